Context: an optimization exercise on an open-source flow, tuned for a short achievable clock period and few clock cycles. The choices shown serve that exercise and are no tape-out recipe.
Function was checked by simulation only, so behaviour that the tests miss may differ from the original.
The runs stand in the order in which they began. Some may have run side by side, so a run need not build on the results above it, and the first need not be the original design.
Some runs may be left out. An edit can pass the tests and still lose a function that they never use.

==> design.v <==
`timescale 1ns/100ps
module Program_Counter(
    input  logic clk,
    input  logic rst,
    input  logic rst_pc,
	input  logic sel_pc_r,
	input  logic [31:0] jump_addr_,
    output logic [31:0] pc
);
    logic [31:0] pc_next;
	logic [31:0] pc4;
    assign pc4 = pc + 4;
	always_comb begin		
		case (sel_pc_r)
			1'b0 : pc_next = pc4;
			1'b1 : pc_next = jump_addr_;
		endcase
	end
    always_ff @(posedge clk or posedge rst) begin
        if (rst)
            pc <= 32'd0;
		  else if (rst_pc) 
				pc <= 32'b0;
        else
            pc <= pc_next;
    end
endmodule
module IF_ID(
    input  logic        clk,
    input  logic        rst,
    input  logic        flush_IFID_r,
    input  logic [31:0] inst,
    input  logic [31:0] pc,
    output logic [31:0] inst_r,
    output logic [31:0] pc_r
);
    logic rst_or_flush_IFID;
    assign rst_or_flush_IFID = rst | flush_IFID_r;
    always_ff @(posedge clk) begin
        if (rst_or_flush_IFID) begin
            inst_r <= 32'h13;
            pc_r   <= 32'd0;
        end else begin
            inst_r <= inst;
            pc_r   <= pc;
        end
    end
endmodule
module INST_DEC(
    input  logic [31:0] inst_r,
    output logic [6:0]  opcode_,
    output logic [2:0]  funct3_,
    output logic [6:0]  funct7_,
    output logic [4:0]  addr_rd_,
    output logic [4:0]  addr_rs1_,
    output logic [4:0]  addr_rs2_,
    output logic [31:0] imm_
);
	logic [31:0] IMM_I;
	logic [31:0] IMM_B;
	logic [31:0] IMM_JAL;
	logic [31:0] IMM_LUI_AUIPC;
	logic [31:0] IMM_S;
    assign opcode_   = inst_r[6:0];
	assign funct3_   = inst_r[14:12];
    assign addr_rd_  = inst_r[11:7];
    assign addr_rs1_ = inst_r[19:15];
    assign addr_rs2_ = inst_r[24:20];
    assign funct7_   = inst_r[31:25];
	assign IMM_I 		 = {{20{inst_r[31]}}, inst_r[31:20]};
    assign IMM_B 		 = {{20{inst_r[31]}}, inst_r[7], inst_r[30:25], inst_r[11:8], 1'b0};
	assign IMM_JAL		 = {{12{inst_r[31]}}, inst_r[19:12], inst_r[20], inst_r[30:21], 1'b0}; 
	assign IMM_LUI_AUIPC = {inst_r[31:12], 12'b0};
	assign IMM_S         = {{20{inst_r[31]}}, inst_r[31:25], inst_r[11:7]};
	 always_comb begin
		 case (opcode_)
		 	 7'b0010011    :imm_ = IMM_I;
			 7'b1100011    :imm_ = IMM_B;
			 7'b1101111  :imm_ = IMM_JAL;
			 7'b1100111 :imm_ = IMM_I;
			 7'b0110111  :imm_ = IMM_LUI_AUIPC;
			 7'b0010111:imm_ = IMM_LUI_AUIPC;
			 7'b0000011    :imm_ = IMM_I;
			 7'b0100011    :imm_ = IMM_S;
			 default      :imm_ = IMM_I;
		 endcase
	 end
endmodule
module CONTROLLER(
    input  logic clk,
    input  logic rst,
    input  logic [6:0] opcode_,
    input  logic [2:0] funct3_,
    input  logic [6:0] funct7_,
	input  logic [31:0] rs1_value_,
    input  logic [31:0] rs2_value_,
    output logic flush_IFID_,
    output logic flush_IDEX_,
	output logic write_read_,
	output logic sel_pc_,
    output logic rst_pc_,
	output logic [1:0] sel_rd_value_,
    output logic write_regf_en,
	output logic [1:0] sel_alu_b_,
	output logic sel_jump_,
	output logic sel_alu_a_,
    output logic [3:0] op
);
	logic BEQ_FLAG;
	logic BNE_FLAG;
	logic BLT_FLAG;
	logic BGE_FLAG;
	logic BLTU_FLAG;
	logic BGEU_FLAG;
	assign BEQ_FLAG  = (rs1_value_ ==  rs2_value_);
	assign BNE_FLAG  = (rs1_value_ !=  rs2_value_);
	assign BLT_FLAG  = ($signed(rs1_value_) <   $signed(rs2_value_));
	assign BGE_FLAG  = ($signed(rs1_value_) >=  $signed(rs2_value_));
	assign BLTU_FLAG = (rs1_value_ <   rs2_value_);
	assign BGEU_FLAG = (rs1_value_ >=  rs2_value_);
    typedef enum logic [1:0] {S0, S1, S2} FSM_STATE;
    FSM_STATE ps, ns;
    always_ff @(posedge clk or posedge rst)
        if (rst) ps <= S0;
        else     ps <= ns;
    always_comb begin
		sel_alu_a_ = 0;
		sel_jump_ = 0;
        rst_pc_ = 0;
        flush_IFID_ = 0;
        flush_IDEX_ = 0;
		sel_pc_ = 0;
        write_regf_en = 0;
		sel_alu_b_ = 0;
		sel_rd_value_ = 0;
		write_read_ = 0;
        ns = ps;
        op = 4'h5;
        case (ps)
            S0: begin
                flush_IFID_ = 1;
                flush_IDEX_ = 1;
                rst_pc_ = 1;
				sel_pc_ = 1;
                ns = S1;
            end
            S1: begin
                flush_IFID_ = 1;
                flush_IDEX_ = 1;
                rst_pc_ = 1;
				sel_pc_ = 1;
                ns = S2;
            end
            S2: begin
                case (opcode_ )
					7'b0010011 : 
					begin
						write_regf_en = 1;
						case (funct3_)
							3'b000  : op = 4'h0;
							3'b010  : op = 4'h8;
							3'b011 : op = 4'h7;
							3'b111  : op = 4'h2;
							3'b110   : op = 4'h3;
							3'b100  : op = 4'h4;
							3'b001  : op = 4'h9;
							3'b101: begin
									case(funct7_)
										7'b0000000 : op = 4'hA;
										7'b0100000 : op = 4'hB;
									endcase
                            end
                            default : op = 4'h5;
						endcase
					end
					7'b0110011 :
					begin
						write_regf_en = 1;
						sel_alu_b_ = 1;
						case (funct7_)
							7'b0000000 : begin
								case(funct3_)
									3'b000 : op = 4'h0;
									3'b001 : op = 4'h9;
									3'b010 : op = 4'h8;
									3'b011 : op = 4'h7;
									3'b100 : op = 4'h4;
									3'b101 : op = 4'hA;
									3'b110 : op = 4'h3;
									3'b111 : op = 4'h2;
								endcase
							end
							7'b0100000 : begin
								case(funct3_)
									3'b000 : op = 4'h1;
									3'b101 : op = 4'hB;
								endcase
							end
							7'b0000001: begin
								case(funct3_)
								3'b000:begin
									write_regf_en = 1;
									sel_rd_value_ = 2;
								end
								3'b011:begin
									write_regf_en = 1;
									sel_rd_value_ = 2;
								end
								3'b010:begin
									write_regf_en = 1;
									sel_rd_value_ = 2;
								end
								3'b001:begin
									write_regf_en = 1;
									sel_rd_value_ = 2;
								end
								3'b100:begin
									write_regf_en = 1;
									sel_rd_value_ = 3;
								end
								3'b101:begin
									write_regf_en = 1;
									sel_rd_value_ = 3;
								end
								3'b110:begin
									write_regf_en = 1;
									sel_rd_value_ = 3;
								end
								3'b111:begin
									write_regf_en = 1;
									sel_rd_value_ = 3;
								end
								endcase
							end
						endcase
					end
					7'b1100011: 
					begin
						sel_jump_  =  1;
						case (funct3_)
							3'b000: begin
								if (BEQ_FLAG) begin  
									sel_pc_     = 1;
									flush_IFID_ = 1;
									flush_IDEX_ = 1;
								end
							end
							3'b001: begin
								if (BNE_FLAG) begin  
									sel_pc_     = 1;
									flush_IFID_ = 1;
									flush_IDEX_ = 1;
								end
							end
							3'b100: begin
								if (BLT_FLAG) begin   
									sel_pc_     = 1;
									flush_IFID_ = 1;
									flush_IDEX_ = 1;
								end
							end
							3'b101: begin
								if (BGE_FLAG) begin   
									sel_pc_     = 1;
									flush_IFID_ = 1;	
									flush_IDEX_ = 1;
								end
							end
							3'b110: begin
								if (BLTU_FLAG) begin  
									sel_pc_     = 1;
									flush_IFID_ = 1;
									flush_IDEX_ = 1;
								end
							end
							3'b111: begin
								if (BGEU_FLAG) begin   
									sel_pc_     = 1;
									flush_IFID_ = 1;
									flush_IDEX_ = 1;
								end
							end
						endcase
					end
					7'b1101111: 
					begin
						sel_pc_       = 1;
						flush_IFID_   = 1;
						flush_IDEX_   = 1;
						sel_alu_a_    = 1;
						sel_alu_b_    = 2'b10;
						sel_jump_     = 1;
						write_regf_en = 1;
						op = 4'h0;
					end
					7'b1100111: 
					begin
						sel_pc_       = 1;
						flush_IFID_   = 1;
						flush_IDEX_   = 1;
						sel_alu_a_    = 1;
						sel_alu_b_    = 2'b10;
						sel_jump_     = 0;
						write_regf_en = 1;
						op = 4'h0;
					end
					7'b0110111: 
					begin
						sel_alu_b_    = 0;
						write_regf_en = 1;
						op = 4'hC;
					end
					7'b0010111: 
					begin
						sel_alu_a_    = 1;
						sel_alu_b_    = 0;
						write_regf_en = 1;
						op = 4'h0;
					end
					7'b0000011: begin
						op = 4'h0;
						sel_rd_value_ = 1;
						write_regf_en = 1;
					end
					7'b0100011: begin
						op = 4'h0;
						write_read_ = 1;
					end
				endcase
			end
		endcase
	end
endmodule
module ID_EX(
    input  logic        clk,
    input  logic        rst,
	input  logic [2:0]  funct3_,
    input  logic        flush_IDEX_,
	input  logic        flush_IFID_,
	input  logic        sel_pc_,
    input  logic        write_regf_en,
	input  logic		sel_jump_,
	input  logic        sel_alu_a_,
	input  logic [1:0]  sel_rd_value_,
	input  logic        write_read_,
	input  logic [1:0]  sel_alu_b_,
	input  logic [31:0] pc_r,
    input  logic [31:0] imm,
    input  logic [31:0] rs1_value_,
    input  logic [31:0] rs2_value_,
    input  logic [4:0]  addr_rd,
	input  logic [3:0]  op,
	output logic [3:0]  op_r,
	output logic [31:0] pc_rr,
    output logic [31:0] imm_r,
    output logic [31:0] rs1_value_r,
    output logic [31:0] rs2_value_r,
	output logic [2:0]  funct3_r,
    output logic [4:0]  addr_rd_r,
    output logic        write_regf_en_r,
	output logic [1:0]  sel_rd_value_r,
	output logic		sel_alu_a_r,
	output logic		write_read_r,
	output logic [1:0]  sel_alu_b_r,
	output logic 		sel_jump_r,
	output logic        flush_IDEX_r,
	output logic        flush_IFID_r,
	output logic        sel_pc_r,
	output logic [31:0] jump_addr_
);
    logic rst_or_flush_IDEX;
	logic [31:0] base_addr_;
	logic [31:0] j_addr_;
    assign rst_or_flush_IDEX = rst | flush_IDEX_r;
	always_comb begin
		case (sel_jump_r)
			1'b0 : base_addr_ = rs1_value_r;
			1'b1 : base_addr_ = pc_rr;
		endcase
	end
	assign j_addr_ = base_addr_ + imm_r;
	assign jump_addr_ = {j_addr_[31:1],(j_addr_[0] & sel_jump_r)};
    always_ff @(posedge clk) begin
        if (rst_or_flush_IDEX) begin
            imm_r           <= 32'd0;
            rs1_value_r     <= 32'd0;
            rs2_value_r     <= 32'd0;
            addr_rd_r       <= 5'd0;
            write_regf_en_r <= 1'b0;
			op_r            <= 4'b0;
			sel_jump_r		<= 1'b0;
			sel_alu_a_r     <= 1'b0;
			sel_alu_b_r     <= 2'b0;
			flush_IDEX_r    <= 1'b0;
			flush_IFID_r    <= 1'b0;
			sel_pc_r        <= 1'b0;
			pc_rr           <= 32'd0;
			funct3_r        <= 3'b0;
			sel_rd_value_r  <= 2'b00;
			write_read_r    <= 1'b0;
        end else begin
            imm_r           <= imm;
            rs1_value_r     <= rs1_value_;
            rs2_value_r     <= rs2_value_;
            addr_rd_r       <= addr_rd;
            write_regf_en_r <= write_regf_en;
			op_r            <= op;
			sel_jump_r		<= sel_jump_;
			sel_alu_a_r		<= sel_alu_a_;
			sel_alu_b_r     <= sel_alu_b_;
			flush_IDEX_r    <= flush_IDEX_;
			flush_IFID_r    <= flush_IFID_;
			sel_pc_r        <= sel_pc_;  
			pc_rr           <= pc_r;
			funct3_r        <= funct3_;
			sel_rd_value_r  <= sel_rd_value_;
			write_read_r    <= write_read_;	
        end
    end
endmodule
module ALU(
	input  logic [3:0]  op_r,       
	input  logic [31:0] imm_r,
	input  logic [31:0] pc_rr,
	input  logic [31:0] rs1_value_r,
	input  logic [31:0] rs2_value_r,
	input  logic        sel_alu_a_r,
	input  logic [1:0]  sel_alu_b_r,
    output logic [31:0] alu_out   
);
	logic [31:0] alu_a;
	logic [31:0] alu_b;
	always_comb begin
		case (sel_alu_b_r)
			2'b0 : alu_b = imm_r;
			2'b1 : alu_b = rs2_value_r;
			2'b10: alu_b = 4;
			default: alu_b = imm_r;
		endcase
	end
	always_comb begin
		case (sel_alu_a_r)
			1'b0 : alu_a = rs1_value_r;
			1'b1 : alu_a = pc_rr;
		endcase
	end
	always_comb begin
        case (op_r)
            4'h0    : alu_out = alu_a + alu_b;                          
            4'h1    : alu_out = $signed(alu_a) - $signed(alu_b);        
            4'h2    : alu_out = alu_a & alu_b;
            4'h3     : alu_out = alu_a | alu_b;
            4'h4    : alu_out = alu_a ^ alu_b;
            4'h5      : alu_out = alu_a;
            4'h6: alu_out = alu_a + 4;
            4'h7    : alu_out = alu_a < alu_b;                          
            4'h8     : alu_out = $signed(alu_a) < $signed(alu_b);        
            4'h9    : alu_out = alu_a << alu_b[4:0];                    
            4'hA    : alu_out = alu_a >> alu_b[4:0];                    
            4'hB    : alu_out = $signed(alu_a) >>> alu_b[4:0];          
            4'hC      : alu_out = alu_b;
            default       : alu_out = alu_a;                                  
        endcase
    end
endmodule
module RAM(
    input  logic        clk,
    input  logic        write_read,
    input  logic [7:0]  rs2_value_r,
    input  logic [6:0] ram_addr,
    output logic [7:0] read_data
);
    logic [7:0] ram[0:127];
	assign read_data = ram[ram_addr];
	always_ff @(posedge clk)begin
		if (write_read)begin
			ram[ram_addr] <= rs2_value_r;
		end
	end
endmodule
module LSU(
    input  logic        clk,
	input  logic [31:0] alu_out,
	input  logic [2:0]  funct3_r,
	input  logic        write_read_r,
	input  logic [31:0] rs1_value_r,
    input  logic [31:0] rs2_value_r,
	input  logic [1:0]	sel_rd_value_r,
    output logic [31:0] rd_value_
);
	logic [31:0] ram_addr;
	logic [31:0] ram_addr_p1;
	logic [31:0] ram_addr_p2;
	logic [31:0] ram_addr_p3;
	logic [31:0] ram_addr_0;
	logic [31:0] ram_addr_1;
	logic [31:0] ram_addr_2;
	logic [31:0] ram_addr_3;
    assign ram_addr = alu_out;
	assign ram_addr_p1 = ram_addr + 1;
	assign ram_addr_p2 = ram_addr + 2;
	assign ram_addr_p3 = ram_addr + 3;
	always_comb begin
		case (ram_addr[1:0])
			2'b00: begin
				ram_addr_0 = ram_addr[31:2];
				ram_addr_1 = ram_addr_p1[31:2];
				ram_addr_2 = ram_addr_p2[31:2];
				ram_addr_3 = ram_addr_p3[31:2];
			end
			2'b01: begin
				ram_addr_0 = ram_addr_p3[31:2];
				ram_addr_1 = ram_addr[31:2];
				ram_addr_2 = ram_addr_p1[31:2];
				ram_addr_3 = ram_addr_p2[31:2];
			end
			2'b10: begin
				ram_addr_0 = ram_addr_p2[31:2];
				ram_addr_1 = ram_addr_p3[31:2];
				ram_addr_2 = ram_addr[31:2];
				ram_addr_3 = ram_addr_p1[31:2];
			end
			2'b11: begin
				ram_addr_0 = ram_addr_p1[31:2];
				ram_addr_1 = ram_addr_p2[31:2];
				ram_addr_2 = ram_addr_p3[31:2];
				ram_addr_3 = ram_addr[31:2];
			end
		endcase
	end
	logic write_0;   
	logic write_1;
	logic write_2;
	logic write_3;
	always_comb begin
		write_0 = 0;
		write_1 = 0;
		write_2 = 0;
		write_3 = 0;
		case (funct3_r)
			3'b000: begin
				case (ram_addr[1:0])
					2'b00 : write_0 = 1;
					2'b01 : write_1 = 1;
					2'b10 : write_2 = 1;
					2'b11 : write_3 = 1;
				endcase
			end
			3'b001: begin
				case (ram_addr[1:0])
					2'b00 : begin
						write_0 = 1;
						write_1 = 1;
					end
					2'b01 : begin 
						write_1 = 1;
						write_2 = 1;
					end
					2'b10 : begin
						write_2 = 1;
						write_3 = 1;
					end
					2'b11 : begin
						write_3 = 1;
						write_0 = 1;
					end
				endcase
			end
			3'b010: begin
				write_0 = 1;
				write_1 = 1;
				write_2 = 1;
				write_3 = 1;
			end
		endcase
	end
	logic write_ram_0;
	logic write_ram_1;
	logic write_ram_2;
	logic write_ram_3;
	assign write_ram_0 = write_0 & write_read_r;
	assign write_ram_1 = write_1 & write_read_r;
	assign write_ram_2 = write_2 & write_read_r;
	assign write_ram_3 = write_3 & write_read_r;
	logic [7:0] write_data_0;
	logic [7:0] write_data_1;
	logic [7:0] write_data_2;
	logic [7:0] write_data_3;
	always_comb begin
		case (ram_addr[1:0])
			2'b00: begin
				write_data_0 = rs2_value_r[7:0];
				write_data_1 = rs2_value_r[15:8];
				write_data_2 = rs2_value_r[23:16];
				write_data_3 = rs2_value_r[31:24];
			end
			2'b01: begin
				write_data_0 = rs2_value_r[31:24];
				write_data_1 = rs2_value_r[7:0];
				write_data_2 = rs2_value_r[15:8];
				write_data_3 = rs2_value_r[23:16];
			end
			2'b10: begin
				write_data_0 = rs2_value_r[23:16];
				write_data_1 = rs2_value_r[31:24];
				write_data_2 = rs2_value_r[7:0];
				write_data_3 = rs2_value_r[15:8];
			end
			2'b11: begin
				write_data_0 = rs2_value_r[15:8];
				write_data_1 = rs2_value_r[23:16];
				write_data_2 = rs2_value_r[31:24];
				write_data_3 = rs2_value_r[7:0];
			end
		endcase
	end
	logic [7:0] read_data_0;
	logic [7:0] read_data_1;
	logic [7:0] read_data_2;
	logic [7:0] read_data_3;
	RAM ram_0(
			.clk        (clk),
			.write_read (write_ram_0),
			.rs2_value_r (write_data_0),
			.ram_addr	(ram_addr_0),
			.read_data  (read_data_0)
	);
	RAM ram_1(
			.clk        (clk),
			.write_read (write_ram_1),
			.rs2_value_r (write_data_1),
			.ram_addr	(ram_addr_1),
			.read_data  (read_data_1)
	);
	RAM ram_2(
			.clk        (clk),
			.write_read (write_ram_2),
			.rs2_value_r (write_data_2),
			.ram_addr	(ram_addr_2),
			.read_data  (read_data_2)
	);
	RAM ram_3(
			.clk        (clk),
			.write_read (write_ram_3),
			.rs2_value_r (write_data_3),
			.ram_addr	(ram_addr_3),
			.read_data  (read_data_3)
	);
	logic [31:0] read_data;
	always_comb begin
		case (funct3_r)
			3'b000: begin
				case(ram_addr[1:0])
					2'b00: read_data = {{24{read_data_0[7]}}, read_data_0};
					2'b01: read_data = {{24{read_data_1[7]}}, read_data_1};
					2'b10: read_data = {{24{read_data_2[7]}}, read_data_2};
					2'b11: read_data = {{24{read_data_3[7]}}, read_data_3};
				endcase
			end
			3'b001: begin
				case(ram_addr[1:0])
					2'b00: read_data = {{16{read_data_1[7]}}, read_data_1, read_data_0};
					2'b01: read_data = {{16{read_data_2[7]}}, read_data_2, read_data_1};
					2'b10: read_data = {{16{read_data_3[7]}}, read_data_3, read_data_2};
					2'b11: read_data = {{16{read_data_0[7]}}, read_data_0, read_data_3};
				endcase
			end
			3'b010: begin
				case(ram_addr[1:0])
					2'b00: read_data = {read_data_3, read_data_2, read_data_1, read_data_0};
					2'b01: read_data = {read_data_0, read_data_3, read_data_2, read_data_1};
					2'b10: read_data = {read_data_1, read_data_0, read_data_3, read_data_2};
					2'b11: read_data = {read_data_2, read_data_1, read_data_0, read_data_3};
				endcase
			end
			3'b100: begin
				case(ram_addr[1:0])
					2'b00: read_data = {24'h0, read_data_0};
					2'b01: read_data = {24'h0, read_data_1};
					2'b10: read_data = {24'h0, read_data_2};
					2'b11: read_data = {24'h0, read_data_3};
				endcase
			end
			3'b101: begin
				case(ram_addr[1:0])
					2'b00: read_data = {16'h0, read_data_1, read_data_0};
					2'b01: read_data = {16'h0, read_data_2, read_data_1};
					2'b10: read_data = {16'h0, read_data_3, read_data_2};
					2'b11: read_data = {16'h0, read_data_0, read_data_3};
				endcase
			end
			default: read_data = 32'h0;
		endcase	
	end
	logic [31:0] rs1_value_twos_comp;
	logic [31:0] rs2_value_twos_comp;
	logic [31:0] abs_rs1_value;
	logic [31:0] abs_rs2_value;
	logic [63:0] product;
	logic [63:0] product_twos_comp;
	logic sel_abs_rs1_value;
	logic sel_abs_rs2_value;
	logic sign;
	logic [31:0] mul_out;
	assign sign = rs1_value_r[31] ^ rs2_value_r[31];
	assign rs1_value_twos_comp = ~rs1_value_r + 1;
	assign rs2_value_twos_comp = ~rs2_value_r + 1;
	assign abs_rs1_value = sel_abs_rs1_value ? rs1_value_twos_comp : rs1_value_r;
	assign abs_rs2_value = sel_abs_rs2_value ? rs2_value_twos_comp : rs2_value_r;
	assign product = abs_rs1_value * abs_rs2_value;
	assign product_twos_comp = ~product + 1;
	always_comb begin
		case(funct3_r)
			3'b000:begin
				sel_abs_rs1_value = rs1_value_r[31];
				sel_abs_rs2_value = rs2_value_r[31];
				mul_out = sign ? product_twos_comp[31:0] : product[31:0];
			end
			3'b001:begin
				sel_abs_rs1_value = rs1_value_r[31];
				sel_abs_rs2_value = rs2_value_r[31];
				mul_out = sign ? product_twos_comp[63:32] : product[63:32];
			end
			3'b010:begin
				sel_abs_rs1_value = rs1_value_r[31];
				sel_abs_rs2_value = 0;
				mul_out = rs1_value_r[31] ? product_twos_comp[63:32] : product[63:32];
			end
			3'b011:begin
				sel_abs_rs1_value = 0;
				sel_abs_rs2_value = 0;
				mul_out = product[63:32];
			end
			default:begin
				sel_abs_rs1_value = 0;
				sel_abs_rs2_value = 0;
				mul_out = product[31:0];
			end
		endcase
	end
	logic [31:0] div_out;
	logic div_by_zero;
	logic div_overflow;
	assign div_by_zero  = (rs2_value_r == 32'h0);
	assign div_overflow = (rs1_value_r == 32'h80000000) && (rs2_value_r == 32'hFFFFFFFF);
	logic [31:0] quo_s, quo_u, rem_s, rem_u;
	assign quo_s = $signed(rs1_value_r) / $signed(rs2_value_r);
	assign quo_u = rs1_value_r / rs2_value_r;
	assign rem_s = $signed(rs1_value_r) % $signed(rs2_value_r);
	assign rem_u = rs1_value_r % rs2_value_r;
	always_comb begin
		case(funct3_r)
			3'b100  :  div_out = div_by_zero ? 32'hFFFFFFFF : div_overflow ? 32'h80000000 : quo_s;
			3'b101 :  div_out = div_by_zero ? 32'hFFFFFFFF : quo_u;
			3'b110  :  div_out = div_by_zero ? rs1_value_r  : div_overflow ? 32'h0 : rem_s;
			3'b111 :  div_out = div_by_zero ? rs1_value_r  : rem_u;
			default :  div_out = 32'h0;
		endcase
	end
	always_comb begin
		case (sel_rd_value_r)
			2'b00 : rd_value_ = alu_out;
			2'b01 : rd_value_ = read_data;
			2'b10 : rd_value_ = mul_out;
			2'b11 : rd_value_ = div_out;
		endcase
	end
endmodule
module REG_FILE(
    input  logic        clk,
    input  logic        rst,
    input  logic        write_regf_en_r,
    input  logic [4:0]  addr_rd_r,
    input  logic [4:0]  addr_rs1,
    input  logic [4:0]  addr_rs2,
    input  logic [31:0] rd_value_,
    output logic [31:0] rs1_value_,
    output logic [31:0] rs2_value_,
	output logic [31:0] regs_31
);
    logic [31:0] regs[0:31];
    logic addr_rd_not_0;
	logic [31:0] rs1_value;
	logic [31:0] rs2_value;
	logic sel_rs1_value_,sel_rs2_value_;
    integer i;
    assign addr_rd_not_0 = |addr_rd_r;
    assign rs1_value = regs[addr_rs1];
    assign rs2_value = regs[addr_rs2];
	assign regs_31 = regs[31];
	assign sel_rs1_value_ = write_regf_en_r & addr_rd_not_0 & (addr_rd_r == addr_rs1);
	assign sel_rs2_value_ = write_regf_en_r & addr_rd_not_0 & (addr_rd_r == addr_rs2);
	assign rs1_value_ = sel_rs1_value_ ? rd_value_ : rs1_value;
	assign rs2_value_ = sel_rs2_value_ ? rd_value_ : rs2_value;
    always_ff @(posedge clk) begin
        if (rst)
            for (i = 0; i < 32; i++) regs[i] <= 0;
        else if (write_regf_en_r && addr_rd_not_0)
            regs[addr_rd_r] <= rd_value_;
    end
endmodule
module Top(
	 input logic clk,
	 input logic rst,
	 output logic [31:0] imem_addr,
	 input  logic [31:0] imem_rdata,
	 output logic [31:0] regs_31
);
    logic rst_pc_;
    logic flush_IFID_, flush_IDEX_,sel_pc_,sel_pc_r,flush_IDEX_r,flush_IFID_r;
    logic [31:0] pc, inst, inst_r, pc_r,pc_rr;
    logic [6:0]  opcode_, funct7_;
    logic [2:0]  funct3_,funct3_r;
    logic [4:0]  addr_rd_, addr_rs1_, addr_rs2_, addr_rd_r;
    logic [31:0] imm_, imm_r,alu_a,alu_b,alu_out,jump_addr_;
    logic [31:0] rs1_value_, rs2_value_, rd_value_, rs1_value_r, rs2_value_r;
    logic        write_regf_en, write_regf_en_r,sel_jump_,sel_jump_r,sel_alu_a_,sel_alu_a_r;
	logic [1:0]  sel_alu_b_,sel_alu_b_r,sel_rd_value_,sel_rd_value_r;
	logic [3:0]  op,op_r;
	logic        write_read_,write_read_r;
	logic [31:0] ram_addr;
    Program_Counter u_pc (
        .clk    	(clk),
        .rst   	    (rst),
        .rst_pc 	(rst_pc_),
        .pc     	(pc),
		.jump_addr_ (jump_addr_),
		.sel_pc_r   (sel_pc_r)
    );
    assign imem_addr = pc;
    assign inst      = imem_rdata;
    IF_ID u_ifid (
        .clk        (clk),
        .rst        (rst),
        .flush_IFID_r(flush_IFID_r),
        .inst       (inst),
        .pc         (pc),
        .inst_r     (inst_r),
        .pc_r       (pc_r)
    );
    INST_DEC u_dec (
        .inst_r     (inst_r),
        .opcode_    (opcode_),
        .funct3_    (funct3_),
        .funct7_    (funct7_),
        .addr_rd_   (addr_rd_),
        .addr_rs1_  (addr_rs1_),
        .addr_rs2_  (addr_rs2_),
        .imm_       (imm_)
    );
    CONTROLLER u_ctrl (
        .clk            (clk),
        .rst            (rst),
        .opcode_        (opcode_),
        .flush_IFID_    (flush_IFID_),
        .flush_IDEX_    (flush_IDEX_),
        .rst_pc_        (rst_pc_),
        .write_regf_en  (write_regf_en),
		.funct3_    	(funct3_),
        .funct7_   	    (funct7_),
		.rs1_value_     (rs1_value_),
        .rs2_value_     (rs2_value_),
		.op             (op),
		.sel_jump_      (sel_jump_),
		.sel_alu_a_     (sel_alu_a_),
		.sel_alu_b_     (sel_alu_b_),
		.sel_pc_        (sel_pc_),
		.sel_rd_value_  (sel_rd_value_),
		.write_read_    (write_read_)
    );
    REG_FILE u_reg (
        .clk            (clk),
        .rst            (rst),
		.write_regf_en_r(write_regf_en_r),
        .addr_rd_r      (addr_rd_r),
        .addr_rs1       (addr_rs1_),
        .addr_rs2       (addr_rs2_),
        .rd_value_      (rd_value_),
        .rs1_value_     (rs1_value_),
        .rs2_value_     (rs2_value_),
		.regs_31        (regs_31) 
    );
    ID_EX u_idex (
        .clk            (clk),
        .rst            (rst),
        .flush_IDEX_    (flush_IDEX_),
		.flush_IFID_    (flush_IFID_),
		.flush_IDEX_r	(flush_IDEX_r),
		.flush_IFID_r	(flush_IFID_r),
		.sel_pc_		(sel_pc_),
		.sel_pc_r		(sel_pc_r),
        .write_regf_en  (write_regf_en),
        .imm            (imm_),
        .rs1_value_     (rs1_value_),
        .rs2_value_     (rs2_value_),
        .addr_rd        (addr_rd_),
        .imm_r          (imm_r),
        .rs1_value_r    (rs1_value_r),
        .rs2_value_r    (rs2_value_r),
        .addr_rd_r      (addr_rd_r),
        .write_regf_en_r(write_regf_en_r),
		.op             (op),
		.op_r           (op_r),
		.sel_jump_		(sel_jump_),
		.sel_jump_r		(sel_jump_r),
		.sel_alu_a_		(sel_alu_a_),
		.sel_alu_a_r	(sel_alu_a_r),
		.sel_alu_b_     (sel_alu_b_),
	    .sel_alu_b_r    (sel_alu_b_r),
		.pc_r           (pc_r),
		.pc_rr          (pc_rr),
		.jump_addr_     (jump_addr_),
		.funct3_        (funct3_),
		.funct3_r		(funct3_r),
		.sel_rd_value_  (sel_rd_value_),
		.sel_rd_value_r (sel_rd_value_r),
		.write_read_    (write_read_),
		.write_read_r   (write_read_r)
    );
	 ALU u_alu (
			.rs1_value_r    (rs1_value_r),
			.rs2_value_r    (rs2_value_r),
			.imm_r          (imm_r),
			.alu_out		(alu_out),
			.op_r           (op_r),
			.sel_alu_a_r	(sel_alu_a_r),
			.sel_alu_b_r    (sel_alu_b_r),
			.pc_rr			(pc_rr)
	 );
	LSU u_lsu (
			.clk            (clk),
			.funct3_r       (funct3_r),
			.rs1_value_r    (rs1_value_r),
			.rs2_value_r    (rs2_value_r), 
			.write_read_r   (write_read_r),
			.alu_out	    (alu_out),
			.sel_rd_value_r (sel_rd_value_r),
			.rd_value_      (rd_value_)
	);
endmodule
==> run.sh <==
#!/bin/bash
# synth_recipe.tcl (not shown) runs the flow's synth.tcl, then flattens the netlist and writes it again
# the make line also repeats each setting of config.mk as NAME=value (left out here)
make -C /OpenROAD-flow-scripts/flow DESIGN_CONFIG=/design/flow/config.mk WORK_HOME=/design/flow/orfs CLKGATE_MAP_FILE= SYNTH_SCRIPT=/design/flow/synth_recipe.tcl finish
==> config.mk <==
export PLATFORM = sky130hd
export DESIGN_NAME = Top
export DESIGN_NICKNAME = Top
export VERILOG_FILES = /design/flow/design.v
export SDC_FILE = /design/flow/constraint.sdc
export NUM_CORES = 8
export LEC_CHECK = 0
export CAP_MARGIN = 20
export CORE_MARGIN = 2
export CORE_UTILIZATION = 40
export SLEW_MARGIN = 20
==> constraint.sdc <==
create_clock -name core_clock -period 115.0 [get_ports {clk}]
set_input_delay 23.0000 -clock core_clock [delete_from_list [all_inputs] [get_ports {clk}]]
set_output_delay 23.0000 -clock core_clock [all_outputs]
set_load 0.01 [all_outputs]
==> results of run 1 <==
## critical path: cells and delay by family, from the launching register on
family | cells | cell delay, ps
buf+inv | 35 | 9470
flops | 1 | 290
simple gates | 108 | 29940
fa+ha+maj | 33 | 10750
compound gates | 176 | 52540
mux | 5 | 1570
## placed cells by master (no fill, tap or decap), types with 150 or more instances in the layout
cell type  count
mux2_2       259
and3_1       358
a31oi_1      377
nor2b_1      244
nand4_1      199
o221ai_1     180
nor3_1       612
ha_1        1505
o21a_1       319
xor2_1       353
nor2_1      3471
buf_4       1105
edfxtp_1    5120
inv_1       1463
a21o_1       454
dfxtp_1      198
o211ai_1     229
o21ai_0     1136
or3_1        238
nand3_1      857
and2_1       283
nor4_1       150
mux4_2       670
nand2_1     3759
xnor2_1      621
clkbuf_16    581
fa_1         901
o31ai_1      165
o22ai_1      453
nand2b_1     168
a211oi_1     479
mux2i_1      535
a21oi_1     1614
## per-layer routing
| layer | GRT usage, % | share of wire [%] |
|---|---|---|
| met2 | 52.78 | 44 |
| met4 | 16.57 | 5.9 |
| met5 | 0.1537 | 0.048 |
| met1 | 46.54 | 39 |
| met3 | 9.333 | 11 |
## state kept, by name, indices dropped and copies added (netlist names), 2 cells and up, named ones only
| register | cells |
|---|---|
| u_ctrl.ps | 2 |
| u_idex.addr_rd_r | 5 |
| u_idex.funct3_r | 3 |
| u_idex.imm_r | 32 |
| u_idex.op_r | 4 |
| u_idex.pc_rr | 32 |
| u_idex.rs1_value_r | 32 |
| u_idex.rs2_value_r | 32 |
| u_idex.sel_alu_b_r | 2 |
| u_idex.sel_rd_value_r | 2 |
| u_ifid.inst_r | 32 |
| u_ifid.pc_r | 32 |
| u_lsu.ram_0.ram | 1024 |
| u_lsu.ram_1.ram | 1024 |
| u_lsu.ram_2.ram | 1024 |
| u_lsu.ram_3.ram | 1024 |
| u_pc.pc | 32 |
| u_reg.regs | 1024 |
## cells in the mapped netlist (104+ instances only)
cell and count:
a211oi_1 500, a21o_1 456, a21oi_1 1632, a221oi_1 104, a31oi_1 381, and2_1 283, and3_1 362, buf_1 190
buf_2 479, buf_4 120, clkbuf_1 1179, dfxtp_1 218, edfxtp_1 5120, fa_1 901, ha_1 1510, inv_1 1475
mux2_2 259, mux2i_1 579, mux4_2 670, nand2_1 3821, nand2b_1 170, nand3_1 889, nand4_1 199, nor2_1 3491
nor2b_1 246, nor3_1 634, nor4_1 166, o211ai_1 229, o21a_1 319, o21ai_0 1154, o21bai_1 132, o221ai_1 183
o22ai_1 454, o31ai_1 174, or2_2 125, or3_1 238, xnor2_1 714, xor2_1 365
## kinds of logic after synthesis
logic type                 share of synthesized area [%]
AOI/OAI and AO/OA                                  14.45
xor gates and xnor gates                           2.757
adders and majority gates                          10.78
buffers and inverters                              4.229
DFF                                                46.38
muxes                                              6.986
other                                           0.001094
and+or+nand+nor                                    14.42
## cell type report
type | instances | area, sq um | share of cell area [%]
Clock buffer | 729 | 15170 | 3.990
Sequential cell | 5372 | 159000 | 41.82
Antenna cell | 138 | 345.3 | 0.09083
Tap cell | 11460 | 14340 | 3.770
Inverter | 1500 | 5640 | 1.484
Timing Repair Buffer | 1234 | 9821 | 2.583
Clock inverter | 286 | 3397 | 0.8935
Multi-Input combinational cell | 23310 | 172500 | 45.36
## through the flow
stage	setup slack (ps)	hold WS, ps	utilization [%]	cell area, sq um
detailed placement	11970	410.9	42.21	361100
floorplan	29940	405.7	-	342800
CTS	11550	416.6	44.38	379700
finish	9960	408.2	44.44	380200
global placement	11830	409.0	42.18	360800
global route	4122	440.6	44.43	380100
## worst paths after layout
path	start	to	slack (ps)
setup / recovery	u_idex.rs2_value_r[1]	u_idex.sel_pc_r	9960
hold / removal	u_ifid.pc_r[30]	u_idex.pc_rr[30]	410
setup reg to reg	u_idex.rs2_value_r[1]	u_idex.sel_pc_r	9960
hold reg to reg	u_ifid.pc_r[30]	u_idex.pc_rr[30]	410
max in group asynchronous	rst	u_pc.pc[1]	91050
min in group asynchronous	rst	u_ctrl.ps[1]	23290
==> key figures, run 1 <==
Routing
  • First drt pass iteration count: 13
  • Via count: between 200k and 300k
  • WL/cell: 35.49 um
  • Initial DRC Count: approximately 40k
  • Vias/cell: 6.446
  • Total wire length: roughly 1600000 um
  • Antenna-violating nets left: 0
  • DRC: 0

Die
  • DIE WIDTH: 929.7 um
  • Die ar.: between 800000 and 900000 sq um
  • Core footprint: roughly 860000 sq um
  • # IOs: slightly below 100
  • Die Ht: roughly 930 um
  • Starting Density: between 40% and 50%
  • Row count: between 300 and 400

Global route
  • Initial antenna violation count: ~130
  • First-pass GRT wire length: 2151000 um
  • Pin count of the biggest net entering global routing: roughly 130
  • GRT Overall Usage: approximately a third
  • Total grt overflow: 0
  • Vias in the first global route: 269.7k

Setup path
  • Crit path largest cell delay: 930 ps
  • Cell mode on critical path: ha_1
  • Reg2reg path depth: roughly 360
  • Startpoint Class: register
  • WS Path Type: register to register
  • Crit path capture type: register
  • Peak fanout along the critical path: 42
  • Worst Path Required: about 120000 ps
  • Critical path arrival: approximately 110000 ps
  • Worst path slowest cell: a211oi_1

Clock tree
  • Clock sinks: roughly 5.4k
  • Clock root buffer: clkbuf_16
  • Clk slew on worst S/H paths: 70 ps
  • Post-CTS resize count: 0
  • Setup repair bufs after CTS: 0
  • CTS max path bufs: 4
  • Htree depth: 6
  • CTS tree: done
  • Worst skew pair latency: 1250 ps
  • # hold bufs at CTS: 0
  • Total CTS buffers: 579

Timing
  • Endpoints failing setup: 0
  • Final Max Slew Viols: 0
  • Min Tclk post-route: roughly 110000 ps
  • RSZ-0062 raised after global routing: false
  • Final Hold Viols: 0
  • Final period utilization: 91.34%
  • Maximum clock frequency: 9.520 MHz
  • Worst rel slew slack: 5.613%
  • Pin slew with the least headroom to its limit: roughly 1400 ps
  • Fin Setup TNS: 0 ps
  • Clock Skew: between 150 and 200 ps

Logic synthesis
  • Post-synthesis register bit count: approximately 5.4k
  • Async S/R FF share, synth: less than 1%
  • Syn Inst Count: 32.15k
  • Top_reg_cell synth: edfxtp_1
  • Largest cells by area after synthesis: edfxtp_1 45%, ha_1 5.5%, fa_1 5.3%, mux4_2 4.4%, nand2_1 4.2%
  • Area fraction of the dominant cell type after synthesis: between 40% and 50%
  • Largest area contributor in the netlist: edfxtp_1
  • EDFF count, synth: between 5k and 6k
  • Mapped Avg Cell Area: around 11 sq um
  • Yosys cell types: 150
  • Synth warn: 13
  • Syn Std Cell Area: around 340000 sq um
  • Sequential fraction of the synthesis area: 46.38%

Cells and area
  • Final net count: ~34k
  • Non-Filler Instances: around 44k
  • Fillers: 79.64k
  • Area Growth Syn to Fin: 10.93%
  • Share of layout cells above drive strength 1: a little under an eighth

Placed design
  • Placed cell count: ~43k
  • Placer Congestion: between 1 and 1.5
  • Port bufs: between 90 and 100
  • DP HPWL: 1113000 um

Run status
  • Status: timing/DRC/antenna clean

Min path
  • Worst Hold Depth: 1
  • HP Class: register to register

Run
  • Maxcap violations: 0
Testbench counts, summed over its fixed seeds: cycles 150,160.
Power of run 1 is not shown: default switching activity piles up to over one toggle a cycle in this logic, so the estimate is an artifact.
==> run 2, diff against run 1 <==
==> design.v (replaced) <==
module ALU(
    input  logic [31:0] a,
    input  logic [31:0] b,
    input  logic [2:0]  f3,
    input  logic        sub,
    input  logic        sra,
    output logic [31:0] y
);
    logic [31:0] sum, srl_y, sra_y;
    assign sum   = sub ? (a - b) : (a + b);
    assign srl_y = a >> b[4:0];
    assign sra_y = $signed(a) >>> b[4:0];
    always_comb begin
        case (f3)
            3'b000: y = sum;
            3'b001: y = a << b[4:0];
            3'b010: y = {31'd0, $signed(a) < $signed(b)};
            3'b011: y = {31'd0, a < b};
            3'b100: y = a ^ b;
            3'b101: y = sra ? sra_y : srl_y;
            3'b110: y = a | b;
            default: y = a & b;
        endcase
    end
endmodule
module BR_CMP(
    input  logic [31:0] a,
    input  logic [31:0] b,
    input  logic [2:0]  f3,
    output logic        taken
);
    logic eq, lt, ltu;
    assign eq  = (a == b);
    assign lt  = ($signed(a) < $signed(b));
    assign ltu = (a < b);
    always_comb begin
        case (f3)
            3'b000: taken = eq;
            3'b001: taken = ~eq;
            3'b100: taken = lt;
            3'b101: taken = ~lt;
            3'b110: taken = ltu;
            3'b111: taken = ~ltu;
            default: taken = 1'b0;
        endcase
    end
endmodule
module DMEM(
    input  logic        clk,
    input  logic [8:0]  raddr,
    input  logic [2:0]  rf3,
    output logic [31:0] rdata,
    input  logic        we,
    input  logic [8:0]  waddr,
    input  logic [2:0]  wf3,
    input  logic [31:0] wdata
);
    logic [7:0] bank [0:3][0:127];
    logic [6:0] ridx0, ridx1, widx0, widx1;
    logic [1:0] rsh, wsh;
    assign ridx0 = raddr[8:2];
    assign ridx1 = raddr[8:2] + 7'd1;
    assign rsh   = raddr[1:0];
    assign widx0 = waddr[8:2];
    assign widx1 = waddr[8:2] + 7'd1;
    assign wsh   = waddr[1:0];
    logic [7:0] bout [0:3];      
    logic [7:0] byt  [0:3];      
    genvar g;
    generate
        for (g = 0; g < 4; g++) begin : g_bank
            logic [6:0] ridx, widx;
            logic [1:0] k;       
            logic       bwe;
            assign ridx = (g < rsh) ? ridx1 : ridx0;
            assign widx = (g < wsh) ? widx1 : widx0;
            assign k    = 2'(g) - wsh;
            assign bout[g] = bank[g][ridx];
            assign bwe  = we & ((wf3[1:0] == 2'b10) | (wf3[1:0] == 2'b01 && k[1] == 1'b0) | (k == 2'd0));
            always_ff @(posedge clk)
                if (bwe) bank[g][widx] <= wdata[8*k +: 8];
        end
    endgenerate
    assign byt[0] = bout[rsh];
    assign byt[1] = bout[rsh + 2'd1];
    assign byt[2] = bout[rsh + 2'd2];
    assign byt[3] = bout[rsh + 2'd3];
    always_comb begin
        case (rf3)
            3'b000:  rdata = {{24{byt[0][7]}}, byt[0]};
            3'b001:  rdata = {{16{byt[1][7]}}, byt[1], byt[0]};
            3'b100:  rdata = {24'd0, byt[0]};
            3'b101:  rdata = {16'd0, byt[1], byt[0]};
            default: rdata = {byt[3], byt[2], byt[1], byt[0]};
        endcase
    end
endmodule
module PREDEC(
    input  logic [31:0] ins,
    input  logic [31:0] pc,
    output logic [4:0]  rd,
    output logic [4:0]  rs1,
    output logic [4:0]  rs2,
    output logic        wrd,       
    output logic        is_ld,
    output logic        is_st,
    output logic        is_br,
    output logic        is_jal,
    output logic        is_jalr,
    output logic        is_mul,
    output logic        is_div,
    output logic [31:0] tgt        
);
    logic [6:0] opc;
    logic       is_op;
    assign opc     = ins[6:0];
    assign rd      = ins[11:7];
    assign rs1     = ins[19:15];
    assign rs2     = ins[24:20];
    assign is_ld   = (opc == 7'b0000011);
    assign is_st   = (opc == 7'b0100011);
    assign is_br   = (opc == 7'b1100011);
    assign is_jal  = (opc == 7'b1101111);
    assign is_jalr = (opc == 7'b1100111);
    assign is_op   = (opc == 7'b0110011);
    assign is_mul  = is_op & ins[25] & ~ins[14];
    assign is_div  = is_op & ins[25] & ins[14];
    assign wrd     = ~is_st & ~is_br & (rd != 5'd0);
    assign tgt     = pc + (is_jal ? {{12{ins[31]}}, ins[19:12], ins[20], ins[30:21], 1'b0}
                                  : {{20{ins[31]}}, ins[7], ins[30:25], ins[11:8], 1'b0});
endmodule
module MULT(
    input  logic [31:0] a,
    input  logic [31:0] b,
    input  logic [1:0]  f3,
    output logic [31:0] y
);
    logic        as, bs;
    logic [65:0] p;
    assign as = (f3 != 2'b11);
    assign bs = ~f3[1];
    assign p  = $signed({as & a[31], a}) * $signed({bs & b[31], b});
    assign y  = (f3 == 2'b00) ? p[31:0] : p[63:32];
endmodule
module DIVIDER #(parameter int STEPS = 4) (
    input  logic        clk,
    input  logic        rst,
    input  logic        req,
    input  logic [31:0] a,
    input  logic [31:0] b,
    input  logic [1:0]  f3,      
    output logic        stall,
    output logic [31:0] y
);
    logic        busy, done;
    logic [31:0] R, S, Q, D, a_save;
    logic [6:0]  cnt;
    logic        negq, negr, rem, dz;
    logic        sgn, an, bn;
    logic [31:0] n, d;
    logic [5:0]  msb_n, msb_d;   
    logic signed [7:0] k;
    logic [63:0] nsh;
    assign sgn = ~f3[0];
    assign an  = sgn & a[31];
    assign bn  = sgn & b[31];
    assign n   = an ? (32'd0 - a) : a;
    assign d   = bn ? (32'd0 - b) : b;
    always_comb begin
        msb_n = 6'd0;
        msb_d = 6'd0;
        for (int i = 0; i < 32; i++) begin
            if (n[i]) msb_n = 6'(i + 1);
            if (d[i]) msb_d = 6'(i + 1);
        end
    end
    assign k   = $signed({2'b0, msb_n}) - $signed({2'b0, msb_d}) + 8'sd1;
    assign nsh = {32'd0, n} << (6'd32 - k[5:0]);
    logic [31:0] Rn, Sn, Qn;
    always_comb begin
        logic [32:0] r2;
        logic        ge;
        Rn = R; Sn = S; Qn = Q;
        r2 = 33'd0;
        ge = 1'b0;
        for (int j = 0; j < STEPS; j++) begin
            if (7'(j) < cnt) begin
                r2 = {Rn, Sn[31]};
                ge = (r2 >= {1'b0, D});
                Rn = ge ? (r2[31:0] - D) : r2[31:0];
                Sn = {Sn[30:0], 1'b0};
                Qn = {Qn[30:0], ge};
            end
        end
    end
    always_ff @(posedge clk) begin
        if (rst) begin
            busy <= 1'b0;
            done <= 1'b0;
        end else if (done) begin
            done <= 1'b0;
        end else if (busy) begin
            R <= Rn; S <= Sn; Q <= Qn;
            cnt <= cnt - 7'(STEPS);
            if (cnt <= 7'(STEPS)) begin
                busy <= 1'b0;
                done <= 1'b1;
            end
        end else if (req) begin
            D      <= d;
            negq   <= sgn & (a[31] ^ b[31]);
            negr   <= an;
            rem    <= f3[1];
            dz     <= (b == 32'd0);
            a_save <= a;
            Q      <= 32'd0;
            if (b == 32'd0 || k <= 8'sd0) begin
                R    <= n;
                done <= 1'b1;
            end else begin
                R    <= nsh[63:32];
                S    <= nsh[31:0];
                cnt  <= k[6:0];
                busy <= 1'b1;
            end
        end
    end
    assign stall = req & ~done;
    always_comb begin
        if (dz)       y = rem ? a_save : 32'hFFFF_FFFF;
        else if (rem) y = negr ? (32'd0 - R) : R;
        else          y = negq ? (32'd0 - Q) : Q;
    end
endmodule
module XSLOT(
    input  logic [31:0] ins,
    input  logic [31:0] pc,
    input  logic [31:0] a,
    input  logic [31:0] b,
    output logic [31:0] res,
    output logic        taken,
    output logic [31:0] tgt,       
    output logic [31:0] jtgt,      
    output logic [31:0] ea         
);
    logic [6:0] opc;
    logic [2:0] f3;
    logic is_lui, is_auipc, is_jal, is_jalr, is_st, is_op;
    assign opc      = ins[6:0];
    assign f3       = ins[14:12];
    assign is_lui   = (opc == 7'b0110111);
    assign is_auipc = (opc == 7'b0010111);
    assign is_jal   = (opc == 7'b1101111);
    assign is_jalr  = (opc == 7'b1100111);
    assign is_st    = (opc == 7'b0100011);
    assign is_op    = (opc == 7'b0110011);
    logic [31:0] imm_i, imm_s, imm_b, imm_u, imm_j;
    assign imm_i = {{20{ins[31]}}, ins[31:20]};
    assign imm_s = {{20{ins[31]}}, ins[31:25], ins[11:7]};
    assign imm_b = {{20{ins[31]}}, ins[7], ins[30:25], ins[11:8], 1'b0};
    assign imm_u = {ins[31:12], 12'b0};
    assign imm_j = {{12{ins[31]}}, ins[19:12], ins[20], ins[30:21], 1'b0};
    logic [31:0] alu_out, jsum;
    ALU u_alu (
        .a(a), .b(is_op ? b : imm_i), .f3(f3),
        .sub(is_op & ins[30]), .sra(ins[30]),
        .y(alu_out)
    );
    BR_CMP u_cmp (.a(a), .b(b), .f3(f3), .taken(taken));
    assign tgt  = pc + (is_jal ? imm_j : imm_b);
    assign jsum = a + imm_i;
    assign jtgt = {jsum[31:1], 1'b0};
    assign ea   = a + (is_st ? imm_s : imm_i);
    always_comb begin
        if (is_jal | is_jalr) res = pc + 32'd4;
        else if (is_lui)      res = imm_u;
        else if (is_auipc)    res = pc + imm_u;
        else                  res = alu_out;
    end
endmodule
module REG_FILE(
    input  logic             clk,
    input  logic             rst,
    input  logic [3:0]       we,
    input  logic [3:0][4:0]  waddr,
    input  logic [3:0][31:0] wdata,
    input  logic [7:0][4:0]  raddr,
    output logic [7:0][31:0] rdata,
    output logic [31:0]      regs_31
);
    logic [31:0] regs [0:31];
    assign regs[0] = 32'd0;
    assign regs_31 = regs[31];
    genvar g;
    generate
        for (g = 0; g < 8; g++) begin : g_rd
            assign rdata[g] = regs[raddr[g]];
        end
        for (g = 1; g < 32; g++) begin : g_reg
            always_ff @(posedge clk) begin
                if (rst)
                    regs[g] <= 32'd0;
                else if (we[3] && waddr[3] == g)
                    regs[g] <= wdata[3];
                else if (we[2] && waddr[2] == g)
                    regs[g] <= wdata[2];
                else if (we[1] && waddr[1] == g)
                    regs[g] <= wdata[1];
                else if (we[0] && waddr[0] == g)
                    regs[g] <= wdata[0];
            end
        end
    endgenerate
endmodule
module Top(
    input  logic        clk,
    input  logic        rst,
    output logic [31:0] imem_addr,
    input  logic [31:0] imem_rdata,
    output logic [31:0] regs_31
);
    localparam int WIN = 60;         
    logic rst_q;
    always_ff @(posedge clk) rst_q <= rst;
    logic [31:0] F;                  
    logic [31:0] P;                  
    logic [31:0] PF;                 
    assign imem_addr = P;
    logic [31:0] PD, PDA;
    logic        PDV;
    logic        cv [0:127];
    logic [22:0] ct [0:127];
    logic [31:0] cd [0:127];
    logic        cb [0:127];         
    logic [4:0][31:0] A;             
    genvar g;
    generate
        for (g = 0; g < 5; g++) begin : g_addr
            assign A[g] = F + 32'(4 * g);
        end
    endgenerate
    logic [3:0][31:0] bd;
    logic [3:0][22:0] bt;
    logic [3:0]       bv, bb;
    generate
        for (g = 0; g < 4; g++) begin : g_bank
            logic [4:0] row;
            logic [6:0] e;
            assign row = F[8:4] + ((2'(g) < F[3:2]) ? 5'd1 : 5'd0);
            assign e   = {row, 2'(g)};
            assign bd[g] = cd[e];
            assign bt[g] = ct[e];
            assign bv[g] = cv[e];
            assign bb[g] = cb[e];
        end
    endgenerate
    logic PD_pred;                   
    assign PD_pred = (PD[6:0] == 7'b1100011) & PD[31];
    logic [3:0][31:0] w;             
    logic [3:0]       hit, cbit;
    generate
        for (g = 0; g < 4; g++) begin : g_slot
            logic [1:0] bs;
            logic       pdm;
            assign bs  = F[3:2] + 2'(g);
            assign pdm = PDV & (PDA[31:2] == A[g][31:2]);
            assign hit[g]  = pdm | (bv[bs] & (bt[bs] == A[g][31:9]));
            assign w[g]    = pdm ? PD : bd[bs];
            assign cbit[g] = pdm ? PD_pred : bb[bs];
        end
    endgenerate
    logic [3:0][4:0]  f_rd, f_rs1, f_rs2;
    logic [3:0]       f_wrd, f_ld, f_st, f_br, f_jal, f_jalr, f_mul, f_div;
    logic [3:0][31:0] f_tgt;
    generate
        for (g = 0; g < 4; g++) begin : g_pd
            PREDEC u_pd (
                .ins(w[g]), .pc(A[g]),
                .rd(f_rd[g]), .rs1(f_rs1[g]), .rs2(f_rs2[g]), .wrd(f_wrd[g]),
                .is_ld(f_ld[g]), .is_st(f_st[g]), .is_br(f_br[g]), .is_jal(f_jal[g]),
                .is_jalr(f_jalr[g]), .is_mul(f_mul[g]), .is_div(f_div[g]),
                .tgt(f_tgt[g])
            );
        end
    endgenerate
    logic [3:0] f_end, f_pred, okv, f_w31;
    logic [3:0][2:0] fs1, fs2;       
    assign f_pred = (f_br & cbit) | f_jal;
    assign f_end  = f_pred | f_jalr | f_div;
    assign f_w31  = f_wrd & {f_rd[3] == 5'd31, f_rd[2] == 5'd31, f_rd[1] == 5'd31, f_rd[0] == 5'd31};
    always_comb begin
        logic st_b, w31_b;
        okv[0] = hit[0];
        st_b   = f_st[0];
        w31_b  = f_w31[0];
        for (int k = 1; k < 4; k++) begin
            okv[k] = okv[k-1] & ~f_end[k-1] & hit[k] &
                     ~(f_ld[k] | f_mul[k] | f_div[k] | f_jalr[k]) &
                     ~(f_st[k] & st_b) & ~(f_w31[k] & w31_b);
            st_b   = st_b | f_st[k];
            w31_b  = w31_b | f_w31[k];
        end
        for (int k = 0; k < 4; k++) begin
            fs1[k] = 3'd0;
            fs2[k] = 3'd0;
            for (int j = 0; j < k; j++) begin
                if (f_wrd[j] && f_rd[j] == f_rs1[k]) fs1[k] = {1'b1, 2'(j)};
                if (f_wrd[j] && f_rd[j] == f_rs2[k]) fs2[k] = {1'b1, 2'(j)};
            end
        end
    end
    logic [31:0] g_next;
    always_comb begin
        g_next = A[1];
        for (int k = 0; k < 4; k++)
            if (okv[k]) g_next = f_pred[k] ? f_tgt[k] : A[k+1];
    end
    logic pg, bubble;
    assign pg     = ~hit[0] & (P == F);      
    assign bubble = ~hit[0] & (P != F);
    logic [31:0] fn;                         
    assign fn = pg ? A[1] : (bubble ? F : g_next);
    logic [3:0][31:0] xins;
    logic [3:0]       xv, xpred;
    logic [3:0][2:0]  xfs1, xfs2;
    logic [31:0]      xpc;
    logic [3:0][31:0] xpcs;
    generate
        for (g = 0; g < 4; g++) begin : g_xpc
            assign xpcs[g] = xpc + 32'(4 * g);
        end
    endgenerate
    logic [7:0][4:0]  rf_ra;
    logic [7:0][31:0] rf_rd;
    logic [3:0]       rf_we;
    logic [3:0][4:0]  rf_wa;
    logic [3:0][31:0] rf_wd;
    generate
        for (g = 0; g < 4; g++) begin : g_ra
            assign rf_ra[2*g]   = xins[g][19:15];
            assign rf_ra[2*g+1] = xins[g][24:20];
        end
    endgenerate
    REG_FILE u_rf (
        .clk(clk), .rst(rst_q),
        .we(rf_we), .waddr(rf_wa), .wdata(rf_wd),
        .raddr(rf_ra), .rdata(rf_rd),
        .regs_31(regs_31)
    );
    logic [3:0][31:0] opa, opb, sres, res, stgt, sjtgt, sea;
    logic [3:0]       staken;
    logic [3:0][4:0]  x_rd, x_rs1, x_rs2;
    logic [3:0]       x_wrd, x_ld, x_st, x_br, x_jal, x_jalr, x_mul, x_div;
    logic [3:0][31:0] x_unused_tgt;
    generate
        for (g = 0; g < 4; g++) begin : g_x
            PREDEC u_xd (
                .ins(xins[g]), .pc(xpcs[g]),
                .rd(x_rd[g]), .rs1(x_rs1[g]), .rs2(x_rs2[g]), .wrd(x_wrd[g]),
                .is_ld(x_ld[g]), .is_st(x_st[g]), .is_br(x_br[g]), .is_jal(x_jal[g]),
                .is_jalr(x_jalr[g]), .is_mul(x_mul[g]), .is_div(x_div[g]),
                .tgt(x_unused_tgt[g])
            );
            if (g == 0) begin : g_s0
                assign opa[0] = rf_rd[0];
                assign opb[0] = rf_rd[1];
            end else begin : g_sn
                logic [31:0] fa, fb;
                always_comb begin
                    fa = res[0];
                    fb = res[0];
                    for (int j = 1; j < g; j++) begin
                        if (xfs1[g][1:0] == 2'(j)) fa = res[j];
                        if (xfs2[g][1:0] == 2'(j)) fb = res[j];
                    end
                end
                assign opa[g] = xfs1[g][2] ? fa : rf_rd[2*g];
                assign opb[g] = xfs2[g][2] ? fb : rf_rd[2*g+1];
            end
            XSLOT u_xs (
                .ins(xins[g]), .pc(xpcs[g]), .a(opa[g]), .b(opb[g]),
                .res(sres[g]), .taken(staken[g]), .tgt(stgt[g]), .jtgt(sjtgt[g]), .ea(sea[g])
            );
        end
    endgenerate
    logic [31:0] ld_val, mul_out, div_out;
    logic        div_stall;
    logic        st_we;
    logic [8:0]  st_addr;
    logic [2:0]  st_f3;
    logic [31:0] st_data;
    DMEM u_dmem (
        .clk(clk),
        .raddr(sea[0][8:0]), .rf3(xins[0][14:12]), .rdata(ld_val),
        .we(st_we), .waddr(st_addr), .wf3(st_f3), .wdata(st_data)
    );
    MULT u_mul (.a(opa[0]), .b(opb[0]), .f3(xins[0][13:12]), .y(mul_out));
    DIVIDER u_div (
        .clk(clk), .rst(rst_q),
        .req(xv[0] & x_div[0]), .a(opa[0]), .b(opb[0]), .f3(xins[0][13:12]),
        .stall(div_stall), .y(div_out)
    );
    always_comb begin
        res = sres;
        if (x_ld[0])       res[0] = ld_val;
        else if (x_mul[0]) res[0] = mul_out;
        else if (x_div[0]) res[0] = div_out;
    end
    logic [3:0]  mis, ev;
    logic [3:0][31:0] rtg;
    always_comb begin
        for (int k = 0; k < 4; k++) begin
            mis[k] = xv[k] & (x_br[k] ? (staken[k] != xpred[k]) :
                              x_jal[k] ? ~xpred[k] : x_jalr[k]);
            rtg[k] = x_jalr[k] ? sjtgt[k] : ((x_br[k] & ~staken[k]) ? xpcs[k] + 32'd4 : stgt[k]);
        end
        ev[0] = xv[0];
        ev[1] = xv[1] & ~mis[0];
        ev[2] = xv[2] & ~mis[0] & ~mis[1];
        ev[3] = xv[3] & ~mis[0] & ~mis[1] & ~mis[2];
    end
    logic        redirect;
    logic [31:0] rtarget;
    assign redirect = |(mis & ev);
    always_comb begin
        rtarget = rtg[3];
        for (int k = 3; k >= 0; k--)
            if (mis[k]) rtarget = rtg[k];
    end
    always_comb begin
        for (int k = 0; k < 4; k++) begin
            rf_we[k] = ev[k] & x_wrd[k] & ~div_stall;
            rf_wa[k] = x_rd[k];
            rf_wd[k] = res[k];
        end
    end
    logic [3:0] stv;
    assign stv   = ev & x_st;
    assign st_we = |stv & ~div_stall;
    always_comb begin
        st_addr = 9'd0;
        st_f3   = 3'd0;
        st_data = 32'd0;
        for (int k = 0; k < 4; k++)
            if (stv[k]) begin
                st_addr = sea[k][8:0];
                st_f3   = xins[k][14:12];
                st_data = opb[k];
            end
    end
    logic [31:0] fsel;               
    assign fsel = redirect ? rtarget : fn;
    logic       fs_hit;
    logic [6:0] fs_e;
    assign fs_e   = fn[8:2];
    assign fs_hit = (cv[fs_e] & (ct[fs_e] == fn[31:9]) &
                     ~(PDV & (PDA[8:2] == fs_e) & (PDA[31:9] != fn[31:9]))) |
                    (PDV & (PDA == fn)) | (P == fn);
    logic [31:0] pf_d;
    assign pf_d = PF - fn;
    logic [31:0] P_f, PF_f, P_n, PF_n;
    always_comb begin
        if (!fs_hit) begin
            P_f  = fn;
            PF_f = fn + 32'd4;
        end else if (pf_d != 32'd0 && pf_d < 32'(4 * WIN)) begin
            P_f  = PF;
            PF_f = PF + 32'd4;
        end else if (pf_d[31] || pf_d == 32'd0) begin
            P_f  = fn;
            PF_f = fn + 32'd4;
        end else begin
            P_f  = fn;
            PF_f = PF;
        end
    end
    assign P_n  = redirect ? rtarget : P_f;
    assign PF_n = redirect ? PF : PF_f;
    always_ff @(posedge clk) begin
        if (rst_q) begin
            F     <= 32'd0;
            P     <= 32'd0;
            PF    <= 32'd4;
            xv    <= 4'd0;
            xpred <= 4'd0;
            xpc   <= 32'd0;
            xins  <= {4{32'h13}};
            xfs1  <= '0;
            xfs2  <= '0;
        end else if (div_stall) begin
        end else begin
            F  <= fsel;
            P  <= P_n;
            PF <= PF_n;
            xpc <= F;
            if (redirect || bubble) begin
                xv <= 4'd0;
            end else if (pg) begin
                xv      <= 4'b0001;
                xpred   <= 4'd0;
                xins[0] <= imem_rdata;
                xfs1    <= '0;
                xfs2    <= '0;
            end else begin
                xv    <= okv;
                xpred <= f_pred & okv;
                xins  <= w;
                xfs1  <= fs1;
                xfs2  <= fs2;
            end
        end
    end
    always_ff @(posedge clk) begin
        PD  <= imem_rdata;
        PDA <= P;
        PDV <= ~rst_q;
    end
    always_ff @(posedge clk) begin
        if (PDV && !rst_q) begin
            cd[PDA[8:2]] <= PD;
            ct[PDA[8:2]] <= PDA[31:9];
        end
    end
    generate
        for (g = 0; g < 128; g++) begin : g_cent
            logic [3:0] upd;
            for (genvar k = 0; k < 4; k++) begin : g_u
                assign upd[k] = ev[k] & x_br[k] & ~div_stall & (xpcs[k][8:2] == 7'(g));
            end
            always_ff @(posedge clk) begin
                if (rst_q)
                    cv[g] <= 1'b0;
                else if (PDV && PDA[8:2] == 7'(g))
                    cv[g] <= 1'b1;
            end
            always_ff @(posedge clk) begin
                if (upd[3])      cb[g] <= staken[3];
                else if (upd[2]) cb[g] <= staken[2];
                else if (upd[1]) cb[g] <= staken[1];
                else if (upd[0]) cb[g] <= staken[0];
                else if (PDV && PDA[8:2] == 7'(g)) cb[g] <= PD_pred;
            end
        end
    endgenerate
endmodule
--- a/config.mk
+++ b/config.mk
@@ -7,2 +7,3 @@
 export LEC_CHECK = 0
+export ABC_CLOCK_PERIOD_IN_PS = 20000
 export CAP_MARGIN = 20
==> run 2 against run 1 <==
  * The flow now stops in global routing (5_1_grt)
  * Synthesized area up 120%
  * Synthesized cell count up 110%
==> key figures, run 2 <==
Global route
  • Pin count of the biggest net entering global routing: between 150 and 200
  • Vias in the first global route: about 740k
  • GRT Overall Usage: 69.88%
  • Total grt overflow: a little over 40
  • First-pass GRT wire length: between 8000000 and 9000000 um

Logic synthesis
  • Area fraction of the dominant cell type after synthesis: ~45%
  • Largest cells by area after synthesis: edfxtp_1 45%, mux4_2 9.6%, dfxtp_1 3.8%, fa_1 3.0%, nor2_1 2.7%
  • Post-synth top cells: 11.44k x edfxtp_1, 5587 x nor2_1, 5502 x nand2_1
  • Syn Std Cell Area: roughly 760000 sq um
  • Synth warn: 12
  • Count leader, synth: edfxtp_1
  • Yosys cell types: 144
  • Post-synthesis register bit count: 12.90k
  • Largest area contributor in the netlist: edfxtp_1
  • Syn Inst Count: 67.19k
  • Sequential fraction of the synthesis area: between 40% and 50%
  • Top_reg_cell synth: edfxtp_1
  • Mapped Avg Cell Area: roughly 11 sq um
  • EDFF count, synth: around 11k
  • Async S/R FF share, synth: 0%

Clock tree
  • Post-CTS resize count: 0
  • Htree depth: 7
  • # hold bufs at CTS: 0
  • Setup repair bufs after CTS: 0
  • Total CTS buffers: around 1.4k
  • Clock root buffer: clkbuf_16
  • CTS max path bufs: 6
  • Clock sinks: approximately 13k

Run status
  • Status: aborted with a tool error
  • Exit stage: global routing (5_1_grt)
  • First error: [ERROR GRT-0116] Global routing finished with congestion. Check the congestion regions in the DRC Viewer.

Placed design
  • DP HPWL: 4408000 um
  • Port bufs: 97
  • Placer Congestion: around 1.3

Die
  • # IOs: 98
  • Starting Density: around two fifths
  • Die Ht: between 1000 and 1500 um
  • Row count: 508
  • DIE WIDTH: 1387 um
run 2: cell count changes after synthesis, sizes merged, moves of 971 or more:
cell / before / now
a221oi: 108 / 1412
a22oi: 80 / 1873
buf: 826 / 1919
nor2: 3536 / 5599
mux4: 670 / 3269
clkbuf: 1180 / 4808
o21ai: 1222 / 2504
mux2i: 588 / 1559
edfxtp: 5120 / 11435
a22o: 16 / 1168
nand2: 3826 / 5507
a21oi: 1639 / 4057
dfxtp: 218 / 1464
a211oi: 512 / 2313
run 2: routing by layer:
layer | overflow | global-route usage [%]
met5 | 4 | 38.62
met4 | 19 | 59.19
met3 | 5 | 56.99
met2 | 13 | 82.05
met1 | 0 | 74.91
run 2: worst max-delay path by stage:
stage               slack [ps]             endpoint     start
detailed placement       79330     u_rf.regs[20][0]  xins[16]
CTS                      79070      u_rf.regs[4][0]  xins[16]
floorplan                88450  u_dmem.bank[384][4]  xins[17]
global placement         78090     u_rf.regs[21][0]  xins[16]
run 2: kinds of logic after synthesis:
logic type	Yosys count	synth area share (%)
and+or+nand+nor	17430	10.28
buffers and inverters	8905	4.670
adders and majority gates	2585	5.367
muxes	5151	12.15
DFF	12900	48.74
AOI/OAI and AO/OA	18800	17.14
xor gates and xnor gates	1427	1.647
run 2: through the flow:
stage	util [%]	setup slack [ps]	instances	instance area [sq um]	hold WS, ps
after global placement	43.04	78090	91290	822000	440.5
after detailed placement	43.12	79330	91350	823500	447.7
after CTS	45.49	79070	93880	868900	455.6
after floorplan	-	88450	67190	764700	416.6
Testbench counts for the RTL of run 2, summed over its fixed seeds: cycles 57,003.
==> run 3, diff against run 2 <==
==> design.v (replaced) <==
module ALU(
    input  logic [31:0] a,
    input  logic [31:0] b,
    input  logic [2:0]  f3,
    input  logic        sub,
    input  logic        sra,
    output logic [31:0] y
);
    logic [31:0] sum, srl_y, sra_y;
    assign sum   = sub ? (a - b) : (a + b);
    assign srl_y = a >> b[4:0];
    assign sra_y = $signed(a) >>> b[4:0];
    always_comb begin
        case (f3)
            3'b000: y = sum;
            3'b001: y = a << b[4:0];
            3'b010: y = {31'd0, $signed(a) < $signed(b)};
            3'b011: y = {31'd0, a < b};
            3'b100: y = a ^ b;
            3'b101: y = sra ? sra_y : srl_y;
            3'b110: y = a | b;
            default: y = a & b;
        endcase
    end
endmodule
module BR_CMP(
    input  logic [31:0] a,
    input  logic [31:0] b,
    input  logic [2:0]  f3,
    output logic        taken
);
    logic eq, lt, ltu;
    assign eq  = (a == b);
    assign lt  = ($signed(a) < $signed(b));
    assign ltu = (a < b);
    always_comb begin
        case (f3)
            3'b000: taken = eq;
            3'b001: taken = ~eq;
            3'b100: taken = lt;
            3'b101: taken = ~lt;
            3'b110: taken = ltu;
            3'b111: taken = ~ltu;
            default: taken = 1'b0;
        endcase
    end
endmodule
module DMEM(
    input  logic        clk,
    input  logic        we,
    input  logic [2:0]  f3,
    input  logic [8:0]  addr,
    input  logic [31:0] wdata,
    output logic [31:0] rdata
);
    logic [7:0] bank [0:3][0:127];
    logic [6:0] idx0, idx1;
    logic [1:0] sh;
    assign idx0 = addr[8:2];
    assign idx1 = addr[8:2] + 7'd1;
    assign sh   = addr[1:0];
    logic [7:0] bout [0:3];      
    logic [7:0] byt  [0:3];      
    genvar g;
    generate
        for (g = 0; g < 4; g++) begin : g_bank
            logic [6:0] bidx;
            logic [1:0] k;       
            logic       bwe;
            assign bidx = (g < sh) ? idx1 : idx0;
            assign k    = 2'(g) - sh;
            assign bout[g] = bank[g][bidx];
            assign bwe  = we & ((f3[1:0] == 2'b10) | (f3[1:0] == 2'b01 && k[1] == 1'b0) | (k == 2'd0));
            always_ff @(posedge clk)
                if (bwe) bank[g][bidx] <= wdata[8*k +: 8];
        end
    endgenerate
    assign byt[0] = bout[sh];
    assign byt[1] = bout[sh + 2'd1];
    assign byt[2] = bout[sh + 2'd2];
    assign byt[3] = bout[sh + 2'd3];
    always_comb begin
        case (f3)
            3'b000:  rdata = {{24{byt[0][7]}}, byt[0]};
            3'b001:  rdata = {{16{byt[1][7]}}, byt[1], byt[0]};
            3'b100:  rdata = {24'd0, byt[0]};
            3'b101:  rdata = {16'd0, byt[1], byt[0]};
            default: rdata = {byt[3], byt[2], byt[1], byt[0]};
        endcase
    end
endmodule
module MULT(
    input  logic [31:0] a,
    input  logic [31:0] b,
    input  logic [1:0]  f3,
    output logic [31:0] y
);
    logic        as, bs;
    logic [65:0] p;
    assign as = (f3 != 2'b11);
    assign bs = ~f3[1];
    assign p  = $signed({as & a[31], a}) * $signed({bs & b[31], b});
    assign y  = (f3 == 2'b00) ? p[31:0] : p[63:32];
endmodule
module DIVIDER #(parameter int STEPS = 4) (
    input  logic        clk,
    input  logic        rst,
    input  logic        req,
    input  logic [31:0] a,
    input  logic [31:0] b,
    input  logic [1:0]  f3,      
    output logic        stall,
    output logic [31:0] y
);
    logic        busy, done;
    logic [31:0] R, S, Q, D, a_save;
    logic [6:0]  cnt;
    logic        negq, negr, rem, dz;
    logic        sgn, an, bn;
    logic [31:0] n, d;
    logic [5:0]  msb_n, msb_d;   
    logic signed [7:0] k;
    logic [63:0] nsh;
    assign sgn = ~f3[0];
    assign an  = sgn & a[31];
    assign bn  = sgn & b[31];
    assign n   = an ? (32'd0 - a) : a;
    assign d   = bn ? (32'd0 - b) : b;
    always_comb begin
        msb_n = 6'd0;
        msb_d = 6'd0;
        for (int i = 0; i < 32; i++) begin
            if (n[i]) msb_n = 6'(i + 1);
            if (d[i]) msb_d = 6'(i + 1);
        end
    end
    assign k   = $signed({2'b0, msb_n}) - $signed({2'b0, msb_d}) + 8'sd1;
    assign nsh = {32'd0, n} << (6'd32 - k[5:0]);
    logic [31:0] Rn, Sn, Qn;
    always_comb begin
        logic [32:0] r2;
        logic        ge;
        Rn = R; Sn = S; Qn = Q;
        r2 = 33'd0;
        ge = 1'b0;
        for (int j = 0; j < STEPS; j++) begin
            if (7'(j) < cnt) begin
                r2 = {Rn, Sn[31]};
                ge = (r2 >= {1'b0, D});
                Rn = ge ? (r2[31:0] - D) : r2[31:0];
                Sn = {Sn[30:0], 1'b0};
                Qn = {Qn[30:0], ge};
            end
        end
    end
    always_ff @(posedge clk) begin
        if (rst) begin
            busy <= 1'b0;
            done <= 1'b0;
        end else if (done) begin
            done <= 1'b0;
        end else if (busy) begin
            R <= Rn; S <= Sn; Q <= Qn;
            cnt <= cnt - 7'(STEPS);
            if (cnt <= 7'(STEPS)) begin
                busy <= 1'b0;
                done <= 1'b1;
            end
        end else if (req) begin
            D      <= d;
            negq   <= sgn & (a[31] ^ b[31]);
            negr   <= an;
            rem    <= f3[1];
            dz     <= (b == 32'd0);
            a_save <= a;
            Q      <= 32'd0;
            if (b == 32'd0 || k <= 8'sd0) begin
                R    <= n;
                done <= 1'b1;
            end else begin
                R    <= nsh[63:32];
                S    <= nsh[31:0];
                cnt  <= k[6:0];
                busy <= 1'b1;
            end
        end
    end
    assign stall = req & ~done;
    always_comb begin
        if (dz)       y = rem ? a_save : 32'hFFFF_FFFF;
        else if (rem) y = negr ? (32'd0 - R) : R;
        else          y = negq ? (32'd0 - Q) : Q;
    end
endmodule
module REG_FILE(
    input  logic        clk,
    input  logic        rst,
    input  logic        we,
    input  logic [4:0]  waddr,
    input  logic [31:0] wdata,
    input  logic [4:0]  raddr1,
    input  logic [4:0]  raddr2,
    output logic [31:0] rdata1,
    output logic [31:0] rdata2,
    output logic [31:0] regs_31
);
    logic [31:0] regs [0:31];
    assign regs[0] = 32'd0;
    assign rdata1  = regs[raddr1];
    assign rdata2  = regs[raddr2];
    assign regs_31 = regs[31];
    genvar g;
    generate
        for (g = 1; g < 32; g++) begin : g_reg
            always_ff @(posedge clk) begin
                if (rst)
                    regs[g] <= 32'd0;
                else if (we && waddr == g)
                    regs[g] <= wdata;
            end
        end
    endgenerate
endmodule
module Top(
    input  logic        clk,
    input  logic        rst,
    output logic [31:0] imem_addr,
    input  logic [31:0] imem_rdata,
    output logic [31:0] regs_31
);
    logic rst_q;
    always_ff @(posedge clk) rst_q <= rst;
    logic [31:0] pc;
    logic [31:0] ir, ir_pc;
    logic        ir_v;
    assign imem_addr = pc;
    logic [6:0] opc;
    logic [4:0] rd, rs1, rs2;
    logic [2:0] f3;
    assign opc = ir[6:0];
    assign rd  = ir[11:7];
    assign f3  = ir[14:12];
    assign rs1 = ir[19:15];
    assign rs2 = ir[24:20];
    logic is_lui, is_auipc, is_jal, is_jalr, is_br, is_ld, is_st, is_opi, is_op, is_m, is_div;
    assign is_lui   = (opc == 7'b0110111);
    assign is_auipc = (opc == 7'b0010111);
    assign is_jal   = (opc == 7'b1101111);
    assign is_jalr  = (opc == 7'b1100111);
    assign is_br    = (opc == 7'b1100011);
    assign is_ld    = (opc == 7'b0000011);
    assign is_st    = (opc == 7'b0100011);
    assign is_opi   = (opc == 7'b0010011);
    assign is_op    = (opc == 7'b0110011);
    assign is_m     = is_op & ir[25];
    assign is_div   = is_m & f3[2];
    logic [31:0] imm_i, imm_s, imm_b, imm_u, imm_j;
    assign imm_i = {{20{ir[31]}}, ir[31:20]};
    assign imm_s = {{20{ir[31]}}, ir[31:25], ir[11:7]};
    assign imm_b = {{20{ir[31]}}, ir[7], ir[30:25], ir[11:8], 1'b0};
    assign imm_u = {ir[31:12], 12'b0};
    assign imm_j = {{12{ir[31]}}, ir[19:12], ir[20], ir[30:21], 1'b0};
    logic [31:0] rv1, rv2, wb_val;
    logic        wb_en;
    REG_FILE u_rf (
        .clk(clk), .rst(rst_q),
        .we(wb_en), .waddr(rd), .wdata(wb_val),
        .raddr1(rs1), .raddr2(rs2),
        .rdata1(rv1), .rdata2(rv2),
        .regs_31(regs_31)
    );
    logic [31:0] alu_b, alu_out;
    assign alu_b = is_op ? rv2 : imm_i;
    ALU u_alu (
        .a(rv1), .b(alu_b), .f3(f3),
        .sub(is_op & ir[30]), .sra(ir[30]),
        .y(alu_out)
    );
    logic        taken, redirect;
    logic [31:0] br_tgt, jalr_tgt, tgt;
    BR_CMP u_cmp (.a(rv1), .b(rv2), .f3(f3), .taken(taken));
    assign br_tgt   = ir_pc + (is_jal ? imm_j : imm_b);
    assign jalr_tgt = rv1 + imm_i;
    assign tgt      = is_jalr ? {jalr_tgt[31:1], 1'b0} : br_tgt;
    assign redirect = ir_v & (is_jal | is_jalr | (is_br & taken));
    logic [31:0] ld_val;
    logic [31:0] ea;
    assign ea = rv1 + (is_st ? imm_s : imm_i);
    DMEM u_dmem (
        .clk(clk), .we(ir_v & is_st), .f3(f3),
        .addr(ea[8:0]), .wdata(rv2), .rdata(ld_val)
    );
    logic [31:0] mul_out, div_out;
    logic        div_stall;
    MULT u_mul (.a(rv1), .b(rv2), .f3(f3[1:0]), .y(mul_out));
    DIVIDER u_div (
        .clk(clk), .rst(rst_q),
        .req(ir_v & is_div), .a(rv1), .b(rv2), .f3(f3[1:0]),
        .stall(div_stall), .y(div_out)
    );
    always_comb begin
        if (is_ld)                 wb_val = ld_val;
        else if (is_m)             wb_val = f3[2] ? div_out : mul_out;
        else if (is_jal | is_jalr) wb_val = ir_pc + 32'd4;
        else if (is_lui)           wb_val = imm_u;
        else if (is_auipc)         wb_val = ir_pc + imm_u;
        else                       wb_val = alu_out;
    end
    assign wb_en = ir_v & ~div_stall & (rd != 5'd0) &
                   (is_op | is_opi | is_lui | is_auipc | is_jal | is_jalr | is_ld);
    always_ff @(posedge clk) begin
        if (rst_q) begin
            pc    <= 32'd0;
            ir_v  <= 1'b0;
            ir    <= 32'h13;
            ir_pc <= 32'd0;
        end else if (div_stall) begin
        end else if (redirect) begin
            pc    <= tgt;
            ir_v  <= 1'b0;
        end else begin
            pc    <= pc + 32'd4;
            ir    <= imem_rdata;
            ir_pc <= pc;
            ir_v  <= 1'b1;
        end
    end
endmodule
--- a/config.mk
+++ b/config.mk
@@ -8,5 +8,5 @@
 export ABC_CLOCK_PERIOD_IN_PS = 20000
-export CAP_MARGIN = 20
+export CAP_MARGIN = 40
 export CORE_MARGIN = 2
-export CORE_UTILIZATION = 40
-export SLEW_MARGIN = 20
+export CORE_UTILIZATION = 30
+export SLEW_MARGIN = 40
==> run 3 against run 2 <==
  * Now clean on timing, DRC and antenna
  * Synthesized cell count is 60% lower
  * Synthesized area down 61%
==> key figures, run 3 <==
Run status
  • Status: timing/DRC/antenna clean

Cells and area
  • Most common cell after layout, fill and taps aside: edfxtp_1
  • Area Growth Syn to Fin: 12.71%
  • Final core utilization: between 30% and 40%
  • Biggest register: u_dmem.bank
  • Share of layout cells above drive strength 1: between 10% and 20%
  • Commonest cells after routing, fill and taps aside: 4267 x edfxtp_1, 2601 x nand2_1, 1848 x nor2_1, 1255 x inv_1, 1238 x a21oi_1
  • Largest register FFs: 4096
  • Non-Filler Instances: ~40k
  • Fillers: 96.85k
  • Final net count: 27.89k

Min path
  • HP Class: register to register

Logic synthesis
  • Syn Inst Count: approximately 27k
  • Top_reg_cell synth: edfxtp_1
  • Synth warn: 9
  • Largest area contributor in the netlist: edfxtp_1
  • Sequential fraction of the synthesis area: around 51%
  • Yosys cell types: between 100 and 150
  • Post-synth top cells: 4267 x edfxtp_1, 2691 x nand2_1, 2276 x nor2_1
  • EDFF count, synth: about 4.3k
  • Syn Std Cell Area: just under 300000 sq um
  • Post-synthesis register bit count: 5359
  • Largest cells by area after synthesis: edfxtp_1 43%, fa_1 7.7%, dfxtp_1 7.4%, nand2_1 3.4%, nor2_1 2.9%
  • Count leader, synth: edfxtp_1
  • Async S/R FF share, synth: 0%
  • Mapped Avg Cell Area: approximately 11 sq um
  • Area fraction of the dominant cell type after synthesis: 43.43%

Timing
  • Endpoints failing setup: 0
  • Maximum clock frequency: a little under 40 MHz
  • Setup ws final: a little under 90000 ps
  • Pin slew with the least headroom to its limit: approximately 1100 ps
  • RSZ-0062 raised after global routing: false
  • Fin Setup TNS: 0 ps
  • Min Tclk post-route: around 26000 ps
  • Worst rel slew slack: 28.31%
  • Final Max Slew Viols: 0
  • Final Hold Viols: 0
  • Final period utilization: 22.34%
  • Clock Skew: 136.4 ps

Clock tree
  • Total CTS buffers: 584
  • CTS tree: done
  • # hold bufs at CTS: 0
  • Setup repair bufs after CTS: 0
  • Clk slew on worst S/H paths: around 60 ps
  • Clock root buffer: clkbuf_16
  • Worst skew pair latency: ~1200 ps
  • Htree depth: 6
  • Clock sinks: 5359
  • Post-CTS resize count: 0
  • CTS max path bufs: 5

Routing
  • Initial DRC Count: 41.32k
  • Via count: between 200k and 250k
  • Antenna-violating nets left: 0
  • DRC: 0
  • Total wire length: around 1300000 um
  • Vias/cell: 6.207
  • First drt pass iteration count: 14
  • WL/cell: 33.41 um

Placed design
  • Setup WS pre-CTS: 90500 ps
  • Port bufs: between 90 and 100
  • DP HPWL: 873100 um
  • Placed cell count: around 38k
  • Placer Congestion: between 1 and 1.5

Setup path
  • Worst Path Required: 92000 ps
  • Critical path arrival: ~2700 ps
  • Crit path capture type: output port
  • Crit path largest cell delay: roughly 890 ps
  • Peak fanout along the critical path: 4
  • Startpoint Class: register
  • WS Path Type: register to output port
  • CP top delay family: flip-flops
  • CP Cell Sequence: clkdlybuf4s50_1
  • WP buf/inv: 1
  • Worst path slowest cell: dfxtp_1

Global route
  • First-pass GRT wire length: around 1800000 um
  • Pin count of the biggest net entering global routing: approximately 170
  • Vias in the first global route: between 200k and 250k
  • GRT Overall Usage: 25.51%
  • Initial antenna violation count: ~130
  • Total grt overflow: 0

Die
  • Starting Density: 30.06%
  • Die Ht: approximately 1000 um
  • Row count: between 300 and 400
  • Die ar.: ~990000 sq um
  • DIE WIDTH: approximately 1000 um
  • # IOs: 98
  • Core footprint: 981500 sq um

Run
  • Maxcap violations: 0
run 3: changes by cell type after synthesis, sizes merged, moves of 1723 or more:
| cell | before | now |
|---|---|---|
| nand2 | 5507 | 2693 |
| mux4 | 3269 | 365 |
| clkbuf | 4808 | 1406 |
| a21oi | 4057 | 1263 |
| nor2 | 5599 | 2277 |
| edfxtp | 11435 | 4267 |
| a211oi | 2313 | 590 |
run 3: path summary, 6_finish.rpt:
check | start | to | slack (ps) | cells after the start
worst max-delay path | u_rf.regs[31][16] | regs_31[16] | 89300 | 1
worst min-delay path | u_rf.regs[17][27] | u_rf.regs[17][27] | 460 | 2
worst max register to register | ir[16] | u_rf.regs[9][9] | 99580 | 40
worst min register to register | u_rf.regs[17][27] | u_rf.regs[17][27] | 460 | 2
run 3: per-stage QoR:
step / cell area [sq um] / hold slack [ps]
3_5_place_dp: 313000 / 454.2
4_1_cts: 331000 / 462.3
2_1_floorplan: 295000 / 436.0
6_report: 332500 / 464.0
3_3_place_gp: 311600 / 452.4
5_1_grt: 332300 / 483.1
run 3: final cells by class:
class / count / area (sq um) / share of cell area, %
Sequential cell: 5359 / 150000 / 45.11
Multi-Input combinational cell: 17920 / 134900 / 40.55
Tap cell: 12990 / 16260 / 4.889
Clock buffer: 728 / 15680 / 4.714
Timing Repair Buffer: 946 / 8190 / 2.463
Inverter: 1300 / 4908 / 1.476
Clock inverter: 265 / 2340 / 0.7036
Antenna cell: 118 / 295.3 / 0.08880
run 3: kinds of logic (layout without fill, tap and decap cells):
kind of cell               count (synthesis)  after routing  synth area share [%]
AOI/OAI and AO/OA                       6655           6655                 15.51
xor gates and xnor gates                 437            437                 1.335
adders and majority gates               1741           1741                 10.27
and+or+nand+nor                         8312           8312                 13.17
buffers and inverters                   3423           3239                 4.656
muxes                                    779            779                 4.220
other                                      0            118                     0
DFF                                     5359           5359                 50.84
run 3: metal layers:
metal / up-vias / wire, um / GRT usage, %
met5: - / 1542 / 0.5946
met4: 88 / 102800 / 16.64
met3: 4918 / 185500 / 9.551
met2: 19220 / 545400 / 36.41
met1: 122900 / 489000 / 32.26
li1: 98850 / - / -
Testbench counts for the RTL of run 3, summed over its fixed seeds: cycles 139,675.
Power of run 3 is not shown: the default activity estimate is doubtful for this run.
==> run 4, diff against run 3 <==
==> design.v (replaced) <==
module ALU(
    input  logic [31:0] a,
    input  logic [31:0] b,
    input  logic [2:0]  f3,
    input  logic        sub,
    input  logic        sra,
    output logic [31:0] y
);
    logic [31:0] sum, srl_y, sra_y;
    logic        lt, ltu, unused_c;
    KSADD #(32) u_add (.a(a), .b(b ^ {32{sub}}), .cin(sub), .s(sum), .cout(unused_c));
    KSCMP u_cmp (.a(a), .b(b), .lt(lt), .ltu(ltu));
    assign srl_y = a >> b[4:0];
    assign sra_y = $signed(a) >>> b[4:0];
    always_comb begin
        case (f3)
            3'b000: y = sum;
            3'b001: y = a << b[4:0];
            3'b010: y = {31'd0, lt};
            3'b011: y = {31'd0, ltu};
            3'b100: y = a ^ b;
            3'b101: y = sra ? sra_y : srl_y;
            3'b110: y = a | b;
            default: y = a & b;
        endcase
    end
endmodule
module BR_CMP(
    input  logic [31:0] a,
    input  logic [31:0] b,
    input  logic [2:0]  f3,
    output logic        taken
);
    logic eq, lt, ltu;
    assign eq  = (a == b);
    KSCMP u_cmp (.a(a), .b(b), .lt(lt), .ltu(ltu));
    always_comb begin
        case (f3)
            3'b000: taken = eq;
            3'b001: taken = ~eq;
            3'b100: taken = lt;
            3'b101: taken = ~lt;
            3'b110: taken = ltu;
            3'b111: taken = ~ltu;
            default: taken = 1'b0;
        endcase
    end
endmodule
module DMEM(
    input  logic        clk,
    input  logic [8:0]  raddr,
    input  logic [2:0]  rf3,
    output logic [31:0] rdata,
    input  logic        we,
    input  logic [8:0]  waddr,
    input  logic [2:0]  wf3,
    input  logic [31:0] wdata
);
    logic [7:0] bank [0:3][0:127];
    logic [6:0] ridx0, ridx1, widx0, widx1;
    logic [1:0] rsh, wsh;
    assign ridx0 = raddr[8:2];
    assign ridx1 = raddr[8:2] + 7'd1;
    assign rsh   = raddr[1:0];
    assign widx0 = waddr[8:2];
    assign widx1 = waddr[8:2] + 7'd1;
    assign wsh   = waddr[1:0];
    logic [7:0] bout [0:3];      
    logic [7:0] byt  [0:3];      
    genvar g;
    generate
        for (g = 0; g < 4; g++) begin : g_bank
            logic [6:0] ridx, widx;
            logic [1:0] k;       
            logic       bwe;
            assign ridx = (g < rsh) ? ridx1 : ridx0;
            assign widx = (g < wsh) ? widx1 : widx0;
            assign k    = 2'(g) - wsh;
            assign bout[g] = bank[g][ridx];
            assign bwe  = we & ((wf3[1:0] == 2'b10) | (wf3[1:0] == 2'b01 && k[1] == 1'b0) | (k == 2'd0));
            always_ff @(posedge clk)
                if (bwe) bank[g][widx] <= wdata[8*k +: 8];
        end
    endgenerate
    logic [2:0] wsize;
    assign wsize = (wf3[1:0] == 2'b10) ? 3'd4 : (wf3[1:0] == 2'b01) ? 3'd2 : 3'd1;
    generate
        for (g = 0; g < 4; g++) begin : g_byte
            logic [8:0] d;
            logic [7:0] mb;
            assign mb = bout[rsh + 2'(g)];
            assign d  = raddr + 9'(g) - waddr;
            assign byt[g] = (we && d < 9'(wsize)) ? wdata[8*d[1:0] +: 8] : mb;
        end
    endgenerate
    always_comb begin
        case (rf3)
            3'b000:  rdata = {{24{byt[0][7]}}, byt[0]};
            3'b001:  rdata = {{16{byt[1][7]}}, byt[1], byt[0]};
            3'b100:  rdata = {24'd0, byt[0]};
            3'b101:  rdata = {16'd0, byt[1], byt[0]};
            default: rdata = {byt[3], byt[2], byt[1], byt[0]};
        endcase
    end
endmodule
module PREDEC(
    input  logic [31:0] ins,
    input  logic [31:0] pc,
    output logic [4:0]  rd,
    output logic [4:0]  rs1,
    output logic [4:0]  rs2,
    output logic        wrd,       
    output logic        is_ld,
    output logic        is_st,
    output logic        is_br,
    output logic        is_jal,
    output logic        is_jalr,
    output logic        is_mul,
    output logic        is_div,
    output logic [31:0] tgt        
);
    logic [6:0] opc;
    logic       is_op;
    assign opc     = ins[6:0];
    assign rd      = ins[11:7];
    assign rs1     = ins[19:15];
    assign rs2     = ins[24:20];
    assign is_ld   = (opc == 7'b0000011);
    assign is_st   = (opc == 7'b0100011);
    assign is_br   = (opc == 7'b1100011);
    assign is_jal  = (opc == 7'b1101111);
    assign is_jalr = (opc == 7'b1100111);
    assign is_op   = (opc == 7'b0110011);
    assign is_mul  = is_op & ins[25] & ~ins[14];
    assign is_div  = is_op & ins[25] & ins[14];
    assign wrd     = ~is_st & ~is_br & (rd != 5'd0);
    logic unused_c;
    KSADD #(32) u_tgt (
        .a(pc), .b(is_jal ? {{12{ins[31]}}, ins[19:12], ins[20], ins[30:21], 1'b0}
                          : {{20{ins[31]}}, ins[7], ins[30:25], ins[11:8], 1'b0}),
        .cin(1'b0), .s(tgt), .cout(unused_c));
endmodule
module MULT(
    input  logic [31:0] a,
    input  logic [31:0] b,
    input  logic [1:0]  f3,
    output logic [31:0] y
);
    logic        as, bs;
    logic [65:0] p;
    assign as = (f3 != 2'b11);
    assign bs = ~f3[1];
    assign p  = $signed({as & a[31], a}) * $signed({bs & b[31], b});
    assign y  = (f3 == 2'b00) ? p[31:0] : p[63:32];
endmodule
module DIVIDER #(parameter int STEPS = 3) (
    input  logic        clk,
    input  logic        rst,
    input  logic        req,
    input  logic [31:0] a,
    input  logic [31:0] b,
    input  logic [1:0]  f3,      
    output logic        stall,
    output logic [31:0] y
);
    logic        busy, done;
    logic [31:0] R, S, Q, D, a_save;
    logic [6:0]  cnt;
    logic        negq, negr, rem, dz;
    logic        sgn, an, bn;
    logic [31:0] n, d;
    logic [5:0]  msb_n, msb_d;   
    logic signed [7:0] k;
    logic [63:0] nsh;
    assign sgn = ~f3[0];
    assign an  = sgn & a[31];
    assign bn  = sgn & b[31];
    assign n   = an ? (32'd0 - a) : a;
    assign d   = bn ? (32'd0 - b) : b;
    always_comb begin
        msb_n = 6'd0;
        msb_d = 6'd0;
        for (int i = 0; i < 32; i++) begin
            if (n[i]) msb_n = 6'(i + 1);
            if (d[i]) msb_d = 6'(i + 1);
        end
    end
    assign k   = $signed({2'b0, msb_n}) - $signed({2'b0, msb_d}) + 8'sd1;
    assign nsh = {32'd0, n} << (6'd32 - k[5:0]);
    logic [31:0] Rn, Sn, Qn;
    always_comb begin
        logic [32:0] r2;
        logic        ge;
        Rn = R; Sn = S; Qn = Q;
        r2 = 33'd0;
        ge = 1'b0;
        for (int j = 0; j < STEPS; j++) begin
            if (7'(j) < cnt) begin
                r2 = {Rn, Sn[31]};
                ge = (r2 >= {1'b0, D});
                Rn = ge ? (r2[31:0] - D) : r2[31:0];
                Sn = {Sn[30:0], 1'b0};
                Qn = {Qn[30:0], ge};
            end
        end
    end
    always_ff @(posedge clk) begin
        if (rst) begin
            busy <= 1'b0;
            done <= 1'b0;
        end else if (done) begin
            done <= 1'b0;
        end else if (busy) begin
            R <= Rn; S <= Sn; Q <= Qn;
            cnt <= cnt - 7'(STEPS);
            if (cnt <= 7'(STEPS)) begin
                busy <= 1'b0;
                done <= 1'b1;
            end
        end else if (req) begin
            D      <= d;
            negq   <= sgn & (a[31] ^ b[31]);
            negr   <= an;
            rem    <= f3[1];
            dz     <= (b == 32'd0);
            a_save <= a;
            Q      <= 32'd0;
            if (!trivial) begin
                R    <= nsh[63:32];
                S    <= nsh[31:0];
                cnt  <= k[6:0];
                busy <= 1'b1;
            end
        end
    end
    logic trivial;
    assign trivial = (b == 32'd0) | (n < d);
    assign stall = req & ~done & ~trivial;
    always_comb begin
        if (!done)    y = f3[1] ? a : ((b == 32'd0) ? 32'hFFFF_FFFF : 32'd0);
        else if (dz)  y = rem ? a_save : 32'hFFFF_FFFF;
        else if (rem) y = negr ? (32'd0 - R) : R;
        else          y = negq ? (32'd0 - Q) : Q;
    end
endmodule
module XSLOT(
    input  logic [31:0] ins,
    input  logic [31:0] pc,
    input  logic [31:0] a,
    input  logic [31:0] b,
    output logic [31:0] res,
    output logic        taken,
    output logic [31:0] tgt,       
    output logic [31:0] jtgt,      
    output logic [31:0] ea         
);
    logic [6:0] opc;
    logic [2:0] f3;
    logic is_lui, is_auipc, is_jal, is_jalr, is_st, is_op;
    assign opc      = ins[6:0];
    assign f3       = ins[14:12];
    assign is_lui   = (opc == 7'b0110111);
    assign is_auipc = (opc == 7'b0010111);
    assign is_jal   = (opc == 7'b1101111);
    assign is_jalr  = (opc == 7'b1100111);
    assign is_st    = (opc == 7'b0100011);
    assign is_op    = (opc == 7'b0110011);
    logic [31:0] imm_i, imm_s, imm_b, imm_u, imm_j;
    assign imm_i = {{20{ins[31]}}, ins[31:20]};
    assign imm_s = {{20{ins[31]}}, ins[31:25], ins[11:7]};
    assign imm_b = {{20{ins[31]}}, ins[7], ins[30:25], ins[11:8], 1'b0};
    assign imm_u = {ins[31:12], 12'b0};
    assign imm_j = {{12{ins[31]}}, ins[19:12], ins[20], ins[30:21], 1'b0};
    logic [31:0] alu_out, jsum;
    ALU u_alu (
        .a(a), .b(is_op ? b : imm_i), .f3(f3),
        .sub(is_op & ins[30]), .sra(ins[30]),
        .y(alu_out)
    );
    BR_CMP u_cmp (.a(a), .b(b), .f3(f3), .taken(taken));
    logic [2:0] unused_c;
    logic [31:0] auipc_v;
    KSADD #(32) u_tgt (.a(pc), .b(is_jal ? imm_j : imm_b), .cin(1'b0), .s(tgt), .cout(unused_c[0]));
    KSADD #(32) u_jt  (.a(a), .b(imm_i), .cin(1'b0), .s(jsum), .cout(unused_c[1]));
    KSADD #(32) u_au  (.a(pc), .b(imm_u), .cin(1'b0), .s(auipc_v), .cout(unused_c[2]));
    assign jtgt = {jsum[31:1], 1'b0};
    assign ea   = a + (is_st ? imm_s : imm_i);
    always_comb begin
        if (is_jal | is_jalr) res = pc + 32'd4;
        else if (is_lui)      res = imm_u;
        else if (is_auipc)    res = auipc_v;
        else                  res = alu_out;
    end
endmodule
module KSADD #(parameter int N = 32) (
    input  logic [N-1:0] a,
    input  logic [N-1:0] b,
    input  logic         cin,
    output logic [N-1:0] s,
    output logic         cout
);
    logic [N-1:0] p, g;
    always_comb begin
        logic [N-1:0] gg, pp, gn, pn;
        p  = a ^ b;
        gg = a & b;
        gg[0] = gg[0] | (p[0] & cin);
        pp = p;
        for (int d = 1; d < N; d = d * 2) begin
            gn = gg;
            pn = pp;
            for (int i = d; i < N; i++) begin
                gn[i] = gg[i] | (pp[i] & gg[i-d]);
                pn[i] = pp[i] & pp[i-d];
            end
            gg = gn;
            pp = pn;
        end
        g = gg;                      
    end
    assign s    = p ^ {g[N-2:0], cin};
    assign cout = g[N-1];
endmodule
module KSCMP (
    input  logic [31:0] a,
    input  logic [31:0] b,
    output logic        lt,          
    output logic        ltu          
);
    always_comb begin
        logic [31:0] l, e, ln, en;
        l = ~a & b;
        e = ~(a ^ b);
        for (int w = 1; w < 32; w = w * 2) begin
            ln = l;
            en = e;
            for (int i = 0; i + w < 32; i = i + 2 * w) begin
                ln[i] = l[i + w] | (e[i + w] & l[i]);
                en[i] = e[i + w] & e[i];
            end
            l = ln;
            e = en;
        end
        ltu = l[0];
    end
    assign lt = (a[31] ^ b[31]) ? a[31] : ltu;
endmodule
module REG_FILE(
    input  logic             clk,
    input  logic             rst,
    input  logic [3:0]       we,
    input  logic [3:0][4:0]  waddr,
    input  logic [3:0][31:0] wdata,
    input  logic [7:0][4:0]  raddr,
    output logic [7:0][31:0] rdata,
    output logic [31:0]      regs_31
);
    logic [31:0] regs [0:31];
    assign regs[0] = 32'd0;
    assign regs_31 = regs[31];
    genvar g;
    generate
        for (g = 0; g < 8; g++) begin : g_rd
            assign rdata[g] = regs[raddr[g]];
        end
        for (g = 1; g < 32; g++) begin : g_reg
            always_ff @(posedge clk) begin
                if (rst)
                    regs[g] <= 32'd0;
                else if (we[3] && waddr[3] == g)
                    regs[g] <= wdata[3];
                else if (we[2] && waddr[2] == g)
                    regs[g] <= wdata[2];
                else if (we[1] && waddr[1] == g)
                    regs[g] <= wdata[1];
                else if (we[0] && waddr[0] == g)
                    regs[g] <= wdata[0];
            end
        end
    endgenerate
endmodule
module Top(
    input  logic        clk,
    input  logic        rst,
    output logic [31:0] imem_addr,
    input  logic [31:0] imem_rdata,
    output logic [31:0] regs_31
);
    localparam int CI  = 6;          
    localparam int CN  = 1 << CI;
    localparam int TW  = 30 - CI;    
    localparam int WIN = 40;         
    localparam logic [15:0] ALLOW = 16'b0011_0011_0001_0000;
    localparam bit FWD_MUL = 1'b0;   
    localparam bit FWD_LD  = 1'b0;   
    localparam int QD     = 4;       
    localparam int W31MAX = 2;       
    logic rst_q;
    always_ff @(posedge clk) rst_q <= rst;
    logic [31:0] F;                  
    logic [31:0] P;                  
    logic [31:0] PF;                 
    logic [31:0] P_o;                
    assign imem_addr = P_o;
    logic [31:0] PD, PDA;
    logic        PDV;
    logic        cv [0:CN-1];
    logic [TW-1:0] ct [0:CN-1];
    logic [31:0] cd [0:CN-1];
    logic        cb [0:CN-1];         
    logic [5:0][31:0] A;             
    genvar g;
    generate
        for (g = 0; g < 6; g++) begin : g_addr
            logic unused_c;
            KSADD #(32) u_a (.a(F), .b(32'(4 * g)), .cin(1'b0), .s(A[g]), .cout(unused_c));
        end
    endgenerate
    logic [3:0][31:0] bd;
    logic [3:0][TW-1:0] bt;
    logic [3:0]       bv, bb;
    generate
        for (g = 0; g < 4; g++) begin : g_bank
            logic [CI-3:0] row;
            logic [CI-1:0] e;
            assign row = F[CI+1:4] + ((2'(g) < F[3:2]) ? (CI-2)'(1) : (CI-2)'(0));
            assign e   = {row, 2'(g)};
            assign bd[g] = cd[e];
            assign bt[g] = ct[e];
            assign bv[g] = cv[e];
            assign bb[g] = cb[e];
        end
    endgenerate
    logic PD_pred;                   
    assign PD_pred = (PD[6:0] == 7'b1100011) & PD[31];
    logic [TW-1:0] ftag0, ftag1;
    logic [3:0]    fcar;
    logic [31:0]   pd_d;             
    assign ftag0 = F[31:CI+2];
    logic [1:0] unused_fc;
    KSADD #(TW) u_ft1 (.a(F[31:CI+2]), .b(TW'(0)), .cin(1'b1), .s(ftag1), .cout(unused_fc[0]));
    KSADD #(32) u_pdd (.a(PDA), .b(~F), .cin(1'b1), .s(pd_d), .cout(unused_fc[1]));
    always_comb
        for (int k = 0; k < 4; k++)
            fcar[k] = ({1'b0, F[CI+1:2]} + (CI+1)'(k)) >= (CI+1)'(CN);
    logic [3:0][31:0] wc;            
    logic [3:0]       hitc, cbitc;
    generate
        for (g = 0; g < 4; g++) begin : g_slot
            logic [1:0] bs;
            logic       pdm;
            assign bs  = F[3:2] + 2'(g);
            assign pdm = PDV & (pd_d[31:2] == 30'(g));
            assign hitc[g]  = pdm | (bv[bs] & (bt[bs] == (fcar[g] ? ftag1 : ftag0)));
            assign wc[g]    = pdm ? PD : bd[bs];
            assign cbitc[g] = pdm ? PD_pred : bb[bs];
        end
    endgenerate
    function automatic logic [31:0] immbj(input logic [31:0] x);
        immbj = (x[6:0] == 7'b1101111) ? {{12{x[31]}}, x[19:12], x[20], x[30:21], 1'b0}
                                       : {{20{x[31]}}, x[7], x[30:25], x[11:8], 1'b0};
    endfunction
    logic [3:0][31:0] tgt_seq, tgt4_seq;
    logic [7:0]       tsc;
    generate
        for (g = 0; g < 4; g++) begin : g_tseq
            KSADD #(32) u_ts  (.a(A[g]),   .b(immbj(wc[g])), .cin(1'b0), .s(tgt_seq[g]),  .cout(tsc[2*g]));
            KSADD #(32) u_ts4 (.a(A[g+1]), .b(immbj(wc[g])), .cin(1'b0), .s(tgt4_seq[g]), .cout(tsc[2*g+1]));
        end
    endgenerate
    localparam int LN = 4;
    logic [LN-1:0]           lv;
    logic [LN-1:0][29:0]     lbpc, ltgt;
    logic [LN-1:0][2:0][31:0] lw;
    logic [LN-1:0][2:0]      lwv;
    logic [LN-1:0][2:0][31:0] lt, lt4;     
    logic [1:0]              lptr;
    logic [2:0] rb;                  
    always_comb
        for (int k = 0; k < 3; k++)
            rb[k] = hitc[k] & (wc[k][6:0] == 7'b1100011) & wc[k][31];
    logic [LN-1:0][4:0][31:0] lgn;
    generate
        for (g = 0; g < LN; g++) begin : g_lgn
            for (genvar m = 0; m < 5; m++) begin : g_m
                logic unused_c;
                KSADD #(32) u_n (.a({ltgt[g], 2'b00}), .b(32'(4 * m)), .cin(1'b0),
                                 .s(lgn[g][m]), .cout(unused_c));
            end
        end
    endgenerate
    logic [4:0][31:0] spn;
    logic [2:0][31:0] spb, spb4;     
    logic        sp;                 
    logic [1:0]  spj;
    logic [31:0] spt;                
    logic [2:0][31:0] spw;
    logic [2:0]  spv;
    always_comb begin
        logic found;
        sp = 1'b0; spj = 2'd0; spt = 32'd0; spw = '0; spv = 3'd0; spn = '0; spb = '0; spb4 = '0;
        found = 1'b0;
        for (int k = 0; k < 3; k++) begin
            if (rb[k] && !found) begin
                found = 1'b1;
                for (int e = 0; e < LN; e++)
                    if (lv[e] && lbpc[e] == A[k][31:2]) begin
                        sp  = 1'b1;
                        spj = 2'(k);
                        spt = {ltgt[e], 2'b00};
                        spn = lgn[e];
                        spb = lt[e];
                        spb4 = lt4[e];
                        spw = lw[e];
                        spv = lwv[e];
                    end
            end
        end
    end
    logic [4:0][31:0] sptn;          
    assign sptn = spn;
    logic [3:0][31:0] w;             
    logic [3:0]       hit, cbit;
    logic [3:0][31:0] Ap;            
    logic [3:0]       spl;           
    logic [3:0][31:0] An;            
    logic [3:0][31:0] An4;           
    logic [3:0][31:0] ftg, ftg4;     
    always_comb begin
        for (int k = 0; k < 4; k++) begin
            spl[k]  = sp && (2'(k) > spj);
            w[k]    = wc[k];
            hit[k]  = hitc[k];
            cbit[k] = cbitc[k];
            Ap[k]   = A[k];
            An[k]   = A[k+1];
            An4[k]  = A[k+2];
            ftg[k]  = tgt_seq[k];
            ftg4[k] = tgt4_seq[k];
            if (spl[k]) begin
                w[k]    = spw[2'(k) - spj - 2'd1];
                hit[k]  = spv[2'(k) - spj - 2'd1];
                cbit[k] = 1'b0;
                Ap[k]   = sptn[2'(k) - spj - 2'd1];
                An[k]   = sptn[2'(k) - spj];
                An4[k]  = sptn[3'(2'(k) - spj) + 3'd1];
                ftg[k]  = spb[2'(k) - spj - 2'd1];
                ftg4[k] = spb4[2'(k) - spj - 2'd1];
            end
        end
    end
    logic [3:0][4:0]  f_rd, f_rs1, f_rs2;
    logic [3:0]       f_wrd, f_ld, f_st, f_br, f_jal, f_jalr, f_mul, f_div;
    logic [3:0][31:0] f_tgt;
    assign f_tgt = ftg;
    generate
        for (g = 0; g < 4; g++) begin : g_pd
            PREDEC u_pd (
                .ins(w[g]), .pc(Ap[g]),
                .rd(f_rd[g]), .rs1(f_rs1[g]), .rs2(f_rs2[g]), .wrd(f_wrd[g]),
                .is_ld(f_ld[g]), .is_st(f_st[g]), .is_br(f_br[g]), .is_jal(f_jal[g]),
                .is_jalr(f_jalr[g]), .is_mul(f_mul[g]), .is_div(f_div[g]),
                .tgt()
            );
        end
    endgenerate
    logic [3:0] f_end, f_pred, okv, f_w31;
    logic [3:0][2:0] fs1, fs2;       
    logic [3:0] f_back;
    assign f_back = {w[3][31], w[2][31], w[1][31], w[0][31]};
    logic [3:0] spm;                 
    assign spm    = sp ? (4'b0001 << spj) : 4'b0000;
    assign f_end  = (f_pred & ~spm) | f_jalr | f_div;
    assign f_w31  = f_wrd & {f_rd[3] == 5'd31, f_rd[2] == 5'd31, f_rd[1] == 5'd31, f_rd[0] == 5'd31};
    always_comb begin
        logic st_b, ld_seen, mul_seen;
        logic [2:0] w31_b;
        okv[0] = hit[0] & ~(f_w31[0] & (w31_room == 3'd0));
        st_b   = f_st[0];
        w31_b  = {2'd0, f_w31[0]};
        ld_seen   = f_ld[0];
        mul_seen = f_mul[0];
        for (int k = 1; k < 4; k++) begin
            okv[k] = okv[k-1] & ~f_end[k-1] & hit[k] & ~fbad[k] &
                     ~(spl[k] & ~spl[k-1] & ~f_pred[k-1]) &
                     ~(f_div[k] | f_jalr[k]) &
                     ~(f_ld[k] & (ld_seen | st_b | fs1[k][2])) &
                     ~(f_mul[k] & (mul_seen | fs1[k][2] | fs2[k][2])) &
                     ~(f_st[k] & st_b) & ~(f_w31[k] & (w31_b >= w31_room));
            st_b   = st_b | f_st[k];
            w31_b  = w31_b + {2'd0, f_w31[k]};
            ld_seen   = ld_seen | f_ld[k];
            mul_seen = mul_seen | f_mul[k];
        end
        for (int k = 0; k < 4; k++) begin
            fs1[k] = 3'd0;
            fs2[k] = 3'd0;
            for (int j = 0; j < k; j++) begin
                if (f_wrd[j] && f_rd[j] == f_rs1[k]) fs1[k] = {1'b1, 2'(j)};
                if (f_wrd[j] && f_rd[j] == f_rs2[k]) fs2[k] = {1'b1, 2'(j)};
            end
        end
    end
    logic [3:0] f_u1, f_u2, fbad;
    logic       s2_indep;
    assign s2_indep = ~(fs1[2] == 3'b101 && f_u1[2]) & ~(fs2[2] == 3'b101 && f_u2[2]);
    always_comb begin
        for (int k = 0; k < 4; k++) begin
            f_u1[k] = ~((w[k][6:0] == 7'b0110111) | (w[k][6:0] == 7'b0010111) | f_jal[k]);
            f_u2[k] = (w[k][6:0] == 7'b0110011) | f_st[k] | f_br[k];
            fbad[k] = 1'b0;
            if (fs1[k][2] && f_u1[k] &&
                (!(ALLOW[4*k + fs1[k][1:0]] || (k == 3 && fs1[k][1:0] == 2'd2 && s2_indep)) ||
                 (!FWD_MUL && f_mul[fs1[k][1:0]]) || (!FWD_LD && f_ld[fs1[k][1:0]])))
                fbad[k] = 1'b1;
            if (fs2[k][2] && f_u2[k] &&
                (!(ALLOW[4*k + fs2[k][1:0]] || (k == 3 && fs2[k][1:0] == 2'd2 && s2_indep)) ||
                 (!FWD_MUL && f_mul[fs2[k][1:0]]) || (!FWD_LD && f_ld[fs2[k][1:0]])))
                fbad[k] = 1'b1;
        end
    end
    function automatic logic evict(input logic [31:0] x);
        evict = PDV & (PDA[CI+1:2] == x[CI+1:2]) & (PDA[31:CI+2] != x[31:CI+2]);
    endfunction
    function automatic logic soon(input logic [31:0] x);
        soon = (PDV & (PDA[31:2] == x[31:2])) | (P[31:2] == x[31:2]);
    endfunction
    logic [8:0][31:0] cand;
    logic [31:0]      f_tgt0;        
    logic [8:0]       nh;
    logic [3:0]       chit;
    generate
        for (g = 0; g < 4; g++) begin : g_chit
            logic [1:0] bs;
            assign bs = F[3:2] + 2'(g);
            assign chit[g] = bv[bs] & (bt[bs] == (fcar[g] ? ftag1 : ftag0));
        end
        for (g = 0; g < 9; g++) begin : g_cand
            if (g == 0) begin : c_f
                assign cand[g] = F;
            end else if (g < 5) begin : c_a
                assign cand[g] = An[g-1];
            end else begin : c_t
                assign cand[g] = (g == 5) ? f_tgt0 : f_tgt[g-5];
            end
            if (g < 4) begin : h_bank
                assign nh[g] = sp ? 1'b1 : ((chit[g] & ~evict(cand[g])) | soon(cand[g]));
            end else begin : h_assume
                assign nh[g] = 1'b1;
            end
        end
    endgenerate
    logic bubble;                            
    assign bubble = ~okv[0];
    logic [3:0] nsel;
    always_comb begin
        nsel = 4'd1;
        for (int k = 0; k < 4; k++)
            if (okv[k]) nsel = f_pred[k] ? 4'(5 + k) : 4'(k + 1);
        if (bubble) nsel = 4'd0;
    end
    logic [8:0][31:0] cand4;
    logic [3:0][31:0] tgt4;
    assign tgt4 = ftg4;
    KSADD #(32) u_j4 (.a({f_av0[31:1], 1'b0}), .b(32'd4), .cin(1'b0), .s(jalr4), .cout(jalr4c));
    always_comb begin
        cand4[0] = A[1];
        for (int k = 0; k < 4; k++) begin
            cand4[1 + k] = An4[k];
            cand4[5 + k] = tgt4[k];
        end
        if (f_jalr[0]) cand4[5] = jalr4;
    end
    logic [31:0] fn;                         
    logic        fs_hit;                     
    assign fn     = cand[nsel];
    assign fs_hit = nh[nsel];
    logic [3:0][31:0] xins;
    logic [3:0]       xv, xpred;
    logic [3:0][2:0]  xfs1, xfs2;
    logic [3:0][31:0] xopa, xopb;    
    logic [3:0][31:0] xpcs;          
    logic [7:0][4:0]  rf_ra;
    logic [7:0][31:0] rf_rd;
    logic [3:0]       rf_we;
    logic [3:0][4:0]  rf_wa;
    logic [3:0][31:0] rf_wd;
    generate
        for (g = 0; g < 4; g++) begin : g_ra
            assign rf_ra[2*g]   = w[g][19:15];
            assign rf_ra[2*g+1] = w[g][24:20];
        end
    endgenerate
    REG_FILE u_rf (
        .clk(clk), .rst(rst_q),
        .we(rf_we), .waddr(rf_wa), .wdata(rf_wd),
        .raddr(rf_ra), .rdata(rf_rd),
        .regs_31()
    );
    logic [3:0][31:0] opa, opb, sres, res, stgt, sjtgt, sea;
    logic [3:0][31:0] fres;          
    logic [31:0]      opa2a, opb2a, sres2a, fres2a;
    logic [3:0]       staken;
    logic [3:0][4:0]  x_rd, x_rs1, x_rs2;
    logic [3:0]       x_wrd, x_ld, x_st, x_br, x_jal, x_jalr, x_mul, x_div;
    logic [3:0][31:0] x_unused_tgt;
    generate
        for (g = 0; g < 4; g++) begin : g_x
            PREDEC u_xd (
                .ins(xins[g]), .pc(xpcs[g]),
                .rd(x_rd[g]), .rs1(x_rs1[g]), .rs2(x_rs2[g]), .wrd(x_wrd[g]),
                .is_ld(x_ld[g]), .is_st(x_st[g]), .is_br(x_br[g]), .is_jal(x_jal[g]),
                .is_jalr(x_jalr[g]), .is_mul(x_mul[g]), .is_div(x_div[g]),
                .tgt(x_unused_tgt[g])
            );
            if (g == 0) begin : g_s0
                assign opa[0] = xopa[0];
                assign opb[0] = xopb[0];
            end else begin : g_sn
                logic [31:0] fa, fb;
                always_comb begin
                    fa = fres[0];
                    fb = fres[0];
                    for (int j = 1; j < g; j++) begin
                        if (ALLOW[4*g + j] && xfs1[g][1:0] == 2'(j)) fa = fres[j];
                        if (ALLOW[4*g + j] && xfs2[g][1:0] == 2'(j)) fb = fres[j];
                    end
                    if (g == 3 && xfs1[g][1:0] == 2'd2) fa = fres2a;
                    if (g == 3 && xfs2[g][1:0] == 2'd2) fb = fres2a;
                end
                assign opa[g] = xfs1[g][2] ? fa : xopa[g];
                assign opb[g] = xfs2[g][2] ? fb : xopb[g];
            end
            XSLOT u_xs (
                .ins(xins[g]), .pc(xpcs[g]), .a(opa[g]), .b(opb[g]),
                .res(sres[g]), .taken(staken[g]), .tgt(stgt[g]), .jtgt(sjtgt[g]), .ea(sea[g])
            );
        end
    endgenerate
    logic [31:0] ld_val, mul_out, div_out;
    logic        div_stall;
    logic        st_we;
    logic [8:0]  st_addr;
    logic [2:0]  st_f3;
    logic [31:0] st_data;
    logic [8:0]  ld_addr;
    logic [2:0]  ld_f3;
    logic [31:0] mul_a, mul_b;
    logic [1:0]  mul_f3;
    logic [8:0]  xl_base, xl_imm;    
    logic [2:0]  xl_f3;
    logic [31:0] xm_a, xm_b;         
    logic [1:0]  xm_f3;
    assign ld_addr = xl_base + xl_imm;
    assign ld_f3   = xl_f3;
    assign mul_a   = xm_a;
    assign mul_b   = xm_b;
    assign mul_f3  = xm_f3;
    DMEM u_dmem (
        .clk(clk),
        .raddr(ld_addr), .rf3(ld_f3), .rdata(ld_val),
        .we(st_we), .waddr(st_addr), .wf3(st_f3), .wdata(st_data)
    );
    MULT u_mul (.a(mul_a), .b(mul_b), .f3(mul_f3), .y(mul_out));
    DIVIDER u_div (
        .clk(clk), .rst(rst_q),
        .req(xv[0] & x_div[0]), .a(opa[0]), .b(opb[0]), .f3(xins[0][13:12]),
        .stall(div_stall), .y(div_out)
    );
    always_comb begin
        res = sres;
        for (int k = 0; k < 4; k++) begin
            if (x_ld[k])       res[k] = ld_val;
            else if (x_mul[k]) res[k] = mul_out;
        end
        if (x_div[0]) res[0] = div_out;
    end
    logic        unused2a_t;
    logic [31:0] unused2a_tg, unused2a_jt, unused2a_ea;
    assign opa2a = (xfs1[2] == 3'b100) ? fres[0] : xopa[2];
    assign opb2a = (xfs2[2] == 3'b100) ? fres[0] : xopb[2];
    XSLOT u_xs2a (
        .ins(xins[2]), .pc(xpcs[2]), .a(opa2a), .b(opb2a),
        .res(sres2a), .taken(unused2a_t), .tgt(unused2a_tg), .jtgt(unused2a_jt), .ea(unused2a_ea)
    );
    assign fres2a = (FWD_LD && x_ld[2]) ? res[2] : sres2a;
    always_comb begin
        for (int k = 0; k < 4; k++)
            fres[k] = ((FWD_LD && x_ld[k]) || (FWD_MUL && x_mul[k])) ? res[k] : sres[k];
    end
    logic [3:0][31:0] f_opa, f_opb;
    always_comb begin
        for (int k = 0; k < 4; k++) begin
            f_opa[k] = rf_rd[2*k];
            f_opb[k] = rf_rd[2*k+1];
            for (int j = 0; j < 4; j++) begin
                if (xv[j] && x_wrd[j] && x_rd[j] == f_rs1[k]) f_opa[k] = res[j];
                if (xv[j] && x_wrd[j] && x_rd[j] == f_rs2[k]) f_opb[k] = res[j];
            end
        end
    end
    logic [31:0] xw_mask;            
    always_comb begin
        xw_mask = 32'd0;
        for (int j = 0; j < 4; j++)
            if (xv[j] && x_wrd[j]) xw_mask[x_rd[j]] = 1'b1;
    end
    logic [3:0]       f_k1, f_k2;    
    logic [3:0][31:0] f_v1, f_v2;
    logic [3:0]       f_ak;          
    logic [3:0]       f_eqz;         
    logic [3:0][31:0] f_nimm;        
    logic [31:0]      f_av0;         
    logic             f_av0c;
    logic [3:0]       f_nic;
    generate
        for (g = 0; g < 4; g++) begin : g_nimm
            KSADD #(32) u_ni (.a(~{{20{w[g][31]}}, w[g][31:20]}), .b(32'd0), .cin(1'b1),
                              .s(f_nimm[g]), .cout(f_nic[g]));
        end
    endgenerate
    KSADD #(32) u_fav (.a(f_v1[0]), .b({{20{w[0][31]}}, w[0][31:20]}), .cin(1'b0),
                       .s(f_av0), .cout(f_av0c));
    always_comb begin
        for (int k = 0; k < 4; k++) begin
            f_k1[k] = (f_rs1[k] == 5'd0) | (~fs1[k][2] & ~xw_mask[f_rs1[k]]);
            f_k2[k] = (f_rs2[k] == 5'd0) | (~fs2[k][2] & ~xw_mask[f_rs2[k]]);
            f_v1[k] = (f_rs1[k] == 5'd0) ? 32'd0 : rf_rd[2*k];
            f_v2[k] = (f_rs2[k] == 5'd0) ? 32'd0 : rf_rd[2*k+1];
            f_ak[k]  = (w[k][6:0] == 7'b0010011) & (w[k][14:12] == 3'b000) & f_k1[k];
            f_eqz[k] = (f_v1[k] == f_nimm[k]);
        end
    end
    logic [3:0] f_known, f_taken;
    generate
        for (g = 0; g < 4; g++) begin : g_fbr
            logic kd, td, ka, ta;
            BR_CMP u_fcmp (.a(f_v1[g]), .b(f_v2[g]), .f3(w[g][14:12]), .taken(td));
            assign kd = f_k1[g] & f_k2[g];
            always_comb begin
                ka = 1'b0;
                ta = 1'b0;
                for (int j = 0; j < g; j++)
                    if (((fs1[g] == {1'b1, 2'(j)} && f_rs2[g] == 5'd0) ||
                         (fs2[g] == {1'b1, 2'(j)} && f_rs1[g] == 5'd0)) && f_ak[j]) begin
                        ka = (w[g][14:13] == 2'b00);
                        ta = f_eqz[j] ^ w[g][12];
                    end
            end
            assign f_known[g] = kd | ka;
            assign f_taken[g] = kd ? td : ta;
        end
    endgenerate
    assign f_pred = (f_br & ((f_known & f_taken) | (~f_known & (f_back | cbit)))) | f_jal |
                    {3'b000, f_jalr[0] & f_k1[0]};
    assign f_tgt0 = f_jalr[0] ? {f_av0[31:1], 1'b0} : f_tgt[0];
    logic [3:0]  mis, ev;
    logic [3:0][31:0] rtg;
    always_comb begin
        for (int k = 0; k < 4; k++) begin
            mis[k] = xv[k] & (x_br[k] ? (staken[k] != xpred[k]) :
                              (x_jal[k] | x_jalr[k]) ? ~xpred[k] : 1'b0);
            rtg[k] = x_jalr[k] ? sjtgt[k] : ((x_br[k] & ~staken[k]) ? xpcs[k] + 32'd4 : stgt[k]);
        end
        ev[0] = xv[0];
        ev[1] = xv[1] & ~mis[0];
        ev[2] = xv[2] & ~mis[0] & ~mis[1];
        ev[3] = xv[3] & ~mis[0] & ~mis[1] & ~mis[2];
    end
    logic        redirect;
    logic [31:0] rtarget;
    assign redirect = |(mis & ev);
    always_comb begin
        rtarget = rtg[3];
        for (int k = 3; k >= 0; k--)
            if (mis[k]) rtarget = rtg[k];
    end
    always_comb begin
        for (int k = 0; k < 4; k++) begin
            rf_we[k] = ev[k] & x_wrd[k] & ~div_stall;
            rf_wa[k] = x_rd[k];
            rf_wd[k] = res[k];
        end
    end
    logic [3:0] stv;
    assign stv   = ev & x_st;
    logic        sx_we;
    logic [8:0]  sx_addr;
    logic [2:0]  sx_f3;
    logic [31:0] sx_data;
    assign sx_we = |stv & ~div_stall;
    always_comb begin
        sx_addr = 9'd0;
        sx_f3   = 3'd0;
        sx_data = 32'd0;
        for (int k = 0; k < 4; k++)
            if (xv[k] && x_st[k]) begin
                sx_addr = sea[k][8:0];
                sx_f3   = xins[k][14:12];
                sx_data = opb[k];
            end
    end
    always_ff @(posedge clk) begin
        if (rst_q) st_we <= 1'b0;
        else       st_we <= sx_we;
        st_addr <= sx_addr;
        st_f3   <= sx_f3;
        st_data <= sx_data;
    end
    logic [31:0] fsel;               
    assign fsel = redirect ? rtarget : fn;
    logic        pf_ahead, pf_behind;
    logic [31:0] pf_d;
    logic unused_pfc;
    KSADD #(32) u_pfd (.a(PF), .b(~F), .cin(1'b1), .s(pf_d), .cout(unused_pfc));
    assign pf_ahead  = (pf_d != 32'd0) && (pf_d < 32'(4 * WIN));
    assign pf_behind = pf_d[31] || (pf_d == 32'd0);
    logic [31:0] P_f, PF_f, P_n, PF_n;
    always_comb begin
        if (!fs_hit) begin
            P_f  = fn;
            PF_f = cand4[nsel];
        end else if (pf_ahead) begin
            P_f  = PF;
            PF_f = PF + 32'd4;
        end else if (pf_behind) begin
            P_f  = fn;
            PF_f = cand4[nsel];
        end else begin
            P_f  = fn;
            PF_f = PF;
        end
    end
    assign P_n  = redirect ? rtarget : P_f;
    logic [31:0] P_on;
    assign P_on = (~redirect & fs_hit & pf_ahead) ? PF : (redirect ? rtarget : fn);
    assign PF_n = redirect ? PF : PF_f;
    always_ff @(posedge clk) begin
        if (rst_q) begin
            F     <= 32'd0;
            P     <= 32'd0;
            P_o   <= 32'd0;
            PF    <= 32'd4;
            xv    <= 4'd0;
            xpred <= 4'd0;
            xpcs  <= '0;
            xins  <= {4{32'h13}};
            xfs1  <= '0;
            xfs2  <= '0;
        end else if (div_stall) begin
        end else begin
            F  <= fsel;
            P  <= P_n;
            P_o <= P_on;
            PF <= PF_n;
            xpcs <= Ap;
            xv    <= (redirect || bubble) ? 4'd0 : okv;
            xpred <= f_pred & okv;
            xins  <= w;
            xfs1  <= fs1;
            xfs2  <= fs2;
            xopa  <= f_opa;
            xopb  <= f_opb;
            for (int k = 3; k >= 0; k--) begin
                if (f_ld[k]) begin
                    xl_base <= f_opa[k][8:0];
                    xl_imm  <= w[k][28:20];
                    xl_f3   <= w[k][14:12];
                end
                if (f_mul[k]) begin
                    xm_a  <= f_opa[k];
                    xm_b  <= f_opb[k];
                    xm_f3 <= w[k][13:12];
                end
            end
        end
    end
    always_ff @(posedge clk) begin
        PD  <= imem_rdata;
        PDA <= P;
        PDV <= ~rst_q;
    end
    always_ff @(posedge clk) begin
        if (PDV && !rst_q) begin
            cd[PDA[CI+1:2]] <= PD;
            ct[PDA[CI+1:2]] <= PDA[31:CI+2];
        end
    end
    generate
        for (g = 0; g < CN; g++) begin : g_cent
            logic [3:0] upd;
            for (genvar k = 0; k < 4; k++) begin : g_u
                assign upd[k] = ev[k] & x_br[k] & ~div_stall & (xpcs[k][CI+1:2] == CI'(g));
            end
            always_ff @(posedge clk) begin
                if (rst_q)
                    cv[g] <= 1'b0;
                else if (PDV && PDA[CI+1:2] == CI'(g))
                    cv[g] <= 1'b1;
            end
            always_ff @(posedge clk) begin
                if (upd[3])      cb[g] <= staken[3];
                else if (upd[2]) cb[g] <= staken[2];
                else if (upd[1]) cb[g] <= staken[1];
                else if (upd[0]) cb[g] <= staken[0];
                else if (PDV && PDA[CI+1:2] == CI'(g)) cb[g] <= PD_pred;
            end
        end
    endgenerate
    logic [31:0]         r31;
    logic [QD-1:0][31:0] q31;
    logic [2:0]          qc;         
    assign regs_31 = r31;
    logic [3:0]  w31x;               
    logic        push1, push2;
    logic [31:0] val1, val2;
    always_comb begin
        logic found1;
        for (int k = 0; k < 4; k++)
            w31x[k] = xv[k] & x_wrd[k] & (x_rd[k] == 5'd31);
        push1 = 1'b0; push2 = 1'b0;
        val1 = res[0]; val2 = res[0];
        found1 = 1'b0;
        for (int k = 0; k < 4; k++) begin
            if (w31x[k] && !found1) begin
                found1 = 1'b1;
                push1  = ev[k] & ~div_stall;
                val1   = res[k];
            end else if (w31x[k] && found1) begin
                push2  = ev[k] & ~div_stall;
                val2   = res[k];
            end
        end
    end
    logic [2:0] x_pushes, w31_room;
    always_comb begin
        x_pushes = 3'd0;
        for (int k = 0; k < 4; k++) x_pushes = x_pushes + {2'd0, w31x[k]};
        if (qc + x_pushes >= 3'(QD))
            w31_room = 3'd0;
        else if (3'(QD) - qc - x_pushes > 3'(W31MAX))
            w31_room = 3'(W31MAX);
        else
            w31_room = 3'(QD) - qc - x_pushes;
    end
    always_ff @(posedge clk) begin
        if (rst_q) begin
            r31 <= 32'd0;
            qc  <= 3'd0;
        end else if (qc == 3'd0) begin
            if (push1) r31 <= val1;
            q31[0] <= val2;
            qc     <= {2'd0, push2};
        end else begin
            r31 <= q31[0];
            for (int e = 0; e < QD; e++) begin
                if (3'(e) == qc - 3'd1)
                    q31[e] <= val1;
                else if (3'(e) == qc)
                    q31[e] <= val2;
                else if (e < QD - 1)
                    q31[e] <= q31[e+1];
            end
            qc <= qc - 3'd1 + {2'd0, push1} + {2'd0, push2};
        end
    end
    logic [3:0]       cap_br;
    logic [3:0][29:0] cap_b, cap_t;
    always_ff @(posedge clk) begin
        if (rst_q) begin
            cap_br <= 4'd0;
            lv     <= '0;
            lptr   <= 2'd0;
        end else if (!div_stall) begin
            for (int k = 0; k < 4; k++) begin
                cap_br[k] <= f_br[k] & w[k][31] & ~spl[k] & ~spm[k];
                cap_b[k]  <= Ap[k][31:2];
                cap_t[k]  <= f_tgt[k][31:2];
            end
            for (int k = 0; k < 4; k++)
                if (cap_br[k] && xv[k] && (k == 3 || !xv[(k + 1) % 4]) &&
                    F[31:2] == cap_t[k] && hitc[0]) begin
                    lv[lptr]   <= 1'b1;
                    lbpc[lptr] <= cap_b[k];
                    ltgt[lptr] <= cap_t[k];
                    lw[lptr]   <= wc[2:0];
                    lwv[lptr]  <= hitc[2:0];
                    lt[lptr]   <= tgt_seq[2:0];
                    lt4[lptr]  <= tgt4_seq[2:0];
                    lptr       <= lptr + 2'd1;
                end
        end
    end
endmodule
--- a/config.mk
+++ b/config.mk
@@ -8,5 +8,8 @@
 export ABC_CLOCK_PERIOD_IN_PS = 20000
-export CAP_MARGIN = 40
+export CAP_MARGIN = 60
+export CELL_PAD_IN_SITES_DETAIL_PLACEMENT = 2
+export CELL_PAD_IN_SITES_GLOBAL_PLACEMENT = 3
 export CORE_MARGIN = 2
-export CORE_UTILIZATION = 30
-export SLEW_MARGIN = 40
+export CORE_UTILIZATION = 22
+export PLACE_DENSITY = 0.34
+export SLEW_MARGIN = 75
==> run 4 against run 3 <==
  * Now fails the layout checks on antenna violations
  * Core utilization decreased by 2.0 points
  * Sequential cell count grew 6288
  * Critical path depth grew 2
  * Via count grew to 4.3 times the previous value
  * Synthesized area rose to 2.9 times the previous value
  * First-iteration DRC count rose to 4.5 times the previous value
  * Global-route usage is 26 points higher
  * Cell area grew to 3.7 times the previous value
  * Critical endpoint is now imem_addr[10]
==> key figures, run 4 <==
Clock tree
  • Setup repair bufs after CTS: 0
  • Clk slew on worst S/H paths: roughly 70 ps
  • Worst skew pair latency: about 1900 ps
  • CTS tree: done
  • Post-CTS resize count: 0
  • Clock root buffer: clkbuf_16
  • # hold bufs at CTS: 0
  • Htree depth: 7
  • CTS max path bufs: 7
  • Clock sinks: 11.65k
  • Total CTS buffers: roughly 1.5k

Placed design
  • Placer Congestion: between 1 and 1.5
  • DP HPWL: around 8500000 um
  • Port bufs: between 90 and 100

Timing
  • Final Hold Viols: 0
  • RSZ-0062 raised after global routing: false
  • Endpoints failing setup: 0
  • Worst rel slew slack: a little under half
  • Fin Setup TNS: 0 ps
  • Pin slew with the least headroom to its limit: around 800 ps
  • Clock Skew: ~290 ps
  • Final Max Slew Viols: 0
  • Min Tclk post-route: 26410 ps
  • Maximum clock frequency: between 30 and 40 MHz
  • Final period utilization: between 20 and 25%

Setup path
  • Crit path capture type: output port
  • Startpoint Class: register
  • Worst Path Required: slightly above 90000 ps
  • Peak fanout along the critical path: 2
  • WS Path Type: register to output port
  • Critical path arrival: between 3000 and 4000 ps

Global route
  • GRT Overall Usage: roughly half
  • Initial antenna violation count: around 2.7k
  • Vias in the first global route: about 950k
  • Pin count of the biggest net entering global routing: 65
  • First-pass GRT wire length: between 10000000 and 15000000 um
  • Total grt overflow: 0

Routing
  • Antenna-violating nets left: 23
  • Vias/cell: approximately 6.8
  • Total wire length: 10430000 um
  • Initial DRC Count: 185.0k
  • DRC: 0
  • Via count: between 1000k and 1500k
  • WL/cell: between 60 and 70 um
  • First drt pass iteration count: 14

Logic synthesis
  • Async S/R FF share, synth: 0%
  • Sequential fraction of the synthesis area: between 30% and 40%
  • Top_reg_cell synth: edfxtp_1
  • Largest area contributor in the netlist: edfxtp_1
  • Count leader, synth: nand2_1
  • Area fraction of the dominant cell type after synthesis: 35.48%
  • Syn Inst Count: 92.49k
  • Yosys cell types: about 170
  • Mapped Avg Cell Area: around 9.2 sq um
  • EDFF count, synth: between 10k and 15k
  • Post-synthesis register bit count: about 12k
  • Largest cells by area after synthesis: edfxtp_1 35%, mux4_2 5.9%, nand2_1 5.0%, a21oi_1 4.6%, nor2_1 4.0%
  • Post-synth top cells: 11.31k x nand2_1, 10.03k x edfxtp_1, 8943 x nor2_1
  • Syn Std Cell Area: 848900 sq um
  • Synth warn: 18

Cells and area
  • Most common cell after layout, fill and taps aside: nand2_1
  • Area Growth Syn to Fin: 44.57%
  • Fillers: roughly 410k
  • Multi-input gate area: about 540000 sq um
  • Commonest cells after routing, fill and taps aside: 10.67k x nand2_1, 10.03k x edfxtp_1, 7421 x nor2_1, 6598 x a21oi_1, 4951 x o21ai_0
  • Largest register FFs: a little over 4k
  • Biggest register: u_dmem.bank
  • FF+latch area: 336000 sq um
  • Final net count: roughly 110k
  • Share of layout cells above drive strength 1: between 30% and 40%

Run status
  • Status: complete, but fails checks
  • Layout violations: antenna violations

Run
  • Maxcap violations: 0

Die
  • DIE WIDTH: 1968 um
  • # IOs: 98
  • Core footprint: approximately 3900000 sq um
  • Row count: 721
  • Starting Density: between 20% and 30%
  • Die Ht: 1968 um
  • Die ar.: roughly 3900000 sq um

Min path
  • HP Class: register to register
==> run 4: critical path: stages, from the launching register on <==
cell and delay (ps):
dfxtp_4 360, buf_16 190, buf_16 180, clkdlybuf4s50_1 700
==> run 4: path summary, 6_finish.rpt <==
path | start | endpoint | slack [ps] | cells after the start
max | P_o[10] | imem_addr[10] | 88590 | 3
max reg2reg | F[3] | P[25] | 92180 | 93
min | P[0] | PDA[0] | 400 | 0
min reg2reg | P[0] | PDA[0] | 400 | 0
==> run 4: logic make-up after synthesis <==
logic type / count (synthesis) / synth area share, %
AOI/OAI and AO/OA: 29090 / 22.18
and+or+nand+nor: 29020 / 15.02
buffers and inverters: 11740 / 5.467
DFF: 11650 / 39.29
muxes: 4951 / 9.224
adders and majority gates: 3284 / 5.878
xor gates and xnor gates: 2759 / 2.939
other: 1 / 0.0004417
==> run 4: per-stage QoR <==
stage               cell area (sq um)  hold WS (ps)  setup WS (ps)  utilization (%)   cells
floorplan                      848900         329.0          70120                -   92490
global placement               958900         379.2          87150            24.90  142900
detailed placement            1153000         376.2          90520            29.94  151200
CTS                           1202000         400.3          88560            31.22  153900
global route                  1222000         399.8          88710            31.74  155700
finish                        1227000         404.1          88590            31.87  157600
==> run 4: layer usage <==
layer,routed length (um),GRT usage (%),up-vias
met1,4055000,61.87,573200
met5,39110,8.860,-
met3,1371000,26.67,28640
met2,3956000,67.88,97370
li1,-,-,368600
met4,1008000,39.59,807
==> run 4: final cells by class <==
type / instances / share of cell area [%]
repair buffers: 17120 / 17.67
flip-flops and latches: 11650 / 27.38
diodes: 3096 / 0.6313
clock inverters: 815 / 0.7675
inverters: 2592 / 0.8416
clock buffers: 1937 / 3.264
multi-input cells: 69100 / 44.22
well taps: 51330 / 5.233
Testbench counts for the RTL of run 4, summed over its fixed seeds: cycles 51,190.
Power of run 4 is not shown: the default activity estimate is doubtful for this run.
==> run 5, diff against run 4 <==
==> design.v: back to that of run 3 <==
--- a/config.mk
+++ b/config.mk
@@ -9,7 +9,4 @@
 export CAP_MARGIN = 60
-export CELL_PAD_IN_SITES_DETAIL_PLACEMENT = 2
-export CELL_PAD_IN_SITES_GLOBAL_PLACEMENT = 3
 export CORE_MARGIN = 2
-export CORE_UTILIZATION = 22
-export PLACE_DENSITY = 0.34
+export CORE_UTILIZATION = 30
 export SLEW_MARGIN = 75
==> run 5 against run 4 <==
  * Now clean on timing, DRC and antenna
  * Synthesized cell count is 71% lower
  * Wire length is 87% lower
  * Sequential share of layout area is 13 points higher
  * Cell count is 74% lower
  * Non-clock buffer count is 14673 lower
  * Clock skew is 120 ps lower
==> key figures, run 5 <==
Die
  • Starting Density: ~30%
  • Core footprint: between 900000 and 1000000 sq um
  • Row count: ~360
  • DIE WIDTH: between 900 and 1000 um
  • # IOs: between 90 and 100
  • Die ar.: between 900000 and 1000000 sq um
  • Die Ht: between 900 and 1000 um

Logic synthesis
  • Sequential fraction of the synthesis area: between 50% and 60%
  • Async S/R FF share, synth: 0%
  • Top_reg_cell synth: edfxtp_1
  • Largest cells by area after synthesis: edfxtp_1 43%, fa_1 7.7%, dfxtp_1 7.4%, nand2_1 3.4%, nor2_1 2.9%
  • Syn Std Cell Area: ~300000 sq um
  • Yosys cell types: 120
  • EDFF count, synth: roughly 4.3k
  • Syn Inst Count: 26.71k
  • Mapped Avg Cell Area: around 11 sq um
  • Post-synthesis register bit count: approximately 5.4k
  • Post-synth top cells: 4267 x edfxtp_1, 2691 x nand2_1, 2276 x nor2_1
  • Area fraction of the dominant cell type after synthesis: 43.43%
  • Largest area contributor in the netlist: edfxtp_1
  • Count leader, synth: edfxtp_1
  • Synth warn: 9

Placed design
  • Port bufs: just under 100
  • Setup WS pre-CTS: between 90000 and 100000 ps
  • Placer Congestion: between 1 and 1.5
  • DP HPWL: roughly 960000 um

Routing
  • Total wire length: approximately 1400000 um
  • Initial DRC Count: a little over 40k
  • Antenna-violating nets left: 0
  • DRC: 0
  • WL/cell: around 33 um
  • First drt pass iteration count: 17
  • Routed wl met2: 556900 um
  • Vias/cell: 6.180
  • M1 wire length: around 490000 um
  • Met3 WL: around 190000 um
  • Via count: 253.9k
  • Top Layer Used: met5

Run
  • Maxcap violations: 0

Timing
  • Pin slew with the least headroom to its limit: around 460 ps
  • RSZ-0062 raised after global routing: false
  • Setup ws final: 89650 ps
  • Final Max Slew Viols: 0
  • Final Hold Viols: 0
  • Maximum clock frequency: approximately 39 MHz
  • Min Tclk post-route: around 25000 ps
  • Endpoints failing setup: 0
  • Fin Setup TNS: 0 ps
  • Clock Skew: 163.1 ps
  • Worst rel slew slack: 69.16%
  • Final period utilization: between 20 and 25%
  • WHS: around 460 ps

Global route
  • Vias in the first global route: 242.7k
  • Total grt overflow: 0
  • Pin count of the biggest net entering global routing: 73
  • First-pass GRT wire length: roughly 1900000 um
  • Initial antenna violation count: 98
  • GRT Overall Usage: a little over a quarter

Setup path
  • Worst Path Required: 92000 ps
  • Worst path slowest cell: clkdlybuf4s50_1
  • Startpoint Class: register
  • CP top delay family: buffers and inverters
  • WS Path Type: register to output port
  • Crit path capture type: output port
  • Critical path arrival: 2350 ps
  • Peak fanout along the critical path: 3
  • WP buf/inv: 1
  • Crit path largest cell delay: roughly 780 ps
  • CP Cell Sequence: clkdlybuf4s50_1

Min path
  • HP Class: register to register

Clock tree
  • Total CTS buffers: between 500 and 600
  • CTS max path bufs: 5
  • Clk slew on worst S/H paths: roughly 60 ps
  • CTS tree: done
  • Worst skew pair latency: 1160 ps
  • Post-CTS resize count: 0
  • Clock sinks: 5359
  • # hold bufs at CTS: 0
  • Setup repair bufs after CTS: 0
  • Clock root buffer: clkbuf_16
  • Htree depth: 6

Cells and area
  • Commonest cells after routing, fill and taps aside: 4267 x edfxtp_1, 2512 x nand2_1, 1562 x nor2_1, 1203 x inv_1, 1134 x fa_1
  • Largest register FFs: about 4k
  • Fillers: 93.18k
  • Area Growth Syn to Fin: 24.47%
  • Final net count: ~30k
  • Biggest register: u_dmem.bank
  • Most common cell after layout, fill and taps aside: edfxtp_1
  • Share of layout cells above drive strength 1: 21.37%

Run status
  • Status: timing/DRC/antenna clean
## run 5: cell count changes after synthesis, moves of 1505 or more
| cell | change |
|---|---|
| a211oi_1 | -1994 |
| a21oi_1 | -6570 |
| a22oi_1 | -1718 |
| clkbuf_1 | -5207 |
| edfxtp_1 | -5763 |
| ha_1 | -1505 |
| mux2i_1 | -1758 |
| mux4_2 | -1870 |
| nand2_1 | -8618 |
| nand3_1 | -1884 |
| nor2_1 | -6667 |
| o211ai_1 | -1804 |
| o21ai_0 | -5675 |
| xnor2_1 | -1557 |
## run 5: final timing paths
path | end | depth (start not counted) | from | slack [ps]
worst min-delay path | u_rf.regs[30][10] | 2 | u_rf.regs[30][10] | 460
worst min register to register | u_rf.regs[30][10] | 2 | u_rf.regs[30][10] | 460
worst max-delay path | regs_31[24] | 1 | u_rf.regs[31][24] | 89650
worst max register to register | u_rf.regs[12][11] | 50 | ir[18] | 101040
## run 5: metal layers
| layer | up-vias | track usage [%] |
|---|---|---|
| li1 | 102000 | - |
| met1 | 126900 | 32.84 |
| met2 | 19730 | 37.19 |
| met3 | 5213 | 9.802 |
| met4 | 77 | 17.70 |
| met5 | - | 0.04757 |
## run 5: kinds of logic (layout without fill, tap and decap cells)
group,after synthesis,after routing,share of synthesized area [%]
compound gates,6655,6655,15.51
xor+xnor,437,437,1.335
fa+ha+maj,1741,1741,10.27
buf+inv,3423,4724,4.656
flops,5359,5359,50.84
mux,779,779,4.220
other cells,0,87,0
simple gates,8312,8312,13.17
## run 5: metrics by stage
| stage | cell area (sq um) | util, % | instances |
|---|---|---|---|
| floorplan | 295000 | - | 26710 |
| global placement | 311600 | 31.75 | 38460 |
| detailed placement | 345300 | 35.19 | 39910 |
| CTS | 363200 | 37.01 | 40890 |
| global route | 367100 | 37.40 | 41010 |
| finish | 367300 | 37.42 | 41090 |
## run 5: layout make-up
class	count	area (sq um)	area share [%]
tap	12990	16260	4.427
inverter	1300	5025	1.368
clock buffer	730	15500	4.219
sequential	5359	150100	40.87
multi-input combinational	17920	148700	40.48
clock inverter	248	2407	0.6555
antenna	87	217.7	0.05928
timing repair buffer	2446	29090	7.921
Testbench counts for the RTL of run 5, summed over its fixed seeds: cycles 139,675.
Power of run 5 is not shown: the default activity estimate is doubtful for this run.

## re-timing with driven ports
How much do the figures lean on ideal ports? The routed layouts below were timed once more, with nothing changed but the port constraints.
Step 1 assumes that a clkbuf_16 drives the clock port and a buf_2 every other input.
Step 2 times the ports against the registers' clock, not the clock port: input delays grow and output delays shrink by t, the midpoint of the rising clock arrivals with the driver on.
Slacks: no drivers / after step 1 / after step 2; pairs: no drivers / after step 1.
run | t (ns) | setup WS [ns] | hold WS [ns] | worst setup path after step 2 | slew at the worst register clock pin (ns)
run 1 | 1.320 | 9.960 / 9.960 / 9.960 | 0.408 / 0.408 / 0.408 | register to register | 0.07 / 0.07
run 3 | 1.221 | 89.305 / 89.160 / 90.381 | 0.464 / 0.464 / 0.464 | register to output | 0.07 / 0.07
run 4 | 2.102 | 88.594 / 88.274 / 90.376 | 0.404 / 0.404 / 0.404 | register to output | 0.10 / 0.10
run 5 | 1.215 | 89.645 / 89.513 / 90.728 | 0.465 / 0.465 / 0.465 | register to output | 0.07 / 0.07
